What follows belongs to an exercise in optimizing a design on an open flow for small area and a short achievable clock period; a production flow would make more cautious choices.
The RTL was checked by simulation tests, not by an equivalence proof against the original design.
The runs stand in the order in which they began. Some may have run side by side, so a run need not build on the results above it, and the first need not be the original design.
The series may have gaps, and a smaller design here may also do less where the tests do not look.
Power is estimated from default activity; no workload was simulated.

### design/flow/config.mk
export PLATFORM = sky130hd
export DESIGN_NAME = dsp_trader
export DESIGN_NICKNAME = dsp_trader
export VERILOG_FILES = /design/flow/design.v
export SDC_FILE = /design/flow/constraint.sdc
export NUM_CORES = 4
export LEC_CHECK = 0
export CAP_MARGIN = 20
export CORE_MARGIN = 2
export CORE_UTILIZATION = 40
export SLEW_MARGIN = 20
### design/flow/constraint.sdc
create_clock -name core_clock -period 7.5 [get_ports {clk}]
set_input_delay 1.5000 -clock core_clock [delete_from_list [all_inputs] [get_ports {clk}]]
set_output_delay 1.5000 -clock core_clock [all_outputs]
set_load 0.01 [all_outputs]
### design/flow/design.v
module dsp_trader (
    input  wire        clk,
    input  wire        rst,
    input  wire [15:0] price_in,
    input  wire        price_valid,
    output reg  [31:0] trade_word,
    output reg         trade_valid
);
    reg        [31:0] ema_short;
    reg        [31:0] ema_long;
    reg signed [32:0] diff;
    reg signed [32:0] prev_diff;
    reg        [31:0] next_short;
    reg        [31:0] next_long;
    wire signed [32:0] price_q   = $signed({1'b0, price_in, 16'd0});
    wire signed [32:0] err_short = price_q - $signed({1'b0, ema_short});
    wire signed [32:0] err_long  = price_q - $signed({1'b0, ema_long});
    wire signed [32:0] step_short = err_short >>> 3;
    wire signed [32:0] step_long  = err_long  >>> 6;
    reg [7:0] warmup_cnt; 
    localparam signed [32:0] THRESHOLD = 33'sd65536; 
    always @(posedge clk) begin
        if (rst) begin
            ema_short   <= 0;
            ema_long    <= 0;
            diff        <= 0;
            prev_diff   <= 0;
            trade_valid <= 0;
            warmup_cnt  <= 0;
        end else begin
            trade_valid <= 0;  
            if (price_valid) begin
                if (warmup_cnt < 200) begin
                    if (warmup_cnt == 0) begin
                         ema_short <= {price_in, 16'd0};
                         ema_long  <= {price_in, 16'd0};
                    end else begin
                        ema_short <= ema_short + step_short[31:0];
                        ema_long  <= ema_long  + step_long[31:0];
                    end
                    warmup_cnt <= warmup_cnt + 1;
                end 
                else begin
                    next_short = ema_short + step_short[31:0];
                    next_long  = ema_long  + step_long[31:0];
                    ema_short <= next_short;
                    ema_long  <= next_long;
                    prev_diff <= diff;
                    diff      <= $signed({1'b0, next_short}) - $signed({1'b0, next_long});
                    if ((prev_diff < THRESHOLD) && (diff >= THRESHOLD)) begin
                        trade_word  <= {1'b1, 15'd50, price_in};  
                        trade_valid <= 1;
                    end
                    else if ((prev_diff > -THRESHOLD) && (diff <= -THRESHOLD)) begin
                        trade_word  <= {1'b0, 15'd50, price_in};  
                        trade_valid <= 1;
                    end
                end
            end
        end
    end
endmodule
### design/flow/run.sh
#!/bin/bash
# synth_recipe.tcl (not shown) runs the flow's synth.tcl, then flattens the netlist and writes it again
# the make line also repeats each setting of config.mk as NAME=value (left out here)
make -C /OpenROAD-flow-scripts/flow DESIGN_CONFIG=/design/flow/config.mk WORK_HOME=/design/flow/orfs CLKGATE_MAP_FILE= SYNTH_SCRIPT=/design/flow/synth_recipe.tcl finish
==> results of run 1 <==
## final cells by class
class                   instances  area, µm²
clock buffers                  17        425
clock inverters                15        171
fillers                      3162      17200
inverters                      63        236
multi-input cells            1370       9140
flip-flops and latches        156       3290
well taps                     402        503
repair buffers                 75        651
## worst paths after layout
kind / slack [ns] / to / cells after the start / startpoint
max: 0.48 / diff[29] / 26 / price_in[0]
min: 0.46 / prev_diff[7] / 2 / prev_diff[7]
max reg2reg: 0.81 / diff[30] / 28 / ema_long[2]
min reg2reg: 0.46 / prev_diff[7] / 2 / prev_diff[7]
## stage by stage
stage | std cells | TNS (ns) | util | setup WS (ns) | hold slack, ns
after global placement | 2066 | 0 | 0.435 | 0.0973 | 0.445
final | 2098 | 0 | 0.456 | 0.476 | 0.457
after detailed placement | 2066 | -0.0186 | 0.435 | -0.0186 | 0.449
after CTS | 2098 | 0 | 0.454 | 0.376 | 0.458
after floorplan | 1664 | 0 | - | 1.18 | 0.436
after global routing | 2098 | 0 | 0.456 | 0.00366 | 0.477
## cell usage after synthesis (all sizes together), types with 33 or more instances
cell	number
nand2	210
a21oi	175
nor2	155
dfxtp	139
ha	119
xnor2	78
o21ai	70
inv	63
clkbuf	53
xor2	49
nor4	34
nor3	33
o21a	33
## layer usage
metal,vias up,routed length [µm]
li1,6033,-
met1,5694,18200
met5,-,0
met2,275,16200
met3,43,1600
met4,0,765
## registers in the layout, indices dropped and copies added (netlist names)
register and cells:
diff 33, ema_short 32, ema_long 32, trade_valid 1, trade_word 17, prev_diff 33
warmup_cnt 8
## logic make-up (layout without fill, tap and decap cells)
| kind of cell | Yosys count | in the layout |
|---|---|---|
| AO/OA/AOI/OAI | 487 | 487 |
| XOR/XNOR | 128 | 128 |
| adder cells (fa/ha/maj) | 129 | 129 |
| buffers and inverters | 138 | 170 |
| flip-flops | 156 | 156 |
| multiplexers | 6 | 6 |
| other | 2 | 15 |
| AND/OR/NAND/NOR | 605 | 605 |
## critical path: stages
cell and delay [ns]:
clkdlybuf4s50_1 0.51, ha_1 0.37, nor4b_1 0.30, a31oi_2 0.20
a21o_1 0.25, xnor2_1 0.14, ha_1 0.36, a21oi_1 0.23
o21ai_0 0.17, a21oi_1 0.22, o21ai_1 0.13, xnor2_2 0.19
ha_1 0.40, o21ai_0 0.12, nand2b_1 0.08, a21oi_1 0.08
nor3_1 0.20, o2bb2ai_1 0.14, nor3_1 0.09, o221ai_2 0.18
a32oi_2 0.16, maj3_4 0.38, a2111oi_2 0.39, a211oi_2 0.11
and3_1 0.18, o31a_1 0.28
## cells in the final DEF (no fill, tap or decap), types with 35 or more instances in the layout
cell             instances
nand2_1                208
a21oi_1                172
nor2_1                 154
dfxtp_1                139
ha_1                   119
xnor2_1                 71
inv_1                   62
o21ai_0                 59
xor2_1                  47
buf_4                   40
clkdlybuf4s50_1         35
==> results.toml, run 1 <==
[synth]
synth_top_area_frac = 0.216
ys_ff_latch = 156
yosys_warnings = 1
synth_cell_types = 98
postSynthAreaPerCell_um2 = 7.81
synth-edff-count = 17
synth_top_cell_by_area = "dfxtp_1"
synth_area_leaders = "dfxtp_1 (22%), ha_1 (12%), a21oi_1 (6.7%)"
synth_top_family_by_area = "compound AO/OA/AOI/OAI gates"
synth-xor-area-share = 0.0917
syn_area_um2 = 12900
synth-compound-area-share = 0.252
synth.area.mux_share = 0.00465
synthSimpleGateAreaFrac = 0.224
synth_adder_area_share = 0.126
yosysSeqAreaShare = 0.255
syn_inst = 1651
synthArstFlopShare = 0
synthFlopType = "dfxtp_1"

[floorplan]
die_x_um = 184
die_area_um2 = 33700
dieHeight_um = 184
ios = 52
start_util = 0.408
num_rows = 65
fp.coreArea_um2 = 31600

[routing]
first_iter_violations = 836
via_per_inst = 5.74
drt_wl_total_um = 36700
wire_per_inst_um = 17.5
first_pass_iters = 5
ant_nets = 0
vias = 12000
drc = 0

[critical_path]
path_max_fanout = 6
required_ns = 7.83
crit_type = "primary input to register"
start_kind = "primary input"
cp-end-kind = "register"
worstPathArrival_ns = 7.35

[global_routing]
grt_use_met1 = 0.316
grt_overflow = 0
grt_pass1_vias = 11300
grt_usage = 0.219
grt_max_degree = 88
use_met2 = 0.346
antenna_found_initial = 0
grt_pass1_wl_um = 59300
grt_busiest_layer = "met2"
grt_util_met3 = 0.0206

[clock_network]
cts-buffers-inserted = 17
hold_buffers = 0
clk_pin_slew_ns = 0.07
clockBufferDepth = 2
clk_latency_ns = 0.44
cts-resized-gates = 0
cts_root_buf = "clkbuf_16"
post_cts_buffers = 0
cts_tree = "yes"
cts_sinks = 156
htreeDepth = 4

[timing]
drv_slew = 0
tightest_slew_ns = 0.974
max_freq_mhz = 142
finalClockSkew_ns = 0.0148
finalCritPeriodShare = 0.937
min_period_ns = 7.02
hold_viol_final = 0
rsz0062_at_grt = "false"
setup_viol = 0
slew_headroom = 0.350

[place]
io_buffers = 36
gp_congestion = 0.935
place_area_um2 = 13800
hpwl_um = 28300

[layout]
n_antenna_cell = 0
finalInstanceArea_um2 = 14400
drive_above_1_share = 0.0796
layout-area-overhead-vs-synth_pct = 11.7
fin_nets = 1824

[run]
drv_cap = 0

[hold_path]
holdCritPathClass = "register to register"

[run_status]
status = "finished clean"
Power of run 1 is not shown: the default activity estimate is doubtful for this run.
==> run 2: changes to the inputs <==
==> design/flow/design.v (replaced) <==
module dsp_trader (
    input  wire        clk,
    input  wire        rst,
    input  wire [15:0] price_in,
    input  wire        price_valid,
    output wire [31:0] trade_word,
    output reg         trade_valid
);
    reg [31:0] ema_short;
    reg [31:0] ema_long;
    reg [7:0]  cnt;
    reg        p_ge;
    reg        p_le;
    reg [15:0] last_price;
    wire signed [32:0] price_q    = $signed({1'b0, price_in, 16'd0});
    wire signed [32:0] err_short  = price_q - $signed({1'b0, ema_short});
    wire signed [32:0] err_long   = price_q - $signed({1'b0, ema_long});
    wire signed [32:0] step_short = err_short >>> 3;
    wire signed [32:0] step_long  = err_long  >>> 6;
    wire        [31:0] next_short = ema_short + step_short[31:0];
    wire        [31:0] next_long  = ema_long  + step_long[31:0];
    wire first   = (cnt == 8'd0);
    wire trading = (cnt >= 8'd200);
    wire d_valid = (cnt == 8'd201);
    wire [32:0] diff_sl = {1'b0, ema_short} - {1'b0, ema_long} - 33'd65536;
    wire [32:0] diff_ls = {1'b0, ema_long} - {1'b0, ema_short} - 33'd65536;
    wire d_ge = d_valid & ~diff_sl[32];
    wire d_le = d_valid & ~diff_ls[32];
    always @(posedge clk) begin
        if (price_valid) begin
            ema_short <= first ? {price_in, 16'd0} : next_short;
            ema_long  <= first ? {price_in, 16'd0} : next_long;
        end
        if (price_valid && trading) begin
            p_ge <= d_ge;
            p_le <= d_le;
        end
        last_price <= price_in;
    end
    always @(posedge clk) begin
        if (rst) begin
            cnt         <= 8'd0;
            trade_valid <= 1'b0;
        end else begin
            trade_valid <= price_valid & trading & ((~p_ge & d_ge) | (~p_le & d_le));
            if (price_valid && cnt != 8'd201)
                cnt <= cnt + 8'd1;
        end
    end
    assign trade_word = {p_ge, 15'd50, last_price};
endmodule
==> run 2 against run 1 <==
  * Still clean on timing, DRC and antenna
  * Critical path depth decreased by 6
  * Sequential cell count down 65
  * Register-to-register slack gained 1.3 ns
  * Global-route usage decreased by 3.0 points
  * Maximum frequency is 21% higher
  * Sequential share of layout area fell by 1.3 points
  * Via count down 29%
  * Hold slack gained 0.038 ns
  * Area after synthesis down 19%
  * Synthesized cell count fell by 27%
  * Clock-buffer cell count fell by 7
  * Largest cell class unchanged
==> results.toml, run 2 <==
[synth]
syn_inst = 1206
synthFlopType = "edfxtp_1"
synth_top_area_frac = 0.263
syn_area_um2 = 10500
yosysSeqAreaShare = 0.236
synth_top_cell_by_area = "ha_1"
synth-edff-count = 66
synthArstFlopShare = 0
postSynthAreaPerCell_um2 = 8.71
synth_cell_types = 74
synth_area_leaders = "ha_1 (26%), edfxtp_1 (19%), xnor2_1 (5.5%)"
synth_most_common_cell = "ha_1"
ys_ff_latch = 91
synthTopCellsByCount = "ha_1 (221), inv_1 (123), a21oi_1 (96)"
yosys_warnings = 1

[timing]
slew_headroom = 0.337
setup_viol = 0
rsz0062_at_grt = "false"
tns_ns = 0
hold_viol_final = 0
tightest_slew_ns = 0.994
drv_slew = 0
finalClockSkew_ns = 0.0139
min_period_ns = 5.81
finalCritPeriodShare = 0.775
max_freq_mhz = 172

[critical_path]
crit_type = "primary input to register"
cp-end-kind = "register"
reg2reg_slack_ns = 2.09
start_kind = "primary input"
required_ns = 7.61
worstPathArrival_ns = 5.92
path_max_fanout = 4

[global_routing]
antenna_found_initial = 1
grt_pass1_wl_um = 42500
grt_usage = 0.189
grt_max_degree = 63
grt_busiest_layer = "met2"
grt_use_met1 = 0.256
use_met2 = 0.318
grt_pass1_vias = 8199
grt_util_met3 = 0.0257
grt_overflow = 0

[routing]
wire_per_inst_um = 16.4
ant_nets = 0
drt_wl_total_um = 25900
first_pass_iters = 5
drc = 0
via_per_inst = 5.39
vias = 8501
first_iter_violations = 503

[floorplan]
fp.coreArea_um2 = 25900
num_rows = 59
die_x_um = 166
start_util = 0.406
die_area_um2 = 27600
dieHeight_um = 166
ios = 52

[place]
io_buffers = 36
hpwl_um = 20600
gp_congestion = 0.912

[clock_network]
cts_sinks = 91
clk_latency_ns = 0.36
hold_buffers = 0
cts-resized-gates = 0
post_cts_buffers = 0
cts_tree = "yes"
cts_root_buf = "clkbuf_16"
cts-buffers-inserted = 9
htreeDepth = 3
clk_pin_slew_ns = 0.07
clockBufferDepth = 2

[layout]
fin_nets = 1478
drive_above_1_share = 0.0395
final_cell_mix = "ha_1 (221), inv_1 (123), a21oi_1 (96)"
layout-area-overhead-vs-synth_pct = 9.48
layout_commonest_cell = "ha_1"
reg_top3 = "ema_long: 32 flops, ema_short: 32 flops, last_price: 16 flops"
n_antenna_cell = 0

[run]
drv_cap = 0

[run_status]
status = "finished clean"

[hold_path]
holdCritPathClass = "register to register"
==> run 2: logic make-up (layout without fill, tap and decap cells) <==
kind of cell	Yosys count	after routing	synth area share
AOI/OAI and AO/OA	310	310	0.194
xor gates and xnor gates	105	105	0.0875
adders and majority gates	223	223	0.267
buffers and inverters	156	178	0.0621
DFF	91	91	0.236
other	2	15	0.000715
and+or+nand+nor	319	319	0.153
==> run 2: layout make-up <==
type	instances	area [µm²]
Fill cell	2521	14400
Multi-Input combinational cell	972	7440
Sequential cell	91	2480
Inverter	123	462
Tap cell	335	419
Timing Repair Buffer	39	380
Clock buffer	10	239
Clock inverter	6	87.6
==> run 2: worst max-delay path, stage by stage <==
cell and delay (ns):
clkdlybuf4s50_1 0.50, ha_1 0.27, or3_1 0.39, o21a_1 0.21, a21oi_1 0.26, o21ai_0 0.21, a21oi_1 0.22, xnor2_1 0.14
ha_1 0.28, nand2_1 0.10, nor2_1 0.08, nand2_1 0.09, nor3_1 0.06, or4_4 0.54, a211oi_1 0.24, nor2_1 0.14
a211o_1 0.27, a21oi_1 0.18, xor2_1 0.17, o21ai_1 0.07
==> run 2: per-stage QoR <==
stage	cells	hold WS, ns	setup slack [ns]	utilization	cell area (µm²)
global placement	1560	0.484	1.41	0.431	11200
detailed placement	1560	0.493	1.36	0.431	11200
CTS	1576	0.501	1.71	0.444	11500
global route	1576	0.523	1.17	0.444	11500
finish	1576	0.494	1.69	0.444	11500
floorplan	1219	0.466	2.24	-	10600
==> run 2: worst paths after layout <==
check / from / end / cells past startpoint
worst min-delay path: cnt[1] / cnt[1] / 2
worst max register to register: ema_short[1] / ema_short[30] / 18
worst max-delay path: price_in[1] / ema_short[30] / 20
worst min register to register: cnt[1] / cnt[1] / 2
==> run 2: routing by layer <==
layer  share of wire  up-vias
li1                -     4353
met1            0.49     3966
met2            0.46      146
met3           0.033       36
met4           0.021        0
met5               0        -
Power of run 2 is not shown: the default activity estimate is doubtful for this run.
==> run 3: changes to the inputs <==
--- a/design/flow/design.v
+++ b/design/flow/design.v
@@ -13,11 +13,8 @@
     reg        p_le;
     reg [15:0] last_price;
-    wire signed [32:0] price_q    = $signed({1'b0, price_in, 16'd0});
-    wire signed [32:0] err_short  = price_q - $signed({1'b0, ema_short});
-    wire signed [32:0] err_long   = price_q - $signed({1'b0, ema_long});
-    wire signed [32:0] step_short = err_short >>> 3;
-    wire signed [32:0] step_long  = err_long  >>> 6;
-    wire        [31:0] next_short = ema_short + step_short[31:0];
-    wire        [31:0] next_long  = ema_long  + step_long[31:0];
+    wire [34:0] sum_short = {ema_short, 3'b0} + {3'b0, price_in, 16'd0} - {3'b0, ema_short};
+    wire [37:0] sum_long  = {ema_long,  6'b0} + {6'b0, price_in, 16'd0} - {6'b0, ema_long};
+    wire [31:0] next_short = sum_short[34:3];
+    wire [31:0] next_long  = sum_long[37:6];
     wire first   = (cnt == 8'd0);
     wire trading = (cnt >= 8'd200);
==> run 3 against run 2 <==
  * Clock skew is 0.0026 ns lower
  * Sequential cell count unchanged
  * Final cell count down 13%
  * Area after synthesis is 8.9% lower
  * Sequential share of layout area rose by 1.9 points
  * Non-clock buffer count unchanged
  * First-iteration DRC count decreased by 38%
  * Die area down 8.7%
  * Wire length is 16% lower
  * Register-to-register slack improved by 1.8 ns
  * Highest routed layer unchanged
  * Critical path depth fell by 6
  * Critical path type unchanged
==> results.toml, run 3 <==
[layout]
fin_nets = 1301
layout_commonest_cell = "ha_1"
reg_top3 = "ema_long: 32 flops, ema_short: 32 flops, last_price: 16 flops"
fillers = 2252
final_cell_mix = "ha_1 (200), inv_1 (194), edfxtp_1 (66)"
finalInstanceArea_um2 = 10600
n_antenna_cell = 0
layout-area-overhead-vs-synth_pct = 10.2
drive_above_1_share = 0.0427

[critical_path]
crit_buf_inv = 3
worstPathArrival_ns = 5.07
start_kind = "primary input"
crit_top_cell = "inv_1"
crit_type = "primary input to register"
critPathTopFamily = "simple AND/OR/NAND/NOR gates"
crit_chain = "clkdlybuf4s50_1 > inv_1 > fa_1 > inv_1 > ha_1 > a211o_1 > a2111oi_2 > and2_1 > nand3_1 > nand3b_1 > nand2_1 > a21o_1 > and4_1 > or3_1"
critPathMaxStageDelay_ns = 0.55
path_max_fanout = 4
cp-end-kind = "register"
cp_slowest_cell = "fa_1"
required_ns = 7.61

[global_routing]
grt_util_met3 = 0.0316
use_met2 = 0.297
grt_max_degree = 71
grt_busiest_layer = "met2"
grt_overflow = 0
grt_pass1_wl_um = 35500
grt_usage = 0.177
grt_use_met1 = 0.233
grt_pass1_vias = 7002
antenna_found_initial = 1

[routing]
drt_wl_total_um = 21700
first_iter_violations = 313
via_per_inst = 5.14
first_pass_iters = 5
drc = 0
vias = 7061
wire_per_inst_um = 15.8
ant_nets = 0

[timing]
tns_ns = 0
hold_slack_ns = 0.525
min_period_ns = 4.97
hold_viol_final = 0
max_freq_mhz = 201
finalClockSkew_ns = 0.0114
rsz0062_at_grt = "false"
setup_viol = 0
drv_slew = 0
finalCritPeriodShare = 0.662
slew_headroom = 0.307
tightest_slew_ns = 1.04

[clock_network]
clk_pin_slew_ns = 0.07
cts_root_buf = "clkbuf_16"
post_cts_buffers = 0
cts_sinks = 91
cts-resized-gates = 0
hold_buffers = 0
clockBufferDepth = 2
cts-buffers-inserted = 9
cts_tree = "yes"
htreeDepth = 3
clk_latency_ns = 0.36

[floorplan]
die_x_um = 159
die_area_um2 = 25200
ios = 52
dieHeight_um = 159
num_rows = 56
fp.coreArea_um2 = 23500
start_util = 0.408

[synth]
synthSimpleGateAreaFrac = 0.0994
yosysSeqAreaShare = 0.259
postSynthAreaPerCell_um2 = 9.43
synth.area.mux_share = 0.00418
syn_area_um2 = 9580
synth_cell_types = 72
yosys_warnings = 1
synth-compound-area-share = 0.147
synth_most_common_cell = "ha_1"
ys_ff_latch = 91
synthArstFlopShare = 0
synth_area_leaders = "ha_1 (26%), edfxtp_1 (21%), inv_1 (7.6%)"
synth-xor-area-share = 0.0613
synth_top_cell_by_area = "ha_1"
synth_top_area_frac = 0.261
synth-edff-count = 66
synth_adder_area_share = 0.332
synthTopCellsByCount = "ha_1 (200), inv_1 (194), edfxtp_1 (66)"
synth_top_family_by_area = "adder cells"
syn_inst = 1016
synthFlopType = "edfxtp_1"

[hold_path]
holdCritPathClass = "register to register"

[place]
hpwl_um = 17400
place_area_um2 = 10200
io_buffers = 36
gp_congestion = 0.823

[run_status]
status = "finished clean"

[run]
drv_cap = 0
-- run 3: cell count changes after synthesis, sizes merged, moves of 21 or more --
cell / before / now
a21o: 63 / 35
a21oi: 96 / 56
fa: 2 / 32
ha: 221 / 200
inv: 123 / 194
nand2: 80 / 47
nor2: 91 / 55
xnor2: 66 / 31
-- run 3: worst paths after layout --
path,start,endpoint,slack [ns],depth (start not counted)
min,cnt[5],cnt[5],0.52,2
min reg2reg,cnt[5],cnt[5],0.52,2
max reg2reg,ema_long[21],ema_long[28],3.84,13
max,price_in[9],ema_long[28],2.53,14
-- run 3: worst min-delay path, stage by stage, from the launching register on --
cell	delay, ns
dfxtp_1	0.33
o21ai_0	0.08
a21oi_1	0.06
-- run 3: final cells by class --
cell class / count / area [µm²] / share of cell area
clock buffer: 10 / 239 / 0.0226
timing repair buffer: 39 / 380 / 0.0360
clock inverter: 6 / 86.3 / 0.00818
sequential: 91 / 2480 / 0.235
multi-input combinational: 715 / 6240 / 0.591
inverter: 194 / 728 / 0.0690
tap: 319 / 399 / 0.0378
-- run 3: cell families (layout without fill, tap and decap cells) --
family	count (synthesis)	after routing
flip-flops	91	91
multiplexers	4	4
buffers and inverters	223	249
adder cells (fa/ha/maj)	236	236
other	2	15
AND/OR/NAND/NOR	186	186
XOR/XNOR	67	67
AO/OA/AOI/OAI	207	207
-- run 3: metrics by stage --
| stage | std cells | setup WS (ns) | util |
|---|---|---|---|
| after CTS | 1374 | 2.55 | 0.450 |
| after global placement | 1358 | 2.22 | 0.436 |
| after global routing | 1374 | 2.33 | 0.450 |
| after detailed placement | 1358 | 2.18 | 0.436 |
| final | 1374 | 2.53 | 0.450 |
| after floorplan | 1029 | 3.05 | - |
-- run 3: metal layers --
metal  wire length, µm  share of wire
met5                 0              0
met4               411          0.019
met1             10300           0.47
met2             10100           0.47
met3               875          0.040
Power of run 3 is not shown: the default activity estimate is doubtful for this run.
==> run 4: changes to the inputs <==
==> design/flow/design.v (replaced) <==
module dsp_trader (
    input  wire        clk,
    input  wire        rst,
    input  wire [15:0] price_in,
    input  wire        price_valid,
    output wire [31:0] trade_word,
    output reg         trade_valid
);
    reg [31:0] ema_short;
    reg [31:0] ema_long;
    reg [7:0]  cnt;
    reg        p_ge;    
    reg        p_le;    
    reg [15:0] last_price;
    wire n1 = ~ema_short[3];
    wire n2 = ~ema_short[4];
    wire n3 = ~ema_short[5];
    wire n4 = ~ema_short[6];
    wire n5 = ~ema_short[7];
    wire n6 = ~ema_short[8];
    wire n7 = ~ema_short[9];
    wire n8 = ~ema_short[10];
    wire n9 = ~ema_short[11];
    wire n10 = ~ema_short[12];
    wire n11 = ~ema_short[13];
    wire n12 = ~ema_short[14];
    wire n13 = ~ema_short[15];
    wire n14 = ~ema_short[16];
    wire n15 = ~ema_short[17];
    wire n16 = ~ema_short[18];
    wire n17 = ~ema_short[19];
    wire n18 = ~ema_short[20];
    wire n19 = ~ema_short[21];
    wire n20 = ~ema_short[22];
    wire n21 = ~ema_short[23];
    wire n22 = ~ema_short[24];
    wire n23 = ~ema_short[25];
    wire n24 = ~ema_short[26];
    wire n25 = ~ema_short[27];
    wire n26 = ~ema_short[28];
    wire n27 = ~ema_short[29];
    wire n28 = ~ema_short[30];
    wire n29 = ~ema_short[31];
    wire n30 = ~|ema_short[2:0];
    wire n31 = ema_short[13] ^ price_in[0];
    wire n32 = n31 ^ n14;
    wire n33 = ema_short[13] & price_in[0];
    wire n34 = ema_short[13] ^ price_in[0];
    wire n35 = n14 & n34;
    wire n36 = n33 | n35;
    wire n37 = ema_short[14] ^ price_in[1];
    wire n38 = n37 ^ n15;
    wire n39 = ema_short[14] & price_in[1];
    wire n40 = ema_short[14] ^ price_in[1];
    wire n41 = n15 & n40;
    wire n42 = n39 | n41;
    wire n43 = ema_short[15] ^ price_in[2];
    wire n44 = n43 ^ n16;
    wire n45 = ema_short[15] & price_in[2];
    wire n46 = ema_short[15] ^ price_in[2];
    wire n47 = n16 & n46;
    wire n48 = n45 | n47;
    wire n49 = ema_short[16] ^ price_in[3];
    wire n50 = n49 ^ n17;
    wire n51 = ema_short[16] & price_in[3];
    wire n52 = ema_short[16] ^ price_in[3];
    wire n53 = n17 & n52;
    wire n54 = n51 | n53;
    wire n55 = ema_short[17] ^ price_in[4];
    wire n56 = n55 ^ n18;
    wire n57 = ema_short[17] & price_in[4];
    wire n58 = ema_short[17] ^ price_in[4];
    wire n59 = n18 & n58;
    wire n60 = n57 | n59;
    wire n61 = ema_short[18] ^ price_in[5];
    wire n62 = n61 ^ n19;
    wire n63 = ema_short[18] & price_in[5];
    wire n64 = ema_short[18] ^ price_in[5];
    wire n65 = n19 & n64;
    wire n66 = n63 | n65;
    wire n67 = ema_short[19] ^ price_in[6];
    wire n68 = n67 ^ n20;
    wire n69 = ema_short[19] & price_in[6];
    wire n70 = ema_short[19] ^ price_in[6];
    wire n71 = n20 & n70;
    wire n72 = n69 | n71;
    wire n73 = ema_short[20] ^ price_in[7];
    wire n74 = n73 ^ n21;
    wire n75 = ema_short[20] & price_in[7];
    wire n76 = ema_short[20] ^ price_in[7];
    wire n77 = n21 & n76;
    wire n78 = n75 | n77;
    wire n79 = ema_short[21] ^ price_in[8];
    wire n80 = n79 ^ n22;
    wire n81 = ema_short[21] & price_in[8];
    wire n82 = ema_short[21] ^ price_in[8];
    wire n83 = n22 & n82;
    wire n84 = n81 | n83;
    wire n85 = ema_short[22] ^ price_in[9];
    wire n86 = n85 ^ n23;
    wire n87 = ema_short[22] & price_in[9];
    wire n88 = ema_short[22] ^ price_in[9];
    wire n89 = n23 & n88;
    wire n90 = n87 | n89;
    wire n91 = ema_short[23] ^ price_in[10];
    wire n92 = n91 ^ n24;
    wire n93 = ema_short[23] & price_in[10];
    wire n94 = ema_short[23] ^ price_in[10];
    wire n95 = n24 & n94;
    wire n96 = n93 | n95;
    wire n97 = ema_short[24] ^ price_in[11];
    wire n98 = n97 ^ n25;
    wire n99 = ema_short[24] & price_in[11];
    wire n100 = ema_short[24] ^ price_in[11];
    wire n101 = n25 & n100;
    wire n102 = n99 | n101;
    wire n103 = ema_short[25] ^ price_in[12];
    wire n104 = n103 ^ n26;
    wire n105 = ema_short[25] & price_in[12];
    wire n106 = ema_short[25] ^ price_in[12];
    wire n107 = n26 & n106;
    wire n108 = n105 | n107;
    wire n109 = ema_short[26] ^ price_in[13];
    wire n110 = n109 ^ n27;
    wire n111 = ema_short[26] & price_in[13];
    wire n112 = ema_short[26] ^ price_in[13];
    wire n113 = n27 & n112;
    wire n114 = n111 | n113;
    wire n115 = ema_short[27] ^ price_in[14];
    wire n116 = n115 ^ n28;
    wire n117 = ema_short[27] & price_in[14];
    wire n118 = ema_short[27] ^ price_in[14];
    wire n119 = n28 & n118;
    wire n120 = n117 | n119;
    wire n121 = ema_short[28] ^ price_in[15];
    wire n122 = n121 ^ n29;
    wire n123 = ema_short[28] & price_in[15];
    wire n124 = ema_short[28] ^ price_in[15];
    wire n125 = n29 & n124;
    wire n126 = n123 | n125;
    wire n127 = ~ema_short[29];
    wire n128 = n127 ^ n126;
    wire n129 = ema_short[29] | n126;
    wire n130 = ~ema_short[30];
    wire n131 = n130 ^ n129;
    wire n132 = ema_short[30] | n129;
    wire n133 = ~ema_short[31];
    wire n134 = n133 ^ n132;
    wire n135 = ema_short[31] | n132;
    wire n136 = ema_short[0] & n1;
    wire n137 = ema_short[1] & n2;
    wire n138 = ema_short[2] & n3;
    wire n139 = ema_short[3] & n4;
    wire n140 = ema_short[4] & n5;
    wire n141 = ema_short[5] & n6;
    wire n142 = ema_short[6] & n7;
    wire n143 = ema_short[7] & n8;
    wire n144 = ema_short[8] & n9;
    wire n145 = ema_short[9] & n10;
    wire n146 = ema_short[10] & n11;
    wire n147 = ema_short[11] & n12;
    wire n148 = ema_short[12] & n13;
    wire n149 = n36 & n38;
    wire n150 = n42 & n44;
    wire n151 = n48 & n50;
    wire n152 = n54 & n56;
    wire n153 = n60 & n62;
    wire n154 = n66 & n68;
    wire n155 = n72 & n74;
    wire n156 = n78 & n80;
    wire n157 = n84 & n86;
    wire n158 = n90 & n92;
    wire n159 = n96 & n98;
    wire n160 = n102 & n104;
    wire n161 = n108 & n110;
    wire n162 = n114 & n116;
    wire n163 = n120 & n122;
    wire n164 = ema_short[0] ^ n1;
    wire n165 = ema_short[1] ^ n2;
    wire n166 = ema_short[2] ^ n3;
    wire n167 = ema_short[3] ^ n4;
    wire n168 = ema_short[4] ^ n5;
    wire n169 = ema_short[5] ^ n6;
    wire n170 = ema_short[6] ^ n7;
    wire n171 = ema_short[7] ^ n8;
    wire n172 = ema_short[8] ^ n9;
    wire n173 = ema_short[9] ^ n10;
    wire n174 = ema_short[10] ^ n11;
    wire n175 = ema_short[11] ^ n12;
    wire n176 = ema_short[12] ^ n13;
    wire n177 = n36 ^ n38;
    wire n178 = n42 ^ n44;
    wire n179 = n48 ^ n50;
    wire n180 = n54 ^ n56;
    wire n181 = n60 ^ n62;
    wire n182 = n66 ^ n68;
    wire n183 = n72 ^ n74;
    wire n184 = n78 ^ n80;
    wire n185 = n84 ^ n86;
    wire n186 = n90 ^ n92;
    wire n187 = n96 ^ n98;
    wire n188 = n102 ^ n104;
    wire n189 = n108 ^ n110;
    wire n190 = n114 ^ n116;
    wire n191 = n120 ^ n122;
    wire n192 = n164 & n30;
    wire n193 = n136 | n192;
    wire n194 = n165 & n193;
    wire n195 = n137 | n194;
    wire n196 = n165 & n164;
    wire n197 = n167 & n138;
    wire n198 = n139 | n197;
    wire n199 = n167 & n166;
    wire n200 = n169 & n140;
    wire n201 = n141 | n200;
    wire n202 = n169 & n168;
    wire n203 = n171 & n142;
    wire n204 = n143 | n203;
    wire n205 = n171 & n170;
    wire n206 = n173 & n144;
    wire n207 = n145 | n206;
    wire n208 = n173 & n172;
    wire n209 = n175 & n146;
    wire n210 = n147 | n209;
    wire n211 = n175 & n174;
    wire n212 = n32 & n148;
    wire n213 = n32 & n176;
    wire n214 = n178 & n149;
    wire n215 = n150 | n214;
    wire n216 = n178 & n177;
    wire n217 = n180 & n151;
    wire n218 = n152 | n217;
    wire n219 = n180 & n179;
    wire n220 = n182 & n153;
    wire n221 = n154 | n220;
    wire n222 = n182 & n181;
    wire n223 = n184 & n155;
    wire n224 = n156 | n223;
    wire n225 = n184 & n183;
    wire n226 = n186 & n157;
    wire n227 = n158 | n226;
    wire n228 = n186 & n185;
    wire n229 = n188 & n159;
    wire n230 = n160 | n229;
    wire n231 = n188 & n187;
    wire n232 = n190 & n161;
    wire n233 = n162 | n232;
    wire n234 = n190 & n189;
    wire n235 = n128 & n163;
    wire n236 = n128 & n191;
    wire n237 = n134 & n131;
    wire n238 = n166 & n195;
    wire n239 = n138 | n238;
    wire n240 = n166 & n196;
    wire n241 = n199 & n195;
    wire n242 = n198 | n241;
    wire n243 = n199 & n196;
    wire n244 = n170 & n201;
    wire n245 = n142 | n244;
    wire n246 = n170 & n202;
    wire n247 = n205 & n201;
    wire n248 = n204 | n247;
    wire n249 = n205 & n202;
    wire n250 = n174 & n207;
    wire n251 = n146 | n250;
    wire n252 = n174 & n208;
    wire n253 = n211 & n207;
    wire n254 = n210 | n253;
    wire n255 = n211 & n208;
    wire n256 = n177 & n212;
    wire n257 = n149 | n256;
    wire n258 = n177 & n213;
    wire n259 = n216 & n212;
    wire n260 = n215 | n259;
    wire n261 = n216 & n213;
    wire n262 = n181 & n218;
    wire n263 = n153 | n262;
    wire n264 = n181 & n219;
    wire n265 = n222 & n218;
    wire n266 = n221 | n265;
    wire n267 = n222 & n219;
    wire n268 = n185 & n224;
    wire n269 = n157 | n268;
    wire n270 = n185 & n225;
    wire n271 = n228 & n224;
    wire n272 = n227 | n271;
    wire n273 = n228 & n225;
    wire n274 = n189 & n230;
    wire n275 = n161 | n274;
    wire n276 = n189 & n231;
    wire n277 = n234 & n230;
    wire n278 = n233 | n277;
    wire n279 = n234 & n231;
    wire n280 = n131 & n235;
    wire n281 = n131 & n236;
    wire n282 = n237 & n235;
    wire n283 = n237 & n236;
    wire n284 = n168 & n242;
    wire n285 = n140 | n284;
    wire n286 = n168 & n243;
    wire n287 = n202 & n242;
    wire n288 = n201 | n287;
    wire n289 = n202 & n243;
    wire n290 = n246 & n242;
    wire n291 = n245 | n290;
    wire n292 = n246 & n243;
    wire n293 = n249 & n242;
    wire n294 = n248 | n293;
    wire n295 = n249 & n243;
    wire n296 = n176 & n254;
    wire n297 = n148 | n296;
    wire n298 = n176 & n255;
    wire n299 = n213 & n254;
    wire n300 = n212 | n299;
    wire n301 = n213 & n255;
    wire n302 = n258 & n254;
    wire n303 = n257 | n302;
    wire n304 = n258 & n255;
    wire n305 = n261 & n254;
    wire n306 = n260 | n305;
    wire n307 = n261 & n255;
    wire n308 = n183 & n266;
    wire n309 = n155 | n308;
    wire n310 = n183 & n267;
    wire n311 = n225 & n266;
    wire n312 = n224 | n311;
    wire n313 = n225 & n267;
    wire n314 = n270 & n266;
    wire n315 = n269 | n314;
    wire n316 = n270 & n267;
    wire n317 = n273 & n266;
    wire n318 = n272 | n317;
    wire n319 = n273 & n267;
    wire n320 = n191 & n278;
    wire n321 = n163 | n320;
    wire n322 = n191 & n279;
    wire n323 = n236 & n278;
    wire n324 = n235 | n323;
    wire n325 = n236 & n279;
    wire n326 = n281 & n278;
    wire n327 = n280 | n326;
    wire n328 = n281 & n279;
    wire n329 = n283 & n278;
    wire n330 = n282 | n329;
    wire n331 = n283 & n279;
    wire n332 = n172 & n294;
    wire n333 = n144 | n332;
    wire n334 = n172 & n295;
    wire n335 = n208 & n294;
    wire n336 = n207 | n335;
    wire n337 = n208 & n295;
    wire n338 = n252 & n294;
    wire n339 = n251 | n338;
    wire n340 = n252 & n295;
    wire n341 = n255 & n294;
    wire n342 = n254 | n341;
    wire n343 = n255 & n295;
    wire n344 = n298 & n294;
    wire n345 = n297 | n344;
    wire n346 = n298 & n295;
    wire n347 = n301 & n294;
    wire n348 = n300 | n347;
    wire n349 = n301 & n295;
    wire n350 = n304 & n294;
    wire n351 = n303 | n350;
    wire n352 = n304 & n295;
    wire n353 = n307 & n294;
    wire n354 = n306 | n353;
    wire n355 = n307 & n295;
    wire n356 = n187 & n318;
    wire n357 = n159 | n356;
    wire n358 = n187 & n319;
    wire n359 = n231 & n318;
    wire n360 = n230 | n359;
    wire n361 = n231 & n319;
    wire n362 = n276 & n318;
    wire n363 = n275 | n362;
    wire n364 = n276 & n319;
    wire n365 = n279 & n318;
    wire n366 = n278 | n365;
    wire n367 = n279 & n319;
    wire n368 = n322 & n318;
    wire n369 = n321 | n368;
    wire n370 = n322 & n319;
    wire n371 = n325 & n318;
    wire n372 = n324 | n371;
    wire n373 = n325 & n319;
    wire n374 = n328 & n318;
    wire n375 = n327 | n374;
    wire n376 = n328 & n319;
    wire n377 = n331 & n318;
    wire n378 = n330 | n377;
    wire n379 = n331 & n319;
    wire n380 = n179 & n354;
    wire n381 = n151 | n380;
    wire n382 = n179 & n355;
    wire n383 = n219 & n354;
    wire n384 = n218 | n383;
    wire n385 = n219 & n355;
    wire n386 = n264 & n354;
    wire n387 = n263 | n386;
    wire n388 = n264 & n355;
    wire n389 = n267 & n354;
    wire n390 = n266 | n389;
    wire n391 = n267 & n355;
    wire n392 = n310 & n354;
    wire n393 = n309 | n392;
    wire n394 = n310 & n355;
    wire n395 = n313 & n354;
    wire n396 = n312 | n395;
    wire n397 = n313 & n355;
    wire n398 = n316 & n354;
    wire n399 = n315 | n398;
    wire n400 = n316 & n355;
    wire n401 = n319 & n354;
    wire n402 = n318 | n401;
    wire n403 = n319 & n355;
    wire n404 = n358 & n354;
    wire n405 = n357 | n404;
    wire n406 = n358 & n355;
    wire n407 = n361 & n354;
    wire n408 = n360 | n407;
    wire n409 = n361 & n355;
    wire n410 = n364 & n354;
    wire n411 = n363 | n410;
    wire n412 = n364 & n355;
    wire n413 = n367 & n354;
    wire n414 = n366 | n413;
    wire n415 = n367 & n355;
    wire n416 = n370 & n354;
    wire n417 = n369 | n416;
    wire n418 = n370 & n355;
    wire n419 = n373 & n354;
    wire n420 = n372 | n419;
    wire n421 = n373 & n355;
    wire n422 = n376 & n354;
    wire n423 = n375 | n422;
    wire n424 = n376 & n355;
    wire n425 = n379 & n354;
    wire n426 = n378 | n425;
    wire n427 = n379 & n355;
    wire n428 = n164 ^ n30;
    wire n429 = n165 ^ n193;
    wire n430 = n166 ^ n195;
    wire n431 = n167 ^ n239;
    wire n432 = n168 ^ n242;
    wire n433 = n169 ^ n285;
    wire n434 = n170 ^ n288;
    wire n435 = n171 ^ n291;
    wire n436 = n172 ^ n294;
    wire n437 = n173 ^ n333;
    wire n438 = n174 ^ n336;
    wire n439 = n175 ^ n339;
    wire n440 = n176 ^ n342;
    wire n441 = n32 ^ n345;
    wire n442 = n177 ^ n348;
    wire n443 = n178 ^ n351;
    wire n444 = n179 ^ n354;
    wire n445 = n180 ^ n381;
    wire n446 = n181 ^ n384;
    wire n447 = n182 ^ n387;
    wire n448 = n183 ^ n390;
    wire n449 = n184 ^ n393;
    wire n450 = n185 ^ n396;
    wire n451 = n186 ^ n399;
    wire n452 = n187 ^ n402;
    wire n453 = n188 ^ n405;
    wire n454 = n189 ^ n408;
    wire n455 = n190 ^ n411;
    wire n456 = n191 ^ n414;
    wire n457 = n128 ^ n417;
    wire n458 = n131 ^ n420;
    wire n459 = n134 ^ n423;
    wire n460 = ~ema_long[6];
    wire n461 = ~ema_long[7];
    wire n462 = ~ema_long[8];
    wire n463 = ~ema_long[9];
    wire n464 = ~ema_long[10];
    wire n465 = ~ema_long[11];
    wire n466 = ~ema_long[12];
    wire n467 = ~ema_long[13];
    wire n468 = ~ema_long[14];
    wire n469 = ~ema_long[15];
    wire n470 = ~ema_long[16];
    wire n471 = ~ema_long[17];
    wire n472 = ~ema_long[18];
    wire n473 = ~ema_long[19];
    wire n474 = ~ema_long[20];
    wire n475 = ~ema_long[21];
    wire n476 = ~ema_long[22];
    wire n477 = ~ema_long[23];
    wire n478 = ~ema_long[24];
    wire n479 = ~ema_long[25];
    wire n480 = ~ema_long[26];
    wire n481 = ~ema_long[27];
    wire n482 = ~ema_long[28];
    wire n483 = ~ema_long[29];
    wire n484 = ~ema_long[30];
    wire n485 = ~ema_long[31];
    wire n486 = ~|ema_long[5:0];
    wire n487 = ema_long[10] ^ price_in[0];
    wire n488 = n487 ^ n470;
    wire n489 = ema_long[10] & price_in[0];
    wire n490 = ema_long[10] ^ price_in[0];
    wire n491 = n470 & n490;
    wire n492 = n489 | n491;
    wire n493 = ema_long[11] ^ price_in[1];
    wire n494 = n493 ^ n471;
    wire n495 = ema_long[11] & price_in[1];
    wire n496 = ema_long[11] ^ price_in[1];
    wire n497 = n471 & n496;
    wire n498 = n495 | n497;
    wire n499 = ema_long[12] ^ price_in[2];
    wire n500 = n499 ^ n472;
    wire n501 = ema_long[12] & price_in[2];
    wire n502 = ema_long[12] ^ price_in[2];
    wire n503 = n472 & n502;
    wire n504 = n501 | n503;
    wire n505 = ema_long[13] ^ price_in[3];
    wire n506 = n505 ^ n473;
    wire n507 = ema_long[13] & price_in[3];
    wire n508 = ema_long[13] ^ price_in[3];
    wire n509 = n473 & n508;
    wire n510 = n507 | n509;
    wire n511 = ema_long[14] ^ price_in[4];
    wire n512 = n511 ^ n474;
    wire n513 = ema_long[14] & price_in[4];
    wire n514 = ema_long[14] ^ price_in[4];
    wire n515 = n474 & n514;
    wire n516 = n513 | n515;
    wire n517 = ema_long[15] ^ price_in[5];
    wire n518 = n517 ^ n475;
    wire n519 = ema_long[15] & price_in[5];
    wire n520 = ema_long[15] ^ price_in[5];
    wire n521 = n475 & n520;
    wire n522 = n519 | n521;
    wire n523 = ema_long[16] ^ price_in[6];
    wire n524 = n523 ^ n476;
    wire n525 = ema_long[16] & price_in[6];
    wire n526 = ema_long[16] ^ price_in[6];
    wire n527 = n476 & n526;
    wire n528 = n525 | n527;
    wire n529 = ema_long[17] ^ price_in[7];
    wire n530 = n529 ^ n477;
    wire n531 = ema_long[17] & price_in[7];
    wire n532 = ema_long[17] ^ price_in[7];
    wire n533 = n477 & n532;
    wire n534 = n531 | n533;
    wire n535 = ema_long[18] ^ price_in[8];
    wire n536 = n535 ^ n478;
    wire n537 = ema_long[18] & price_in[8];
    wire n538 = ema_long[18] ^ price_in[8];
    wire n539 = n478 & n538;
    wire n540 = n537 | n539;
    wire n541 = ema_long[19] ^ price_in[9];
    wire n542 = n541 ^ n479;
    wire n543 = ema_long[19] & price_in[9];
    wire n544 = ema_long[19] ^ price_in[9];
    wire n545 = n479 & n544;
    wire n546 = n543 | n545;
    wire n547 = ema_long[20] ^ price_in[10];
    wire n548 = n547 ^ n480;
    wire n549 = ema_long[20] & price_in[10];
    wire n550 = ema_long[20] ^ price_in[10];
    wire n551 = n480 & n550;
    wire n552 = n549 | n551;
    wire n553 = ema_long[21] ^ price_in[11];
    wire n554 = n553 ^ n481;
    wire n555 = ema_long[21] & price_in[11];
    wire n556 = ema_long[21] ^ price_in[11];
    wire n557 = n481 & n556;
    wire n558 = n555 | n557;
    wire n559 = ema_long[22] ^ price_in[12];
    wire n560 = n559 ^ n482;
    wire n561 = ema_long[22] & price_in[12];
    wire n562 = ema_long[22] ^ price_in[12];
    wire n563 = n482 & n562;
    wire n564 = n561 | n563;
    wire n565 = ema_long[23] ^ price_in[13];
    wire n566 = n565 ^ n483;
    wire n567 = ema_long[23] & price_in[13];
    wire n568 = ema_long[23] ^ price_in[13];
    wire n569 = n483 & n568;
    wire n570 = n567 | n569;
    wire n571 = ema_long[24] ^ price_in[14];
    wire n572 = n571 ^ n484;
    wire n573 = ema_long[24] & price_in[14];
    wire n574 = ema_long[24] ^ price_in[14];
    wire n575 = n484 & n574;
    wire n576 = n573 | n575;
    wire n577 = ema_long[25] ^ price_in[15];
    wire n578 = n577 ^ n485;
    wire n579 = ema_long[25] & price_in[15];
    wire n580 = ema_long[25] ^ price_in[15];
    wire n581 = n485 & n580;
    wire n582 = n579 | n581;
    wire n583 = ~ema_long[26];
    wire n584 = n583 ^ n582;
    wire n585 = ema_long[26] | n582;
    wire n586 = ~ema_long[27];
    wire n587 = n586 ^ n585;
    wire n588 = ema_long[27] | n585;
    wire n589 = ~ema_long[28];
    wire n590 = n589 ^ n588;
    wire n591 = ema_long[28] | n588;
    wire n592 = ~ema_long[29];
    wire n593 = n592 ^ n591;
    wire n594 = ema_long[29] | n591;
    wire n595 = ~ema_long[30];
    wire n596 = n595 ^ n594;
    wire n597 = ema_long[30] | n594;
    wire n598 = ~ema_long[31];
    wire n599 = n598 ^ n597;
    wire n600 = ema_long[31] | n597;
    wire n601 = ema_long[0] & n460;
    wire n602 = ema_long[1] & n461;
    wire n603 = ema_long[2] & n462;
    wire n604 = ema_long[3] & n463;
    wire n605 = ema_long[4] & n464;
    wire n606 = ema_long[5] & n465;
    wire n607 = ema_long[6] & n466;
    wire n608 = ema_long[7] & n467;
    wire n609 = ema_long[8] & n468;
    wire n610 = ema_long[9] & n469;
    wire n611 = n492 & n494;
    wire n612 = n498 & n500;
    wire n613 = n504 & n506;
    wire n614 = n510 & n512;
    wire n615 = n516 & n518;
    wire n616 = n522 & n524;
    wire n617 = n528 & n530;
    wire n618 = n534 & n536;
    wire n619 = n540 & n542;
    wire n620 = n546 & n548;
    wire n621 = n552 & n554;
    wire n622 = n558 & n560;
    wire n623 = n564 & n566;
    wire n624 = n570 & n572;
    wire n625 = n576 & n578;
    wire n626 = ema_long[0] ^ n460;
    wire n627 = ema_long[1] ^ n461;
    wire n628 = ema_long[2] ^ n462;
    wire n629 = ema_long[3] ^ n463;
    wire n630 = ema_long[4] ^ n464;
    wire n631 = ema_long[5] ^ n465;
    wire n632 = ema_long[6] ^ n466;
    wire n633 = ema_long[7] ^ n467;
    wire n634 = ema_long[8] ^ n468;
    wire n635 = ema_long[9] ^ n469;
    wire n636 = n492 ^ n494;
    wire n637 = n498 ^ n500;
    wire n638 = n504 ^ n506;
    wire n639 = n510 ^ n512;
    wire n640 = n516 ^ n518;
    wire n641 = n522 ^ n524;
    wire n642 = n528 ^ n530;
    wire n643 = n534 ^ n536;
    wire n644 = n540 ^ n542;
    wire n645 = n546 ^ n548;
    wire n646 = n552 ^ n554;
    wire n647 = n558 ^ n560;
    wire n648 = n564 ^ n566;
    wire n649 = n570 ^ n572;
    wire n650 = n576 ^ n578;
    wire n651 = n626 & n486;
    wire n652 = n601 | n651;
    wire n653 = n627 & n652;
    wire n654 = n602 | n653;
    wire n655 = n627 & n626;
    wire n656 = n629 & n603;
    wire n657 = n604 | n656;
    wire n658 = n629 & n628;
    wire n659 = n631 & n605;
    wire n660 = n606 | n659;
    wire n661 = n631 & n630;
    wire n662 = n633 & n607;
    wire n663 = n608 | n662;
    wire n664 = n633 & n632;
    wire n665 = n635 & n609;
    wire n666 = n610 | n665;
    wire n667 = n635 & n634;
    wire n668 = n636 & n488;
    wire n669 = n638 & n612;
    wire n670 = n613 | n669;
    wire n671 = n638 & n637;
    wire n672 = n640 & n614;
    wire n673 = n615 | n672;
    wire n674 = n640 & n639;
    wire n675 = n642 & n616;
    wire n676 = n617 | n675;
    wire n677 = n642 & n641;
    wire n678 = n644 & n618;
    wire n679 = n619 | n678;
    wire n680 = n644 & n643;
    wire n681 = n646 & n620;
    wire n682 = n621 | n681;
    wire n683 = n646 & n645;
    wire n684 = n648 & n622;
    wire n685 = n623 | n684;
    wire n686 = n648 & n647;
    wire n687 = n650 & n624;
    wire n688 = n625 | n687;
    wire n689 = n650 & n649;
    wire n690 = n587 & n584;
    wire n691 = n593 & n590;
    wire n692 = n599 & n596;
    wire n693 = n628 & n654;
    wire n694 = n603 | n693;
    wire n695 = n628 & n655;
    wire n696 = n658 & n654;
    wire n697 = n657 | n696;
    wire n698 = n658 & n655;
    wire n699 = n632 & n660;
    wire n700 = n607 | n699;
    wire n701 = n632 & n661;
    wire n702 = n664 & n660;
    wire n703 = n663 | n702;
    wire n704 = n664 & n661;
    wire n705 = n488 & n666;
    wire n706 = n488 & n667;
    wire n707 = n668 & n666;
    wire n708 = n611 | n707;
    wire n709 = n668 & n667;
    wire n710 = n639 & n670;
    wire n711 = n614 | n710;
    wire n712 = n639 & n671;
    wire n713 = n674 & n670;
    wire n714 = n673 | n713;
    wire n715 = n674 & n671;
    wire n716 = n643 & n676;
    wire n717 = n618 | n716;
    wire n718 = n643 & n677;
    wire n719 = n680 & n676;
    wire n720 = n679 | n719;
    wire n721 = n680 & n677;
    wire n722 = n647 & n682;
    wire n723 = n622 | n722;
    wire n724 = n647 & n683;
    wire n725 = n686 & n682;
    wire n726 = n685 | n725;
    wire n727 = n686 & n683;
    wire n728 = n584 & n688;
    wire n729 = n584 & n689;
    wire n730 = n690 & n688;
    wire n731 = n690 & n689;
    wire n732 = n596 & n691;
    wire n733 = n692 & n691;
    wire n734 = n630 & n697;
    wire n735 = n605 | n734;
    wire n736 = n630 & n698;
    wire n737 = n661 & n697;
    wire n738 = n660 | n737;
    wire n739 = n661 & n698;
    wire n740 = n701 & n697;
    wire n741 = n700 | n740;
    wire n742 = n701 & n698;
    wire n743 = n704 & n697;
    wire n744 = n703 | n743;
    wire n745 = n704 & n698;
    wire n746 = n637 & n708;
    wire n747 = n612 | n746;
    wire n748 = n637 & n709;
    wire n749 = n671 & n708;
    wire n750 = n670 | n749;
    wire n751 = n671 & n709;
    wire n752 = n712 & n708;
    wire n753 = n711 | n752;
    wire n754 = n712 & n709;
    wire n755 = n715 & n708;
    wire n756 = n714 | n755;
    wire n757 = n715 & n709;
    wire n758 = n645 & n720;
    wire n759 = n620 | n758;
    wire n760 = n645 & n721;
    wire n761 = n683 & n720;
    wire n762 = n682 | n761;
    wire n763 = n683 & n721;
    wire n764 = n724 & n720;
    wire n765 = n723 | n764;
    wire n766 = n724 & n721;
    wire n767 = n727 & n720;
    wire n768 = n726 | n767;
    wire n769 = n727 & n721;
    wire n770 = n590 & n730;
    wire n771 = n590 & n731;
    wire n772 = n691 & n730;
    wire n773 = n691 & n731;
    wire n774 = n732 & n730;
    wire n775 = n732 & n731;
    wire n776 = n733 & n730;
    wire n777 = n733 & n731;
    wire n778 = n634 & n744;
    wire n779 = n609 | n778;
    wire n780 = n634 & n745;
    wire n781 = n667 & n744;
    wire n782 = n666 | n781;
    wire n783 = n667 & n745;
    wire n784 = n706 & n744;
    wire n785 = n705 | n784;
    wire n786 = n706 & n745;
    wire n787 = n709 & n744;
    wire n788 = n708 | n787;
    wire n789 = n709 & n745;
    wire n790 = n748 & n744;
    wire n791 = n747 | n790;
    wire n792 = n748 & n745;
    wire n793 = n751 & n744;
    wire n794 = n750 | n793;
    wire n795 = n751 & n745;
    wire n796 = n754 & n744;
    wire n797 = n753 | n796;
    wire n798 = n754 & n745;
    wire n799 = n757 & n744;
    wire n800 = n756 | n799;
    wire n801 = n757 & n745;
    wire n802 = n649 & n768;
    wire n803 = n624 | n802;
    wire n804 = n649 & n769;
    wire n805 = n689 & n768;
    wire n806 = n688 | n805;
    wire n807 = n689 & n769;
    wire n808 = n729 & n768;
    wire n809 = n728 | n808;
    wire n810 = n729 & n769;
    wire n811 = n731 & n768;
    wire n812 = n730 | n811;
    wire n813 = n731 & n769;
    wire n814 = n771 & n768;
    wire n815 = n770 | n814;
    wire n816 = n771 & n769;
    wire n817 = n773 & n768;
    wire n818 = n772 | n817;
    wire n819 = n773 & n769;
    wire n820 = n775 & n768;
    wire n821 = n774 | n820;
    wire n822 = n775 & n769;
    wire n823 = n777 & n768;
    wire n824 = n776 | n823;
    wire n825 = n777 & n769;
    wire n826 = n641 & n800;
    wire n827 = n616 | n826;
    wire n828 = n641 & n801;
    wire n829 = n677 & n800;
    wire n830 = n676 | n829;
    wire n831 = n677 & n801;
    wire n832 = n718 & n800;
    wire n833 = n717 | n832;
    wire n834 = n718 & n801;
    wire n835 = n721 & n800;
    wire n836 = n720 | n835;
    wire n837 = n721 & n801;
    wire n838 = n760 & n800;
    wire n839 = n759 | n838;
    wire n840 = n760 & n801;
    wire n841 = n763 & n800;
    wire n842 = n762 | n841;
    wire n843 = n763 & n801;
    wire n844 = n766 & n800;
    wire n845 = n765 | n844;
    wire n846 = n766 & n801;
    wire n847 = n769 & n800;
    wire n848 = n768 | n847;
    wire n849 = n769 & n801;
    wire n850 = n804 & n800;
    wire n851 = n803 | n850;
    wire n852 = n804 & n801;
    wire n853 = n807 & n800;
    wire n854 = n806 | n853;
    wire n855 = n807 & n801;
    wire n856 = n810 & n800;
    wire n857 = n809 | n856;
    wire n858 = n810 & n801;
    wire n859 = n813 & n800;
    wire n860 = n812 | n859;
    wire n861 = n813 & n801;
    wire n862 = n816 & n800;
    wire n863 = n815 | n862;
    wire n864 = n816 & n801;
    wire n865 = n819 & n800;
    wire n866 = n818 | n865;
    wire n867 = n819 & n801;
    wire n868 = n822 & n800;
    wire n869 = n821 | n868;
    wire n870 = n822 & n801;
    wire n871 = n825 & n800;
    wire n872 = n824 | n871;
    wire n873 = n825 & n801;
    wire n874 = n626 ^ n486;
    wire n875 = n627 ^ n652;
    wire n876 = n628 ^ n654;
    wire n877 = n629 ^ n694;
    wire n878 = n630 ^ n697;
    wire n879 = n631 ^ n735;
    wire n880 = n632 ^ n738;
    wire n881 = n633 ^ n741;
    wire n882 = n634 ^ n744;
    wire n883 = n635 ^ n779;
    wire n884 = n488 ^ n782;
    wire n885 = n636 ^ n785;
    wire n886 = n637 ^ n788;
    wire n887 = n638 ^ n791;
    wire n888 = n639 ^ n794;
    wire n889 = n640 ^ n797;
    wire n890 = n641 ^ n800;
    wire n891 = n642 ^ n827;
    wire n892 = n643 ^ n830;
    wire n893 = n644 ^ n833;
    wire n894 = n645 ^ n836;
    wire n895 = n646 ^ n839;
    wire n896 = n647 ^ n842;
    wire n897 = n648 ^ n845;
    wire n898 = n649 ^ n848;
    wire n899 = n650 ^ n851;
    wire n900 = n584 ^ n854;
    wire n901 = n587 ^ n857;
    wire n902 = n590 ^ n860;
    wire n903 = n593 ^ n863;
    wire n904 = n596 ^ n866;
    wire n905 = n599 ^ n869;
    wire [31:0] next_short = {n459, n458, n457, n456, n455, n454, n453, n452, n451, n450, n449, n448, n447, n446, n445, n444, n443, n442, n441, n440, n439, n438, n437, n436, n435, n434, n433, n432, n431, n430, n429, n428};
    wire [31:0] next_long = {n905, n904, n903, n902, n901, n900, n899, n898, n897, n896, n895, n894, n893, n892, n891, n890, n889, n888, n887, n886, n885, n884, n883, n882, n881, n880, n879, n878, n877, n876, n875, n874};
    wire n906 = ~ema_long[0];
    wire n907 = ~ema_long[1];
    wire n908 = ~ema_long[2];
    wire n909 = ~ema_long[3];
    wire n910 = ~ema_long[4];
    wire n911 = ~ema_long[5];
    wire n912 = ~ema_long[6];
    wire n913 = ~ema_long[7];
    wire n914 = ~ema_long[8];
    wire n915 = ~ema_long[9];
    wire n916 = ~ema_long[10];
    wire n917 = ~ema_long[11];
    wire n918 = ~ema_long[12];
    wire n919 = ~ema_long[13];
    wire n920 = ~ema_long[14];
    wire n921 = ~ema_long[15];
    wire n922 = ~ema_long[16];
    wire n923 = ~ema_long[17];
    wire n924 = ~ema_long[18];
    wire n925 = ~ema_long[19];
    wire n926 = ~ema_long[20];
    wire n927 = ~ema_long[21];
    wire n928 = ~ema_long[22];
    wire n929 = ~ema_long[23];
    wire n930 = ~ema_long[24];
    wire n931 = ~ema_long[25];
    wire n932 = ~ema_long[26];
    wire n933 = ~ema_long[27];
    wire n934 = ~ema_long[28];
    wire n935 = ~ema_long[29];
    wire n936 = ~ema_long[30];
    wire n937 = ~ema_long[31];
    wire n938 = ema_short[0] & n906;
    wire n939 = ema_short[1] & n907;
    wire n940 = ema_short[2] & n908;
    wire n941 = ema_short[3] & n909;
    wire n942 = ema_short[4] & n910;
    wire n943 = ema_short[5] & n911;
    wire n944 = ema_short[6] & n912;
    wire n945 = ema_short[7] & n913;
    wire n946 = ema_short[8] & n914;
    wire n947 = ema_short[9] & n915;
    wire n948 = ema_short[10] & n916;
    wire n949 = ema_short[11] & n917;
    wire n950 = ema_short[12] & n918;
    wire n951 = ema_short[13] & n919;
    wire n952 = ema_short[14] & n920;
    wire n953 = ema_short[15] & n921;
    wire n954 = ema_short[16] & n922;
    wire n955 = ema_short[17] & n923;
    wire n956 = ema_short[18] & n924;
    wire n957 = ema_short[19] & n925;
    wire n958 = ema_short[20] & n926;
    wire n959 = ema_short[21] & n927;
    wire n960 = ema_short[22] & n928;
    wire n961 = ema_short[23] & n929;
    wire n962 = ema_short[24] & n930;
    wire n963 = ema_short[25] & n931;
    wire n964 = ema_short[26] & n932;
    wire n965 = ema_short[27] & n933;
    wire n966 = ema_short[28] & n934;
    wire n967 = ema_short[29] & n935;
    wire n968 = ema_short[30] & n936;
    wire n969 = ema_short[31] & n937;
    wire n970 = ema_short[0] ^ n906;
    wire n971 = ema_short[1] ^ n907;
    wire n972 = ema_short[2] ^ n908;
    wire n973 = ema_short[3] ^ n909;
    wire n974 = ema_short[4] ^ n910;
    wire n975 = ema_short[5] ^ n911;
    wire n976 = ema_short[6] ^ n912;
    wire n977 = ema_short[7] ^ n913;
    wire n978 = ema_short[8] ^ n914;
    wire n979 = ema_short[9] ^ n915;
    wire n980 = ema_short[10] ^ n916;
    wire n981 = ema_short[11] ^ n917;
    wire n982 = ema_short[12] ^ n918;
    wire n983 = ema_short[13] ^ n919;
    wire n984 = ema_short[14] ^ n920;
    wire n985 = ema_short[15] ^ n921;
    wire n986 = ema_short[16] ^ n922;
    wire n987 = ema_short[17] ^ n923;
    wire n988 = ema_short[18] ^ n924;
    wire n989 = ema_short[19] ^ n925;
    wire n990 = ema_short[20] ^ n926;
    wire n991 = ema_short[21] ^ n927;
    wire n992 = ema_short[22] ^ n928;
    wire n993 = ema_short[23] ^ n929;
    wire n994 = ema_short[24] ^ n930;
    wire n995 = ema_short[25] ^ n931;
    wire n996 = ema_short[26] ^ n932;
    wire n997 = ema_short[27] ^ n933;
    wire n998 = ema_short[28] ^ n934;
    wire n999 = ema_short[29] ^ n935;
    wire n1000 = ema_short[30] ^ n936;
    wire n1001 = ema_short[31] ^ n937;
    wire n1002 = n938 | n970;
    wire n1003 = n971 & n1002;
    wire n1004 = n939 | n1003;
    wire n1005 = n971 & n970;
    wire n1006 = n973 & n940;
    wire n1007 = n941 | n1006;
    wire n1008 = n973 & n972;
    wire n1009 = n975 & n942;
    wire n1010 = n943 | n1009;
    wire n1011 = n975 & n974;
    wire n1012 = n977 & n944;
    wire n1013 = n945 | n1012;
    wire n1014 = n977 & n976;
    wire n1015 = n979 & n946;
    wire n1016 = n947 | n1015;
    wire n1017 = n979 & n978;
    wire n1018 = n981 & n948;
    wire n1019 = n949 | n1018;
    wire n1020 = n981 & n980;
    wire n1021 = n983 & n950;
    wire n1022 = n951 | n1021;
    wire n1023 = n983 & n982;
    wire n1024 = n985 & n952;
    wire n1025 = n953 | n1024;
    wire n1026 = n985 & n984;
    wire n1027 = n987 & n954;
    wire n1028 = n955 | n1027;
    wire n1029 = n987 & n986;
    wire n1030 = n989 & n956;
    wire n1031 = n957 | n1030;
    wire n1032 = n989 & n988;
    wire n1033 = n991 & n958;
    wire n1034 = n959 | n1033;
    wire n1035 = n991 & n990;
    wire n1036 = n993 & n960;
    wire n1037 = n961 | n1036;
    wire n1038 = n993 & n992;
    wire n1039 = n995 & n962;
    wire n1040 = n963 | n1039;
    wire n1041 = n995 & n994;
    wire n1042 = n997 & n964;
    wire n1043 = n965 | n1042;
    wire n1044 = n997 & n996;
    wire n1045 = n999 & n966;
    wire n1046 = n967 | n1045;
    wire n1047 = n999 & n998;
    wire n1048 = n1001 & n968;
    wire n1049 = n969 | n1048;
    wire n1050 = n1001 & n1000;
    wire n1051 = n1008 & n1004;
    wire n1052 = n1007 | n1051;
    wire n1053 = n1008 & n1005;
    wire n1054 = n1014 & n1010;
    wire n1055 = n1013 | n1054;
    wire n1056 = n1014 & n1011;
    wire n1057 = n1020 & n1016;
    wire n1058 = n1019 | n1057;
    wire n1059 = n1020 & n1017;
    wire n1060 = n1026 & n1022;
    wire n1061 = n1025 | n1060;
    wire n1062 = n1026 & n1023;
    wire n1063 = n1032 & n1028;
    wire n1064 = n1031 | n1063;
    wire n1065 = n1032 & n1029;
    wire n1066 = n1038 & n1034;
    wire n1067 = n1037 | n1066;
    wire n1068 = n1038 & n1035;
    wire n1069 = n1044 & n1040;
    wire n1070 = n1043 | n1069;
    wire n1071 = n1044 & n1041;
    wire n1072 = n1050 & n1046;
    wire n1073 = n1049 | n1072;
    wire n1074 = n1050 & n1047;
    wire n1075 = n1056 & n1052;
    wire n1076 = n1055 | n1075;
    wire n1077 = n1056 & n1053;
    wire n1078 = n1062 & n1058;
    wire n1079 = n1061 | n1078;
    wire n1080 = n1062 & n1059;
    wire n1081 = n1068 & n1064;
    wire n1082 = n1067 | n1081;
    wire n1083 = n1068 & n1065;
    wire n1084 = n1074 & n1070;
    wire n1085 = n1073 | n1084;
    wire n1086 = n1074 & n1071;
    wire n1087 = n1080 & n1076;
    wire n1088 = n1079 | n1087;
    wire n1089 = n1080 & n1077;
    wire n1090 = n1086 & n1082;
    wire n1091 = n1085 | n1090;
    wire n1092 = n1086 & n1083;
    wire n1093 = n1092 & n1088;
    wire n1094 = n1091 | n1093;
    wire n1095 = n1092 & n1089;
    wire n1096 = n1083 & n1088;
    wire n1097 = n1082 | n1096;
    wire n1098 = n1083 & n1089;
    wire n1099 = n1059 & n1076;
    wire n1100 = n1058 | n1099;
    wire n1101 = n1059 & n1077;
    wire n1102 = n1065 & n1088;
    wire n1103 = n1064 | n1102;
    wire n1104 = n1065 & n1089;
    wire n1105 = n1071 & n1097;
    wire n1106 = n1070 | n1105;
    wire n1107 = n1071 & n1098;
    wire n1108 = n1011 & n1052;
    wire n1109 = n1010 | n1108;
    wire n1110 = n1011 & n1053;
    wire n1111 = n1017 & n1076;
    wire n1112 = n1016 | n1111;
    wire n1113 = n1017 & n1077;
    wire n1114 = n1023 & n1100;
    wire n1115 = n1022 | n1114;
    wire n1116 = n1023 & n1101;
    wire n1117 = n1029 & n1088;
    wire n1118 = n1028 | n1117;
    wire n1119 = n1029 & n1089;
    wire n1120 = n1035 & n1103;
    wire n1121 = n1034 | n1120;
    wire n1122 = n1035 & n1104;
    wire n1123 = n1041 & n1097;
    wire n1124 = n1040 | n1123;
    wire n1125 = n1041 & n1098;
    wire n1126 = n1047 & n1106;
    wire n1127 = n1046 | n1126;
    wire n1128 = n1047 & n1107;
    wire n1129 = n972 & n1004;
    wire n1130 = n940 | n1129;
    wire n1131 = n972 & n1005;
    wire n1132 = n974 & n1052;
    wire n1133 = n942 | n1132;
    wire n1134 = n974 & n1053;
    wire n1135 = n976 & n1109;
    wire n1136 = n944 | n1135;
    wire n1137 = n976 & n1110;
    wire n1138 = n978 & n1076;
    wire n1139 = n946 | n1138;
    wire n1140 = n978 & n1077;
    wire n1141 = n980 & n1112;
    wire n1142 = n948 | n1141;
    wire n1143 = n980 & n1113;
    wire n1144 = n982 & n1100;
    wire n1145 = n950 | n1144;
    wire n1146 = n982 & n1101;
    wire n1147 = n984 & n1115;
    wire n1148 = n952 | n1147;
    wire n1149 = n984 & n1116;
    wire n1150 = n986 & n1088;
    wire n1151 = n954 | n1150;
    wire n1152 = n986 & n1089;
    wire n1153 = n988 & n1118;
    wire n1154 = n956 | n1153;
    wire n1155 = n988 & n1119;
    wire n1156 = n990 & n1103;
    wire n1157 = n958 | n1156;
    wire n1158 = n990 & n1104;
    wire n1159 = n992 & n1121;
    wire n1160 = n960 | n1159;
    wire n1161 = n992 & n1122;
    wire n1162 = n994 & n1097;
    wire n1163 = n962 | n1162;
    wire n1164 = n994 & n1098;
    wire n1165 = n996 & n1124;
    wire n1166 = n964 | n1165;
    wire n1167 = n996 & n1125;
    wire n1168 = n998 & n1106;
    wire n1169 = n966 | n1168;
    wire n1170 = n998 & n1107;
    wire n1171 = n1000 & n1127;
    wire n1172 = n968 | n1171;
    wire n1173 = n1000 & n1128;
    wire n1174 = ~n970;
    wire n1175 = n971 ^ n1002;
    wire n1176 = n972 ^ n1004;
    wire n1177 = n973 ^ n1130;
    wire n1178 = n974 ^ n1052;
    wire n1179 = n975 ^ n1133;
    wire n1180 = n976 ^ n1109;
    wire n1181 = n977 ^ n1136;
    wire n1182 = n978 ^ n1076;
    wire n1183 = n979 ^ n1139;
    wire n1184 = n980 ^ n1112;
    wire n1185 = n981 ^ n1142;
    wire n1186 = n982 ^ n1100;
    wire n1187 = n983 ^ n1145;
    wire n1188 = n984 ^ n1115;
    wire n1189 = n985 ^ n1148;
    wire n1190 = n986 ^ n1088;
    wire n1191 = n987 ^ n1151;
    wire n1192 = n988 ^ n1118;
    wire n1193 = n989 ^ n1154;
    wire n1194 = n990 ^ n1103;
    wire n1195 = n991 ^ n1157;
    wire n1196 = n992 ^ n1121;
    wire n1197 = n993 ^ n1160;
    wire n1198 = n994 ^ n1097;
    wire n1199 = n995 ^ n1163;
    wire n1200 = n996 ^ n1124;
    wire n1201 = n997 ^ n1166;
    wire n1202 = n998 ^ n1106;
    wire n1203 = n999 ^ n1169;
    wire n1204 = n1000 ^ n1127;
    wire n1205 = n1001 ^ n1172;
    wire n1206 = ~n1094;
    wire [32:0] d_now = {n1206, n1205, n1204, n1203, n1202, n1201, n1200, n1199, n1198, n1197, n1196, n1195, n1194, n1193, n1192, n1191, n1190, n1189, n1188, n1187, n1186, n1185, n1184, n1183, n1182, n1181, n1180, n1179, n1178, n1177, n1176, n1175, n1174};    
    wire s_ge = ~d_now[32] & (|d_now[31:16]);                      
    wire s_le = d_now[32] & ~((&d_now[31:16]) & (|d_now[15:0]));   
    wire first   = (cnt == 8'd0);
    wire trading = (cnt >= 8'd200);
    wire d_valid = (cnt == 8'd201);
    wire d_ge = d_valid & s_ge;
    wire d_le = d_valid & s_le;
    always @(posedge clk) begin
        if (price_valid) begin
            ema_short <= first ? {price_in, 16'd0} : next_short;
            ema_long  <= first ? {price_in, 16'd0} : next_long;
        end
        if (price_valid && trading) begin
            p_ge <= d_ge;
            p_le <= d_le;
        end
        last_price <= price_in;
    end
    always @(posedge clk) begin
        if (rst) begin
            cnt         <= 8'd0;
            trade_valid <= 1'b0;
        end else begin
            trade_valid <= price_valid & trading & ((~p_ge & d_ge) | (~p_le & d_le));
            if (price_valid && cnt != 8'd201)
                cnt <= cnt + 8'd1;
        end
    end
    assign trade_word = {p_ge, 15'd50, last_price};
endmodule
==> run 4 against run 3 <==
  * Utilization increased by 0.57 points
  * Final area decreased by 15%
  * Still clean
  * Register-to-register slack got worse by 0.96 ns
  * First-iteration DRC count fell by 19%
  * Critical path type unchanged
  * Setup slack gained 0.33 ns
  * Highest routed layer unchanged
==> results.toml, run 4 <==
[synth]
yosysSeqAreaShare = 0.308
synth-edff-count = 66
synth_most_common_cell = "inv_1"
synthFlopType = "edfxtp_1"
syn_area_um2 = 8050
ys_ff_latch = 91
synth_top_cell_by_area = "edfxtp_1"
synth_top_area_frac = 0.246
synth_cell_types = 66
synthArstFlopShare = 0
synth_area_leaders = "edfxtp_1 (25%), fa_1 (15%), ha_1 (14%)"
synthTopCellsByCount = "inv_1 (93), ha_1 (90), edfxtp_1 (66)"
yosys_warnings = 1
syn_inst = 786
postSynthAreaPerCell_um2 = 10.2

[global_routing]
grt_overflow = 0
grt_usage = 0.179
grt_pass1_wl_um = 30200
grt_max_degree = 62
grt_pass1_vias = 5813
antenna_found_initial = 0

[power_and_ir_drop]
power_density_nw_per_um2 = 412
ir_drop_mv = 0.226
netSwitchingPower_w = 0.00169
pwr-share-clk = 0.121
power_frac_comb = 0.653
internal_power_w = 0.00198
swShare = 0.461
pwr-share-seq = 0.227
leakage_nw = 3.77

[place]
io_buffers = 36
hpwl_um = 14400
gp_congestion = 0.835
place_ws_ns = 2.50
place_area_um2 = 8650

[critical_path]
worstPathArrival_ns = 4.71
path_max_fanout = 5
required_ns = 7.57
crit_type = "primary input to register"
cp-end-kind = "register"
start_kind = "primary input"

[timing]
finalClockSkew_ns = 0.0122
setup_viol = 0
setup_ws_ns = 2.86
tns_ns = 0
hold_slack_ns = 0.505
hold_viol_final = 0
drv_slew = 0
tightest_slew_ns = 0.903
max_freq_mhz = 215
finalCritPeriodShare = 0.619
rsz0062_at_grt = "false"
min_period_ns = 4.64
slew_headroom = 0.398

[layout]
reg_top3 = "ema_long: 32 flops, ema_short: 32 flops, last_price: 16 flops"
fin_nets = 991
fillers = 1873
layout-area-overhead-vs-synth_pct = 10.8
final_util = 0.455
finalInstanceArea_um2 = 8920
final_cell_mix = "inv_1 (93), ha_1 (90), edfxtp_1 (66)"
layout_commonest_cell = "inv_1"
n_antenna_cell = 0
drive_above_1_share = 0.0508

[clock_network]
cts-resized-gates = 0
cts_sinks = 91
clk_latency_ns = 0.36
post_cts_buffers = 0
cts_root_buf = "clkbuf_16"
htreeDepth = 3
clockBufferDepth = 2
cts-buffers-inserted = 9
clk_pin_slew_ns = 0.06
hold_buffers = 0
cts_tree = "yes"

[floorplan]
die_area_um2 = 21300
die_x_um = 146
num_rows = 51
ios = 52
dieHeight_um = 146
fp.coreArea_um2 = 19600
start_util = 0.411

[routing]
first_pass_iters = 5
drt_wl_total_um = 18300
first_iter_violations = 252
ant_nets = 0
wire_per_inst_um = 16.8
via_per_inst = 5.32
drc = 0
vias = 5809

[run_status]
status = "finished clean"

[hold_path]
holdCritPathClass = "register to register"

[run]
drv_cap = 0
run 4: cell types whose count changed after synthesis, moves of 11 or more:
cell and delta:
xor2_1 -11, a21oi_1 -15, fa_1 +28, a21o_1 -16, ha_1 -110, inv_1 -101
run 4: final timing paths:
check	startpoint	to	slack, ns	cells after the start
setup / recovery	price_in[2]	ema_short[30]	2.86	10
hold / removal	cnt[1]	cnt[1]	0.51	2
setup reg to reg	ema_short[0]	trade_valid	2.88	18
hold reg to reg	cnt[1]	cnt[1]	0.51	2
run 4: cell families (layout without fill, tap and decap cells):
group | after synthesis | in the layout | share of synthesized area
simple gates | 210 | 210 | 0.139
compound gates | 161 | 161 | 0.142
fa+ha+maj | 150 | 150 | 0.289
buf+inv | 119 | 147 | 0.0629
flops | 91 | 91 | 0.308
xor+xnor | 52 | 52 | 0.0566
other cells | 2 | 15 | 0.000933
mux | 1 | 1 | 0.00124
run 4: worst max-delay path: stages:
cell and delay, ns:
clkdlybuf4s50_1 0.54, fa_1 0.52, ha_1 0.32, and4_1 0.25
a221oi_1 0.47, or2_2 0.25, a311oi_4 0.13, o41ai_2 0.46
xnor2_1 0.17, o21ai_0 0.09
run 4: area by class of cell:
type	instances	area [µm²]	area share
clock buffers	12	246	0.0276
well taps	265	332	0.0372
flip-flops and latches	91	2480	0.278
repair buffers	38	370	0.0415
clock inverters	4	26.3	0.00295
inverters	93	349	0.0391
multi-input cells	589	5110	0.573
run 4: routing by layer:
| layer | GRT usage | wire length (µm) |
|---|---|---|
| met5 | 0 | 0 |
| met4 | 0.0446 | 265 |
| met3 | 0.0351 | 722 |
| met2 | 0.289 | 8440 |
| met1 | 0.250 | 8870 |
run 4: through the flow:
stage	cells	power, W
after floorplan	799	0.00270
after global placement	1076	0.00322
after detailed placement	1076	0.00323
after CTS	1092	0.00369
after global routing	1092	0.00407
final	1092	0.00368
run 4: power by group through the flow:
stage	Sequential, W	Combinational, W	Clock [W]
after floorplan	0.000798	0.00190	0
after global placement	0.000848	0.00237	0
after detailed placement	0.000848	0.00238	0
after CTS	0.000836	0.00240	0.000457
after global routing	0.000854	0.00275	0.000475
final	0.000834	0.00240	0.000443
==> run 5: changes to the inputs <==
--- a/design/flow/design.v
+++ b/design/flow/design.v
@@ -1016,212 +1016,166 @@
     wire n1000 = ema_short[30] ^ n936;
     wire n1001 = ema_short[31] ^ n937;
-    wire n1002 = n938 | n970;
-    wire n1003 = n971 & n1002;
-    wire n1004 = n939 | n1003;
-    wire n1005 = n971 & n970;
-    wire n1006 = n973 & n940;
-    wire n1007 = n941 | n1006;
-    wire n1008 = n973 & n972;
-    wire n1009 = n975 & n942;
-    wire n1010 = n943 | n1009;
-    wire n1011 = n975 & n974;
-    wire n1012 = n977 & n944;
-    wire n1013 = n945 | n1012;
-    wire n1014 = n977 & n976;
-    wire n1015 = n979 & n946;
-    wire n1016 = n947 | n1015;
-    wire n1017 = n979 & n978;
-    wire n1018 = n981 & n948;
-    wire n1019 = n949 | n1018;
-    wire n1020 = n981 & n980;
-    wire n1021 = n983 & n950;
-    wire n1022 = n951 | n1021;
-    wire n1023 = n983 & n982;
-    wire n1024 = n985 & n952;
-    wire n1025 = n953 | n1024;
-    wire n1026 = n985 & n984;
-    wire n1027 = n987 & n954;
-    wire n1028 = n955 | n1027;
-    wire n1029 = n987 & n986;
-    wire n1030 = n989 & n956;
-    wire n1031 = n957 | n1030;
-    wire n1032 = n989 & n988;
-    wire n1033 = n991 & n958;
-    wire n1034 = n959 | n1033;
-    wire n1035 = n991 & n990;
-    wire n1036 = n993 & n960;
-    wire n1037 = n961 | n1036;
-    wire n1038 = n993 & n992;
-    wire n1039 = n995 & n962;
-    wire n1040 = n963 | n1039;
-    wire n1041 = n995 & n994;
-    wire n1042 = n997 & n964;
-    wire n1043 = n965 | n1042;
-    wire n1044 = n997 & n996;
-    wire n1045 = n999 & n966;
-    wire n1046 = n967 | n1045;
-    wire n1047 = n999 & n998;
-    wire n1048 = n1001 & n968;
-    wire n1049 = n969 | n1048;
-    wire n1050 = n1001 & n1000;
-    wire n1051 = n1008 & n1004;
-    wire n1052 = n1007 | n1051;
-    wire n1053 = n1008 & n1005;
-    wire n1054 = n1014 & n1010;
-    wire n1055 = n1013 | n1054;
-    wire n1056 = n1014 & n1011;
-    wire n1057 = n1020 & n1016;
-    wire n1058 = n1019 | n1057;
-    wire n1059 = n1020 & n1017;
-    wire n1060 = n1026 & n1022;
-    wire n1061 = n1025 | n1060;
-    wire n1062 = n1026 & n1023;
-    wire n1063 = n1032 & n1028;
-    wire n1064 = n1031 | n1063;
-    wire n1065 = n1032 & n1029;
-    wire n1066 = n1038 & n1034;
-    wire n1067 = n1037 | n1066;
-    wire n1068 = n1038 & n1035;
-    wire n1069 = n1044 & n1040;
-    wire n1070 = n1043 | n1069;
-    wire n1071 = n1044 & n1041;
-    wire n1072 = n1050 & n1046;
-    wire n1073 = n1049 | n1072;
-    wire n1074 = n1050 & n1047;
-    wire n1075 = n1056 & n1052;
-    wire n1076 = n1055 | n1075;
-    wire n1077 = n1056 & n1053;
-    wire n1078 = n1062 & n1058;
-    wire n1079 = n1061 | n1078;
-    wire n1080 = n1062 & n1059;
-    wire n1081 = n1068 & n1064;
-    wire n1082 = n1067 | n1081;
-    wire n1083 = n1068 & n1065;
-    wire n1084 = n1074 & n1070;
-    wire n1085 = n1073 | n1084;
-    wire n1086 = n1074 & n1071;
-    wire n1087 = n1080 & n1076;
-    wire n1088 = n1079 | n1087;
-    wire n1089 = n1080 & n1077;
-    wire n1090 = n1086 & n1082;
-    wire n1091 = n1085 | n1090;
-    wire n1092 = n1086 & n1083;
-    wire n1093 = n1092 & n1088;
-    wire n1094 = n1091 | n1093;
-    wire n1095 = n1092 & n1089;
-    wire n1096 = n1083 & n1088;
-    wire n1097 = n1082 | n1096;
-    wire n1098 = n1083 & n1089;
-    wire n1099 = n1059 & n1076;
-    wire n1100 = n1058 | n1099;
-    wire n1101 = n1059 & n1077;
-    wire n1102 = n1065 & n1088;
-    wire n1103 = n1064 | n1102;
-    wire n1104 = n1065 & n1089;
-    wire n1105 = n1071 & n1097;
-    wire n1106 = n1070 | n1105;
-    wire n1107 = n1071 & n1098;
-    wire n1108 = n1011 & n1052;
-    wire n1109 = n1010 | n1108;
-    wire n1110 = n1011 & n1053;
-    wire n1111 = n1017 & n1076;
-    wire n1112 = n1016 | n1111;
-    wire n1113 = n1017 & n1077;
-    wire n1114 = n1023 & n1100;
-    wire n1115 = n1022 | n1114;
-    wire n1116 = n1023 & n1101;
-    wire n1117 = n1029 & n1088;
-    wire n1118 = n1028 | n1117;
-    wire n1119 = n1029 & n1089;
-    wire n1120 = n1035 & n1103;
-    wire n1121 = n1034 | n1120;
-    wire n1122 = n1035 & n1104;
-    wire n1123 = n1041 & n1097;
-    wire n1124 = n1040 | n1123;
-    wire n1125 = n1041 & n1098;
-    wire n1126 = n1047 & n1106;
-    wire n1127 = n1046 | n1126;
-    wire n1128 = n1047 & n1107;
-    wire n1129 = n972 & n1004;
-    wire n1130 = n940 | n1129;
-    wire n1131 = n972 & n1005;
-    wire n1132 = n974 & n1052;
-    wire n1133 = n942 | n1132;
-    wire n1134 = n974 & n1053;
-    wire n1135 = n976 & n1109;
-    wire n1136 = n944 | n1135;
-    wire n1137 = n976 & n1110;
-    wire n1138 = n978 & n1076;
-    wire n1139 = n946 | n1138;
-    wire n1140 = n978 & n1077;
-    wire n1141 = n980 & n1112;
-    wire n1142 = n948 | n1141;
-    wire n1143 = n980 & n1113;
-    wire n1144 = n982 & n1100;
-    wire n1145 = n950 | n1144;
-    wire n1146 = n982 & n1101;
-    wire n1147 = n984 & n1115;
-    wire n1148 = n952 | n1147;
-    wire n1149 = n984 & n1116;
-    wire n1150 = n986 & n1088;
-    wire n1151 = n954 | n1150;
-    wire n1152 = n986 & n1089;
-    wire n1153 = n988 & n1118;
-    wire n1154 = n956 | n1153;
-    wire n1155 = n988 & n1119;
-    wire n1156 = n990 & n1103;
-    wire n1157 = n958 | n1156;
-    wire n1158 = n990 & n1104;
-    wire n1159 = n992 & n1121;
-    wire n1160 = n960 | n1159;
-    wire n1161 = n992 & n1122;
-    wire n1162 = n994 & n1097;
-    wire n1163 = n962 | n1162;
-    wire n1164 = n994 & n1098;
-    wire n1165 = n996 & n1124;
-    wire n1166 = n964 | n1165;
-    wire n1167 = n996 & n1125;
-    wire n1168 = n998 & n1106;
-    wire n1169 = n966 | n1168;
-    wire n1170 = n998 & n1107;
-    wire n1171 = n1000 & n1127;
-    wire n1172 = n968 | n1171;
-    wire n1173 = n1000 & n1128;
-    wire n1174 = ~n970;
-    wire n1175 = n971 ^ n1002;
-    wire n1176 = n972 ^ n1004;
-    wire n1177 = n973 ^ n1130;
-    wire n1178 = n974 ^ n1052;
-    wire n1179 = n975 ^ n1133;
-    wire n1180 = n976 ^ n1109;
-    wire n1181 = n977 ^ n1136;
-    wire n1182 = n978 ^ n1076;
-    wire n1183 = n979 ^ n1139;
-    wire n1184 = n980 ^ n1112;
-    wire n1185 = n981 ^ n1142;
-    wire n1186 = n982 ^ n1100;
-    wire n1187 = n983 ^ n1145;
-    wire n1188 = n984 ^ n1115;
-    wire n1189 = n985 ^ n1148;
-    wire n1190 = n986 ^ n1088;
-    wire n1191 = n987 ^ n1151;
-    wire n1192 = n988 ^ n1118;
-    wire n1193 = n989 ^ n1154;
-    wire n1194 = n990 ^ n1103;
-    wire n1195 = n991 ^ n1157;
-    wire n1196 = n992 ^ n1121;
-    wire n1197 = n993 ^ n1160;
-    wire n1198 = n994 ^ n1097;
-    wire n1199 = n995 ^ n1163;
-    wire n1200 = n996 ^ n1124;
-    wire n1201 = n997 ^ n1166;
-    wire n1202 = n998 ^ n1106;
-    wire n1203 = n999 ^ n1169;
-    wire n1204 = n1000 ^ n1127;
-    wire n1205 = n1001 ^ n1172;
-    wire n1206 = ~n1094;
-    wire [32:0] d_now = {n1206, n1205, n1204, n1203, n1202, n1201, n1200, n1199, n1198, n1197, n1196, n1195, n1194, n1193, n1192, n1191, n1190, n1189, n1188, n1187, n1186, n1185, n1184, n1183, n1182, n1181, n1180, n1179, n1178, n1177, n1176, n1175, n1174};    
-    wire s_ge = ~d_now[32] & (|d_now[31:16]);                      
-    wire s_le = d_now[32] & ~((&d_now[31:16]) & (|d_now[15:0]));   
+    wire n1002 = ema_short[0] | n906;
+    wire n1003 = ema_short[1] | n907;
+    wire n1004 = ema_short[2] | n908;
+    wire n1005 = ema_short[3] | n909;
+    wire n1006 = ema_short[4] | n910;
+    wire n1007 = ema_short[5] | n911;
+    wire n1008 = ema_short[6] | n912;
+    wire n1009 = ema_short[7] | n913;
+    wire n1010 = ema_short[8] | n914;
+    wire n1011 = ema_short[9] | n915;
+    wire n1012 = ema_short[10] | n916;
+    wire n1013 = ema_short[11] | n917;
+    wire n1014 = ema_short[12] | n918;
+    wire n1015 = ema_short[13] | n919;
+    wire n1016 = ema_short[14] | n920;
+    wire n1017 = ema_short[15] | n921;
+    wire n1018 = ema_short[16] | n922;
+    wire n1019 = ema_short[17] | n923;
+    wire n1020 = ema_short[18] | n924;
+    wire n1021 = ema_short[19] | n925;
+    wire n1022 = ema_short[20] | n926;
+    wire n1023 = ema_short[21] | n927;
+    wire n1024 = ema_short[22] | n928;
+    wire n1025 = ema_short[23] | n929;
+    wire n1026 = ema_short[24] | n930;
+    wire n1027 = ema_short[25] | n931;
+    wire n1028 = ema_short[26] | n932;
+    wire n1029 = ema_short[27] | n933;
+    wire n1030 = ema_short[28] | n934;
+    wire n1031 = ema_short[29] | n935;
+    wire n1032 = ema_short[30] | n936;
+    wire n1033 = ema_short[31] | n937;
+    wire n1034 = n971 & n938;
+    wire n1035 = n939 | n1034;
+    wire n1036 = n971 & n970;
+    wire n1037 = n973 & n940;
+    wire n1038 = n941 | n1037;
+    wire n1039 = n973 & n972;
+    wire n1040 = n975 & n942;
+    wire n1041 = n943 | n1040;
+    wire n1042 = n975 & n974;
+    wire n1043 = n977 & n944;
+    wire n1044 = n945 | n1043;
+    wire n1045 = n977 & n976;
+    wire n1046 = n979 & n946;
+    wire n1047 = n947 | n1046;
+    wire n1048 = n979 & n978;
+    wire n1049 = n981 & n948;
+    wire n1050 = n949 | n1049;
+    wire n1051 = n981 & n980;
+    wire n1052 = n983 & n950;
+    wire n1053 = n951 | n1052;
+    wire n1054 = n983 & n982;
+    wire n1055 = n985 & n952;
+    wire n1056 = n953 | n1055;
+    wire n1057 = n985 & n984;
+    wire n1058 = n1039 & n1035;
+    wire n1059 = n1038 | n1058;
+    wire n1060 = n1039 & n1036;
+    wire n1061 = n1045 & n1041;
+    wire n1062 = n1044 | n1061;
+    wire n1063 = n1045 & n1042;
+    wire n1064 = n1051 & n1047;
+    wire n1065 = n1050 | n1064;
+    wire n1066 = n1051 & n1048;
+    wire n1067 = n1057 & n1053;
+    wire n1068 = n1056 | n1067;
+    wire n1069 = n1057 & n1054;
+    wire n1070 = n1063 & n1059;
+    wire n1071 = n1062 | n1070;
+    wire n1072 = n1063 & n1060;
+    wire n1073 = n1069 & n1065;
+    wire n1074 = n1068 | n1073;
+    wire n1075 = n1069 & n1066;
+    wire n1076 = n1075 & n1071;
+    wire n1077 = n1074 | n1076;
+    wire n1078 = n1075 & n1072;
+    wire n1079 = n1077 | n1078;
+    wire n1080 = n987 & n954;
+    wire n1081 = n955 | n1080;
+    wire n1082 = n987 & n986;
+    wire n1083 = n989 & n956;
+    wire n1084 = n957 | n1083;
+    wire n1085 = n989 & n988;
+    wire n1086 = n991 & n958;
+    wire n1087 = n959 | n1086;
+    wire n1088 = n991 & n990;
+    wire n1089 = n993 & n960;
+    wire n1090 = n961 | n1089;
+    wire n1091 = n993 & n992;
+    wire n1092 = n995 & n962;
+    wire n1093 = n963 | n1092;
+    wire n1094 = n995 & n994;
+    wire n1095 = n997 & n964;
+    wire n1096 = n965 | n1095;
+    wire n1097 = n997 & n996;
+    wire n1098 = n999 & n966;
+    wire n1099 = n967 | n1098;
+    wire n1100 = n999 & n998;
+    wire n1101 = n1001 & n968;
+    wire n1102 = n969 | n1101;
+    wire n1103 = n1001 & n1000;
+    wire n1104 = n1085 & n1081;
+    wire n1105 = n1084 | n1104;
+    wire n1106 = n1085 & n1082;
+    wire n1107 = n1091 & n1087;
+    wire n1108 = n1090 | n1107;
+    wire n1109 = n1091 & n1088;
+    wire n1110 = n1097 & n1093;
+    wire n1111 = n1096 | n1110;
+    wire n1112 = n1097 & n1094;
+    wire n1113 = n1103 & n1099;
+    wire n1114 = n1102 | n1113;
+    wire n1115 = n1103 & n1100;
+    wire n1116 = n1109 & n1105;
+    wire n1117 = n1108 | n1116;
+    wire n1118 = n1109 & n1106;
+    wire n1119 = n1115 & n1111;
+    wire n1120 = n1114 | n1119;
+    wire n1121 = n1115 & n1112;
+    wire n1122 = n1121 & n1117;
+    wire n1123 = n1120 | n1122;
+    wire n1124 = n1121 & n1118;
+    wire n1125 = n1124 & n1079;
+    wire n1126 = n1123 | n1125;
+    wire n1127 = ~(n986 ^ n1079);
+    wire n1128 = ~(n987 ^ n1018);
+    wire n1129 = ~(n988 ^ n1019);
+    wire n1130 = ~(n989 ^ n1020);
+    wire n1131 = ~(n990 ^ n1021);
+    wire n1132 = ~(n991 ^ n1022);
+    wire n1133 = ~(n992 ^ n1023);
+    wire n1134 = ~(n993 ^ n1024);
+    wire n1135 = ~(n994 ^ n1025);
+    wire n1136 = ~(n995 ^ n1026);
+    wire n1137 = ~(n996 ^ n1027);
+    wire n1138 = ~(n997 ^ n1028);
+    wire n1139 = ~(n998 ^ n1029);
+    wire n1140 = ~(n999 ^ n1030);
+    wire n1141 = ~(n1000 ^ n1031);
+    wire n1142 = ~(n1001 ^ n1032);
+    wire n1143 = n986 ^ n1079;
+    wire n1144 = n987 ^ n954;
+    wire n1145 = n988 ^ n955;
+    wire n1146 = n989 ^ n956;
+    wire n1147 = n990 ^ n957;
+    wire n1148 = n991 ^ n958;
+    wire n1149 = n992 ^ n959;
+    wire n1150 = n993 ^ n960;
+    wire n1151 = n994 ^ n961;
+    wire n1152 = n995 ^ n962;
+    wire n1153 = n996 ^ n963;
+    wire n1154 = n997 ^ n964;
+    wire n1155 = n998 ^ n965;
+    wire n1156 = n999 ^ n966;
+    wire n1157 = n1000 ^ n967;
+    wire n1158 = n1001 ^ n968;
+    wire dh_zero = n1127 & n1128 & n1129 & n1130 & n1131 & n1132 & n1133 & n1134 & n1135 & n1136 & n1137 & n1138 & n1139 & n1140 & n1141 & n1142;
+    wire dh_ones = n1143 & n1144 & n1145 & n1146 & n1147 & n1148 & n1149 & n1150 & n1151 & n1152 & n1153 & n1154 & n1155 & n1156 & n1157 & n1158;
+    wire s_geq = n1126;
+    wire s_ge = s_geq & ~dh_zero;                                         
+    wire s_le = ~s_geq & ~(dh_ones & (ema_short[15:0] != ema_long[15:0]));   
     wire first   = (cnt == 8'd0);
     wire trading = (cnt >= 8'd200);
==> design/flow/flow/run.sh (new file) <==
#!/bin/bash
# The standard layout, with the port buffers made of buf_2 cells instead of the
# default choice (a slow delay-buffer cell that resizing may not swap out).
set -euo pipefail
bash standard.sh 'BUFFER_PORTS_ARGS=-buffer_cell sky130_fd_sc_hd__buf_2' finish > standard_flow.log 2>&1
==> design/flow/standard.sh (new file) <==
#!/bin/bash
# synth_recipe.tcl (not shown) runs the flow's synth.tcl, then flattens the netlist and writes it again
# the make line also repeats each setting of config.mk as NAME=value (left out here)
make -C /OpenROAD-flow-scripts/flow DESIGN_CONFIG=/design/flow/config.mk WORK_HOME=/design/flow/orfs CLKGATE_MAP_FILE= SYNTH_SCRIPT=/design/flow/synth_recipe.tcl "${@:-finish}"
--- a/design/flow/config.mk
+++ b/design/flow/config.mk
@@ -9,3 +9,4 @@
 export CORE_MARGIN = 2
 export CORE_UTILIZATION = 40
+export SETUP_SLACK_MARGIN = 3.5
 export SLEW_MARGIN = 20
removed: design/flow/run.sh
==> run 5 against run 4 <==
  * Still clean
  * Clock skew about the same
  * Sequential cell count unchanged
  * First-iteration DRC count increased by 48%
  * Clock-buffer cell count increased by 3
  * Hold slack got worse by 0.0049 ns
  * Final cell count increased by 0.27%
  * Synthesized cell count decreased by 0.25%
  * Maximum frequency increased by 18%
  * Wire length increased by 5.5%
  * Critical path depth increased by 1
  * Final area increased by 1.1%
  * Non-clock buffer count increased by 5
  * Critical path type unchanged
==> results.toml, run 5 <==
[run_status]
status = "finished clean"

[critical_path]
critPathMaxStageDelay_ns = 0.56
cp_slowest_cell = "fa_1"
start_kind = "primary input"
path_max_fanout = 5
reg2reg_depth = 14
crit_chain = "buf_2 > fa_1 > ha_4 > nand4_4 > a21oi_4 > a2111oi_4 > o21ai_2 > o2111ai_4 > a2111oi_4 > xnor2_1 > o21ai_1"
required_ns = 7.60
rr_endpoint = "ema_long[29]"
worstPathArrival_ns = 4.04
crit_top_cell = "a2111oi_4"
reg2reg_slack_ns = 4.00
crit_buf_inv = 1
critPathTopFamily = "compound AO/OA/AOI/OAI gates"
crit_type = "primary input to register"
r2r_start = "ema_long[4]"
cp-end-kind = "register"

[timing]
finalClockSkew_ns = 0.0119
setup_ws_ns = 3.56
tightest_slew_ns = 0.860
min_period_ns = 3.94
tns_ns = 0
slew_headroom = 0.427
hold_viol_final = 0
max_freq_mhz = 254
finalCritPeriodShare = 0.525
drv_slew = 0
rsz0062_at_grt = "true"
setup_viol = 0

[synth]
synth_top_area_frac = 0.247
synth_top_cell_by_area = "edfxtp_1"
synthArstFlopShare = 0
yosys_warnings = 1
syn_inst = 784
synth_cell_types = 67
synth-edff-count = 66
synth_area_leaders = "edfxtp_1 (25%), ha_1 (17%), fa_1 (13%)"
synthTopCellsByCount = "ha_1 (106), inv_1 (93), edfxtp_1 (66)"
ys_ff_latch = 91
synthFlopType = "edfxtp_1"
yosysSeqAreaShare = 0.309
synth_most_common_cell = "ha_1"
postSynthAreaPerCell_um2 = 10.2
syn_area_um2 = 8030

[hold_path]
hp-start = "cnt[1]"
worstHoldEndpoint = "cnt[1]"
holdCritPathClass = "register to register"
min_path_cells = 2

[layout]
layout-area-overhead-vs-synth_pct = 12.3
finalInstanceArea_um2 = 9020
drive_above_1_share = 0.117
fin_nets = 1002
multiInputGateArea_um2 = 5290
fillers = 1859
n_antenna_cell = 0
final_cell_mix = "ha_1 (99), inv_1 (93), edfxtp_1 (66)"
layout_commonest_cell = "ha_1"
reg_top3 = "ema_long: 32 flops, ema_short: 32 flops, last_price: 16 flops"
seq_area_um2 = 2480

[global_routing]
grt_max_degree = 39
grt_pass1_wl_um = 31000
grt_overflow = 0
antenna_found_initial = 0
grt_usage = 0.188
grt_pass1_vias = 5621

[floorplan]
start_util = 0.410
dieHeight_um = 146
num_rows = 51
ios = 52
fp.coreArea_um2 = 19600
die_x_um = 146
die_area_um2 = 21200

[routing]
ant_nets = 0
via_per_inst = 5.24
first_iter_violations = 372
first_pass_iters = 4
vias = 5741
drt_wl_total_um = 19300
wire_per_inst_um = 17.6
drc = 0

[clock_network]
clk_latency_ns = 0.35
cts_tree = "yes"
cts-buffers-inserted = 9
clockBufferDepth = 2
cts_root_buf = "clkbuf_16"
htreeDepth = 3
clk_pin_slew_ns = 0.07
cts_sinks = 91

[place]
gp_congestion = 0.916
io_buffers = 36
hpwl_um = 15100
place_ws_ns = 2.95
place_area_um2 = 8470

[run]
drv_cap = 0
run 5: cell types whose count changed in the layout (fill, tap and decap cells not counted), sizes merged, moves of 16 or more:
cell,delta
clkdlybuf4s50,-35
ha,+16
buf,+40
xor2,+23
run 5: worst register-to-register path: stages (launching register included):
cell,delay (ns)
edfxtp_1,0.40
inv_1,0.17
nand4_1,0.12
nor3_1,0.18
fa_1,0.20
inv_1,0.05
fa_1,0.42
nor2b_1,0.21
o31a_4,0.19
o211ai_2,0.15
a2111oi_4,0.36
buf_4,0.19
o221ai_4,0.16
o41a_1,0.34
o31ai_1,0.19
run 5: cell families after synthesis:
family	share of synthesized area
xor+xnor	0.0709
flops	0.309
simple gates	0.127
buf+inv	0.0631
other cells	0.000935
compound gates	0.134
fa+ha+maj	0.295
run 5: stage by stage:
step,utilization,hold slack [ns],cells
detailed placement,0.432,0.496,1075
floorplan,-,0.466,797
global placement,0.432,0.488,1075
finish,0.460,0.501,1095
global route,0.460,0.523,1095
CTS,0.450,0.505,1091
run 5: metal layers:
metal	track usage	part of all wire	vias up
met1	0.278	0.50	2771
met3	0.0295	0.037	28
met5	0	0	-
met2	0.280	0.44	133
met4	0.0623	0.023	0
li1	-	-	2809
run 5: worst max-delay path by stage:
stage | depth (start not counted) | to | slack (ns) | start
after CTS | 11 | ema_short[31] | 3.53 | price_in[6]
after global routing | 11 | ema_short[31] | 3.48 | price_in[3]
final | 11 | ema_short[31] | 3.56 | price_in[3]
after global placement | 11 | ema_long[28] | 2.99 | price_in[1]
after detailed placement | 11 | ema_long[28] | 2.95 | price_in[1]
after floorplan | 10 | ema_short[31] | 3.52 | price_in[2]
run 5: layout make-up:
| type | count | area share |
|---|---|---|
| Sequential cell | 91 | 0.275 |
| Clock inverter | 1 | 0.00333 |
| Clock buffer | 15 | 0.0320 |
| Timing Repair Buffer | 43 | 0.0272 |
| Inverter | 93 | 0.0387 |
| Multi-Input combinational cell | 587 | 0.587 |
| Tap cell | 265 | 0.0368 |
run 5: timing repair:
item / in CTS / in global routing
endpoints found under the hold margin: 0 / 0
gates resized for setup: 5 / 29
pin swaps: 3 / 18
setup buffers: 0 / 4
hold buffers: 0 / 0
endpoints found under the setup margin: 13 / 13
Power of run 5 is not shown: the default activity estimate is doubtful for this run.
==> run 6: changes to the inputs <==
==> design/flow/flow/run.sh (replaced) <==
#!/bin/bash
# The standard layout, with the port buffers made of buf_1 cells instead of the
# default choice (a slow delay-buffer cell that resizing may not swap out).
set -euo pipefail
bash standard.sh 'BUFFER_PORTS_ARGS=-buffer_cell sky130_fd_sc_hd__buf_1' finish > standard_flow.log 2>&1
--- a/design/flow/config.mk
+++ b/design/flow/config.mk
@@ -9,4 +9,5 @@
 export CORE_MARGIN = 2
 export CORE_UTILIZATION = 40
+export CTS_BUF_LIST = sky130_fd_sc_hd__clkbuf_4 sky130_fd_sc_hd__clkbuf_8
 export SETUP_SLACK_MARGIN = 3.5
 export SLEW_MARGIN = 20
==> run 6 against run 5 <==
  * Synthesized cell count stayed put
  * Setup slack gained 0.049 ns
  * Wire length grew 0.23%
  * Highest routed layer unchanged
==> results.toml, run 6 <==
[run_status]
status = "finished clean"

[layout]
reg_top3 = "ema_long: 32 flops, ema_short: 32 flops, last_price: 16 flops"
drive_above_1_share = 0.0763
final_util = 0.448
fin_nets = 998
finalNonFillerCells = 1091
final_cell_mix = "ha_1 (103), inv_1 (93), edfxtp_1 (66)"
layout_commonest_cell = "ha_1"
layout-area-overhead-vs-synth_pct = 9.41
n_antenna_cell = 0

[synth]
syn_area_um2 = 8030
synthArstFlopShare = 0
synthFlopType = "edfxtp_1"
yosysSeqAreaShare = 0.309
synth_top_cell_by_area = "edfxtp_1"
yosys_warnings = 1
synth_area_leaders = "edfxtp_1 (25%), ha_1 (17%), fa_1 (13%)"
synthTopCellsByCount = "ha_1 (106), inv_1 (93), edfxtp_1 (66)"
synth-edff-count = 66
synth_top_area_frac = 0.247
ys_ff_latch = 91
synth_cell_types = 67
syn_inst = 784
postSynthAreaPerCell_um2 = 10.2
synth_most_common_cell = "ha_1"

[critical_path]
worstPathArrival_ns = 4.03
required_ns = 7.64
reg2reg_slack_ns = 3.93
cp-end-kind = "register"
crit_buf_inv = 1
critPathTopFamily = "compound AO/OA/AOI/OAI gates"
start_kind = "primary input"
crit_type = "primary input to register"
cp_slowest_cell = "fa_1"
crit_chain = "buf_2 > fa_1 > ha_1 > a21oi_2 > a21oi_2 > a2111oi_4 > o21ai_2 > o2111ai_4 > a2111oi_4 > xnor2_1 > o21ai_1"
critPathMaxStageDelay_ns = 0.48
path_max_fanout = 5

[place]
io_buffers = 36
hpwl_um = 15500
dp_cells = 1075
place_ws_ns = 2.86
gp_congestion = 0.892

[floorplan]
start_util = 0.410
die_x_um = 146
dieHeight_um = 146
ios = 52
die_area_um2 = 21200
num_rows = 51
fp.coreArea_um2 = 19600

[clock_network]
clk_latency_ns = 0.39
clockBufferDepth = 2
cts-buffers-inserted = 9
clk_pin_slew_ns = 0.10
hold_buffers = 0
cts_sinks = 91
post_cts_buffers = 0
htreeDepth = 3
cts_root_buf = "clkbuf_8"
cts_tree = "yes"

[global_routing]
antenna_found_initial = 0
grt_overflow = 0
grt_max_degree = 47
grt_usage = 0.190
grt_pass1_vias = 5810
grt_pass1_wl_um = 31500

[timing]
hold_viol_final = 0
finalClockSkew_ns = 0.0203
slew_headroom = 0.566
min_period_ns = 3.89
setup_ws_ns = 3.61
finalCritPeriodShare = 0.518
setup_viol = 0
tns_ns = 0
rsz0062_at_grt = "true"
tightest_slew_ns = 0.650
max_freq_mhz = 257
drv_slew = 0

[hold_path]
holdCritPathClass = "register to register"

[routing]
first_pass_iters = 5
wire_per_inst_um = 17.7
ant_nets = 0
first_iter_violations = 250
drt_wl_total_um = 19300
drc = 0
via_per_inst = 5.23
vias = 5704

[power_and_ir_drop]
power_density_nw_per_um2 = 428
p_total_w = 0.00376
leakage_nw = 3.75
ir_drop_mv = 0.196

[run]
drv_cap = 0
==> run 6: cell families after synthesis <==
| kind of cell | Yosys count | share of synthesized area |
|---|---|---|
| AOI/OAI and AO/OA | 149 | 0.134 |
| xor gates and xnor gates | 65 | 0.0709 |
| adders and majority gates | 158 | 0.295 |
| buffers and inverters | 119 | 0.0631 |
| DFF | 91 | 0.309 |
| other | 2 | 0.000935 |
| and+or+nand+nor | 200 | 0.127 |
==> run 6: power breakdown <==
part | internal, W | switching, W | leakage [nW]
clock network | 0.000210 | 0.000194 | 0.120
registers | 0.000708 | 0.000140 | 0.875
logic | 0.00108 | 0.00143 | 2.76
==> run 6: final timing paths <==
path | to | start | depth (start not counted)
worst max-delay path | ema_short[31] | price_in[2] | 11
worst min-delay path | cnt[1] | cnt[1] | 2
worst max register to register | ema_long[28] | ema_long[4] | 14
worst min register to register | cnt[1] | cnt[1] | 2
==> run 6: per-layer routing <==
layer  part of all wire  vias up  global-route usage
li1                   -     2802                   -
met1               0.49     2764               0.273
met2               0.45      115               0.298
met3              0.037       23              0.0288
met4              0.019        0              0.0554
met5                  0        -                   0
==> run 6: through the flow <==
step | hold WS, ns | instance area (µm²)
2_1_floorplan | 0.466 | 8080
3_3_place_gp | 0.489 | 8430
3_5_place_dp | 0.493 | 8430
4_1_cts | 0.506 | 8700
5_1_grt | 0.539 | 8780
6_report | 0.497 | 8780
==> run 6: timing repair <==
item	4_1_cts	5_1_grt
endpoints found under the setup margin	17	15
gates resized for setup	8	19
pin swaps	0	6
==> run 6: worst register-to-register path: cells and delay by family (launching register included) <==
family                     cells  cell delay [ns]
xor gates and xnor gates       1             0.17
and+or+nand+nor                4             0.76
adders and majority gates      2             0.62
buffers and inverters          2             0.21
DFF                            1             0.42
AOI/OAI and AO/OA              5             1.14
==> run 6: cell type report <==
cell class / count / area, µm²
fillers: 1897 / 10800
multi-input cells: 587 / 5210
flip-flops and latches: 91 / 2480
inverters: 93 / 349
well taps: 265 / 332
repair buffers: 39 / 175
clock buffers: 12 / 159
clock inverters: 4 / 73.8
==> run 7: changes to the inputs <==
--- a/design/flow/design.v
+++ b/design/flow/design.v
@@ -1181,11 +1181,12 @@
     wire trading = (cnt >= 8'd200);
     wire d_valid = (cnt == 8'd201);
+    wire ld   = price_valid & first;
+    wire hold = ~price_valid;
+    wire upd  = price_valid & ~first;
     wire d_ge = d_valid & s_ge;
     wire d_le = d_valid & s_le;
     always @(posedge clk) begin
-        if (price_valid) begin
-            ema_short <= first ? {price_in, 16'd0} : next_short;
-            ema_long  <= first ? {price_in, 16'd0} : next_long;
-        end
+        ema_short <= ({32{ld}} & {price_in, 16'd0}) | ({32{hold}} & ema_short) | ({32{upd}} & next_short);
+        ema_long  <= ({32{ld}} & {price_in, 16'd0}) | ({32{hold}} & ema_long)  | ({32{upd}} & next_long);
         if (price_valid && trading) begin
             p_ge <= d_ge;
==> run 7 against run 6 <==
  * Final area is 0.68% lower
  * Still clean
  * Clock skew decreased by 0.0063 ns
  * Final cell count grew 7.5%
==> results.toml, run 7 <==
[routing]
drc = 0
via_per_inst = 5.23
vias = 6136
wire_per_inst_um = 16.8
ant_nets = 0
first_pass_iters = 5
drt_wl_total_um = 19700
first_iter_violations = 426

[synth]
synthArstFlopShare = 0
synth_cell_types = 58
synth_most_common_cell = "inv_1"
synthTopCellsByCount = "inv_1 (120), ha_1 (106), dfxtp_1 (89)"
synth_top_cell_by_area = "dfxtp_1"
synthFlopType = "dfxtp_1"
synth_top_area_frac = 0.229
yosysSeqAreaShare = 0.237
syn_inst = 876
ys_ff_latch = 91
synth_area_leaders = "dfxtp_1 (23%), ha_1 (17%), fa_1 (13%)"
yosys_warnings = 1
syn_area_um2 = 7770
postSynthAreaPerCell_um2 = 8.87
synth-edff-count = 2

[floorplan]
fp.coreArea_um2 = 18900
die_x_um = 143
ios = 52
dieHeight_um = 143
die_area_um2 = 20600
num_rows = 50
start_util = 0.411

[global_routing]
grt_overflow = 0
grt_usage = 0.202
grt_pass1_wl_um = 31800
grt_max_degree = 116
grt_pass1_vias = 5934
antenna_found_initial = 0

[layout]
layout-area-overhead-vs-synth_pct = 12.3
reg_top3 = "ema_long: 32 flops, ema_short: 32 flops, last_price: 16 flops"
drive_above_1_share = 0.0931
final_cell_mix = "inv_1 (113), ha_1 (94), dfxtp_1 (89)"
n_antenna_cell = 0
fin_nets = 1085
layout_commonest_cell = "inv_1"

[clock_network]
cts_tree = "yes"
clockBufferDepth = 2
cts-buffers-inserted = 9
htreeDepth = 3
clk_latency_ns = 0.40
cts_sinks = 91
cts_root_buf = "clkbuf_8"
clk_pin_slew_ns = 0.10

[timing]
slew_headroom = 0.382
finalClockSkew_ns = 0.0140
rsz0062_at_grt = "true"
setup_viol = 0
min_period_ns = 3.93
drv_slew = 0
finalCritPeriodShare = 0.524
hold_viol_final = 0
max_freq_mhz = 254
tns_ns = 0
tightest_slew_ns = 0.927
hold_slack_ns = 0.515

[hold_path]
min_path_cells = 2
holdCritPathClass = "register to register"
hp-start = "ema_long[3]"

[critical_path]
path_max_fanout = 4
cp-end-kind = "register"
startpoint = "price_in[1]"
critPathMaxStageDelay_ns = 0.48
worstPathArrival_ns = 4.22
critPathTopFamily = "compound AO/OA/AOI/OAI gates"
cp_slowest_cell = "fa_1"
crit_buf_inv = 1
required_ns = 7.79
r2r_start = "ema_short[2]"
cp.depth = 12
start_kind = "primary input"
crit_chain = "buf_2 > fa_1 > ha_1 > nand2_1 > a31oi_4 > o21bai_4 > a31o_4 > a211oi_4 > o21ai_4 > or4_4 > a21oi_2 > nor3b_2"
crit_type = "primary input to register"
reg2reg_depth = 14

[place]
hpwl_um = 15000
io_buffers = 36
gp_congestion = 0.900

[run]
drv_cap = 0

[run_status]
status = "finished clean"
==> run 7: final timing paths <==
check / to / slack [ns]
worst max-delay path: ema_long[31] / 3.57
worst min-delay path: ema_long[3] / 0.52
worst min register to register: ema_long[3] / 0.52
worst max register to register: ema_short[16] / 3.84
==> run 7: cell families after synthesis <==
| logic type | synth area share |
|---|---|
| adders and majority gates | 0.305 |
| and+or+nand+nor | 0.130 |
| other | 0.000967 |
| DFF | 0.237 |
| buffers and inverters | 0.0845 |
| AOI/OAI and AO/OA | 0.164 |
| xor gates and xnor gates | 0.0733 |
| muxes | 0.00515 |
==> run 7: per-layer routing <==
metal / share of wire / wire length [µm] / vias to the layer above / global-route usage
met4: 0.023 / 449 / 0 / 0.0707
met2: 0.42 / 8280 / 140 / 0.295
met5: 0 / 0 / - / 0
li1: - / - / 3052 / -
met3: 0.044 / 859 / 30 / 0.0277
met1: 0.51 / 10100 / 2914 / 0.303
==> run 7: worst register-to-register path, cell delays in order (launching register included) <==
cell      delay, ns
dfxtp_1        0.38
inv_1          0.10
nand3_1        0.09
fa_1           0.36
inv_1          0.07
fa_1           0.22
a211oi_1       0.11
o21a_1         0.22
nor3b_1        0.63
o21ai_2        0.13
nand2b_2       0.14
a221o_1        0.34
fa_1           0.52
a21oi_1        0.15
a21oi_1        0.08
==> run 7: timing repair <==
action | CTS | global route
gates cloned | 0 | 0
gates resized for setup | 47 | 25
endpoints found under the setup margin | 21 | 19
pin swaps | 19 | 19
hold buffers | 0 | 0
buffers inserted | 7 | 1
==> run 7: final cells by class <==
cell class                      instances  area, µm²
Inverter                              120        455
Tap cell                              260        325
Clock buffer                            9        124
Multi-Input combinational cell        639       5630
Fill cell                            1861      10200
Timing Repair Buffer                   47        284
Clock inverter                          7       67.6
Sequential cell                        91       1840
==> run 7: through the flow <==
stage,util,std cells,area (µm²),setup WS [ns]
after global routing,0.462,1173,8720,3.44
after CTS,0.453,1172,8560,3.42
final,0.462,1173,8720,3.57
after global placement,0.431,1149,8150,2.76
after floorplan,-,889,7870,3.49
after detailed placement,0.431,1149,8150,2.72
Power of run 7 is left out: the tool's default activity adds up to more than one toggle a clock period on the data nets, which glitch-free logic cannot reach.
==> run 8: changes to the inputs <==
==> design/flow/flow/run.sh (replaced) <==
#!/bin/bash
# The standard layout with two changes:
#  - synthesis maps logic with a shorter ABC script (one &dch + &nf mapping pass and
#    gate sizing) instead of ORFS's five-round speed script; every other synthesis step,
#    and so every register, is unchanged. The ORFS scripts are copied into this work
#    folder and only abc_speed.script is replaced.
#  - the port buffers are buf_1 cells instead of the default choice (a slow delay-buffer
#    cell that resizing may not swap out).
set -euo pipefail
here=$PWD
rm -rf "$here/orfs_scripts"
cp -r "$FLOW_HOME/scripts" "$here/orfs_scripts"
cp "$here/flow/abc_speed.script" "$here/orfs_scripts/abc_speed.script"
bash standard.sh "SCRIPTS_DIR=$here/orfs_scripts" \
  'BUFFER_PORTS_ARGS=-buffer_cell sky130_fd_sc_hd__buf_1' finish > standard_flow.log 2>&1
==> design/flow/flow/abc_speed.script (new file) <==
&get -n
&st
&dch
&nf
&put
buffer -c
topo
stime -c
upsize -c
dnsize -c
==> run 8 against run 7 <==
  * Final area is 5.2% lower
  * Utilization is 2.0 points lower
  * Register-to-register slack better by 0.22 ns
  * Sequential cell count did not move
  * Synthesized cell count decreased by 4.2%
  * Non-clock buffer count shrank 3
==> results.toml, run 8 <==
[run_status]
status = "finished clean"

[synth]
synthTopCellsByCount = "inv_1 (121), ha_1 (106), dfxtp_1 (89)"
synth_cell_types = 64
synth_top_cell_by_area = "dfxtp_1"
ys_ff_latch = 91
postSynthAreaPerCell_um2 = 9.06
synthArstFlopShare = 0
synth_top_area_frac = 0.234
yosys_warnings = 1
syn_inst = 839
yosysSeqAreaShare = 0.242
synth_most_common_cell = "inv_1"
synth-edff-count = 2
synth_area_leaders = "dfxtp_1 (23%), ha_1 (17%), fa_1 (14%)"
synthFlopType = "dfxtp_1"
syn_area_um2 = 7600

[run]
drv_cap = 0

[critical_path]
crit_type = "primary input to register"
r2r_start = "ema_long[1]"
path_max_fanout = 4
start_kind = "primary input"
cp-end-kind = "register"
rr_endpoint = "ema_long[29]"
worstPathArrival_ns = 4.11
reg2reg_depth = 14
required_ns = 7.73
reg2reg_slack_ns = 4.06

[timing]
min_period_ns = 3.88
slew_headroom = 0.359
setup_viol = 0
finalClockSkew_ns = 0.0181
drv_slew = 0
finalCritPeriodShare = 0.517
max_freq_mhz = 258
rsz0062_at_grt = "false"
tightest_slew_ns = 0.962
setup_ws_ns = 3.62
tns_ns = 0
hold_viol_final = 0

[floorplan]
start_util = 0.406
dieHeight_um = 142
ios = 52
die_x_um = 142
fp.coreArea_um2 = 18700
die_area_um2 = 20100
num_rows = 50

[hold_path]
min_path_cells = 2
worstHoldEndpoint = "ema_short[30]"
holdCritPathClass = "register to register"
hp-start = "ema_short[30]"

[global_routing]
grt_overflow = 0
antenna_found_initial = 0
grt_pass1_wl_um = 30900
grt_usage = 0.198
grt_max_degree = 53
grt_pass1_vias = 5891

[routing]
ant_nets = 0
drc = 0
vias = 5964
wire_per_inst_um = 16.9
first_pass_iters = 5
drt_wl_total_um = 18800
via_per_inst = 5.36
first_iter_violations = 303

[layout]
finalInstanceArea_um2 = 8270
layout_commonest_cell = "inv_1"
final_cell_mix = "inv_1 (120), ha_1 (101), dfxtp_1 (89)"
layout-area-overhead-vs-synth_pct = 8.81
finalNonFillerCells = 1113
n_antenna_cell = 0
reg_top3 = "ema_long: 32 flops, ema_short: 32 flops, last_price: 16 flops"
fin_nets = 1051
drive_above_1_share = 0.0819

[place]
dp_cells = 1093
place_area_um2 = 7940
gp_congestion = 0.844
io_buffers = 36
place_ws_ns = 2.62
hpwl_um = 14400

[clock_network]
htreeDepth = 3
hold_buffers = 0
clk_latency_ns = 0.40
cts_root_buf = "clkbuf_8"
cts-buffers-inserted = 9
cts_sinks = 91
clk_pin_slew_ns = 0.09
clockBufferDepth = 2
cts_tree = "yes"
run 8: cell types whose count changed after synthesis, moves of 11 or more:
cell	before	now
a21o_1	27	11
a21oi_1	41	52
a31oi_1	18	3
nand2_1	42	63
nand3_1	31	14
o21ai_0	52	39
xnor2_1	45	20
xor2_1	20	36
run 8: final cells by class:
| class | count | area [µm²] |
|---|---|---|
| repair buffers | 44 | 226 |
| well taps | 234 | 293 |
| flip-flops and latches | 91 | 1840 |
| inverters | 122 | 458 |
| multi-input cells | 606 | 5280 |
| fillers | 1832 | 10400 |
| clock buffers | 12 | 146 |
| clock inverters | 4 | 27.5 |
run 8: kinds of logic after synthesis:
logic type	after synthesis	synth area share
buffers and inverters	155	0.0846
other	2	0.000988
AND/OR/NAND/NOR	172	0.111
flip-flops	91	0.242
XOR/XNOR	57	0.0681
AO/OA/AOI/OAI	204	0.182
adder cells (fa/ha/maj)	158	0.311
run 8: how the worst max path moves through the flow:
stage,cells past startpoint,from,end,slack [ns]
2_1_floorplan,12,price_in[10],ema_long[31],3.51
3_3_place_gp,12,price_in[1],ema_short[30],2.71
3_5_place_dp,12,price_in[1],ema_short[30],2.62
4_1_cts,12,price_in[2],ema_short[30],3.48
5_1_grt,11,price_in[4],ema_short[31],3.51
6_report,12,price_in[13],ema_long[31],3.62
run 8: metal layers:
metal | up-vias | share of wire | routed length, µm | track usage
li1 | 2953 | - | - | -
met1 | 2868 | 0.48 | 9070 | 0.272
met2 | 126 | 0.47 | 8850 | 0.326
met3 | 17 | 0.034 | 641 | 0.0321
met4 | 0 | 0.012 | 223 | 0.0505
met5 | - | 0 | 0 | 0
run 8: worst max-delay path: stages:
cell	delay (ns)
buf_1	0.25
inv_1	0.12
fa_1	0.57
inv_1	0.05
ha_1	0.34
and2_1	0.16
a221o_1	0.33
a21o_1	0.19
a31o_4	0.24
nand3b_1	0.13
xnor2_1	0.13
o221ai_1	0.11
run 8: through the flow:
stage               hold WS (ns)   util
global placement           0.502  0.425
detailed placement         0.512  0.425
floorplan                  0.470      -
global route               0.561  0.442
CTS                        0.527  0.437
finish                     0.524  0.442
run 8: repair_timing:
| action | in CTS | in global routing |
|---|---|---|
| cloned | 0 | 0 |
| pin swaps | 1 | 5 |
| gates resized for setup | 9 | 22 |
| setup buffers | 3 | 1 |
| setup endpoints to repair | 14 | 17 |
Power of run 8 is not shown: the default activity estimate is doubtful for this run.
==> run 9: changes to the inputs <==
==> design/flow/flow/run.sh (replaced) <==
#!/bin/bash
# The standard layout with three changes:
#  - synthesis maps logic with a shorter ABC script (one &dch + &nf mapping pass and
#    gate sizing) instead of ORFS's five-round speed script; the ORFS scripts are copied
#    into this work folder and only abc_speed.script is replaced;
#  - the half-adder cells (ha_*) are added to the don't-use list, so Yosys extracts only
#    full adders and ABC maps the rest of the adders' logic itself; every register is as
#    in the standard synthesis;
#  - the port buffers are buf_1 cells instead of the default choice (a slow delay-buffer
#    cell that resizing may not swap out).
set -euo pipefail
here=$PWD
rm -rf "$here/orfs_scripts"
cp -r "$FLOW_HOME/scripts" "$here/orfs_scripts"
cp "$here/flow/abc_speed.script" "$here/orfs_scripts/abc_speed.script"
# the platform's own don't-use list, plus the half adders
dont_use=$(sed -n '/^export DONT_USE_CELLS += /,/^#/p' "$FLOW_HOME/platforms/sky130hd/config.mk" \
  | grep -o 'sky130_fd_sc_hd__[a-z0-9_]*' | tr '\n' ' ')
dont_use="$dont_use sky130_fd_sc_hd__ha_1 sky130_fd_sc_hd__ha_2 sky130_fd_sc_hd__ha_4"
echo "DONT_USE_CELLS=$dont_use" > dont_use.log
bash standard.sh "SCRIPTS_DIR=$here/orfs_scripts" "DONT_USE_CELLS=$dont_use" \
  'BUFFER_PORTS_ARGS=-buffer_cell sky130_fd_sc_hd__buf_1' finish > standard_flow.log 2>&1
==> run 9 against run 8 <==
  * Still clean
  * Area after synthesis down 4.2%
  * Setup slack better by 0.033 ns
  * Register-to-register slack worse by 0.30 ns
  * Wire length down 0.19%
  * Clock skew down 0.0021 ns
  * Critical endpoint is now ema_long[21]
==> results.toml, run 9 <==
[critical_path]
rr_endpoint = "ema_short[16]"
worstPathArrival_ns = 4.08
reg2reg_slack_ns = 3.76
cp_slowest_cell = "fa_1"
reg2reg_depth = 13
crit_chain = "buf_1 > fa_1 > and2_1 > nor2_1 > a31o_1 > a221o_1 > a31o_4 > a21bo_2 > maj3_2 > xor2_1 > o221ai_2"
cp-end-kind = "register"
startpoint = "price_in[1]"
start_kind = "primary input"
path_max_fanout = 6
crit_type = "primary input to register"
required_ns = 7.73
r2r_start = "ema_short[2]"
endpoint = "ema_long[21]"
critPathMaxStageDelay_ns = 0.57

[layout]
finalNonFillerCells = 1117
final_util = 0.436
n_antenna_cell = 0
layout-area-overhead-vs-synth_pct = 7.11
fin_nets = 954
drive_above_1_share = 0.0518
layout_commonest_cell = "dfxtp_1"
finalInstanceArea_um2 = 7800
fillers = 1793
final_cell_mix = "dfxtp_1 (89), xnor2_1 (85), nand2_1 (84)"
reg_top3 = "ema_long: 32 flops, ema_short: 32 flops, last_price: 16 flops"

[floorplan]
die_area_um2 = 19300
die_x_um = 139
fp.coreArea_um2 = 17900
ios = 52
start_util = 0.407
dieHeight_um = 139
num_rows = 49

[synth]
synth_top_cell_by_area = "dfxtp_1"
synthSimpleGateAreaFrac = 0.179
synth.area.mux_share = 0
synthFlopType = "dfxtp_1"
synthArstFlopShare = 0
synth_cell_types = 69
synth_top_family_by_area = "compound AO/OA/AOI/OAI gates"
syn_inst = 862
syn_area_um2 = 7280
ys_ff_latch = 91
synth-xor-area-share = 0.154
synth_area_leaders = "dfxtp_1 (24%), fa_1 (14%), xnor2_1 (10%)"
synth-compound-area-share = 0.195
synth_adder_area_share = 0.154
synth-edff-count = 2
yosysSeqAreaShare = 0.253
synth_top_area_frac = 0.245
synth_most_common_cell = "dfxtp_1"
synthTopCellsByCount = "dfxtp_1 (89), xnor2_1 (87), nand2_1 (84)"
yosys_warnings = 1
postSynthAreaPerCell_um2 = 8.45

[clock_network]
clk_latency_ns = 0.38
htreeDepth = 3
clockBufferDepth = 2
cts-buffers-inserted = 9
cts_root_buf = "clkbuf_8"
hold_buffers = 0
cts_sinks = 91
clk_pin_slew_ns = 0.10
cts_tree = "yes"
cts-resized-gates = 1
post_cts_buffers = 0

[timing]
tightest_slew_ns = 0.884
drv_slew = 0
tns_ns = 0
setup_viol = 0
hold_viol_final = 0
finalClockSkew_ns = 0.0160
min_period_ns = 3.85
max_freq_mhz = 260
finalCritPeriodShare = 0.513
rsz0062_at_grt = "true"
slew_headroom = 0.409

[global_routing]
grt_usage = 0.196
grt_max_degree = 55
grt_overflow = 0
antenna_found_initial = 0
grt_pass1_wl_um = 30400
grt_pass1_vias = 5734

[run]
drv_cap = 0

[routing]
drt_wl_total_um = 18700
via_per_inst = 5.41
first_iter_violations = 439
first_pass_iters = 5
wire_per_inst_um = 16.8
vias = 6038
drc = 0
ant_nets = 0

[hold_path]
holdCritPathClass = "register to register"
hp-start = "cnt[0]"

[place]
gp_congestion = 0.859
dp_cells = 1101
io_buffers = 36
hpwl_um = 14400
place_area_um2 = 7560

[run_status]
status = "finished clean"
[run 9: worst min-delay path by stage]
stage             end  slack (ns)  cells past startpoint
6_report       cnt[0]        0.53                      1
5_1_grt        cnt[2]        0.55                      2
4_1_cts        cnt[2]        0.53                      2
3_5_place_dp   cnt[0]        0.51                      1
3_3_place_gp   cnt[0]        0.49                      1
2_1_floorplan  cnt[0]        0.47                      1
[run 9: area by class of cell]
type / count / area [µm²] / area share
clock buffers: 12 / 153 / 0.0196
clock inverters: 4 / 50.0 / 0.00642
inverters: 65 / 244 / 0.0313
multi-input cells: 676 / 5050 / 0.648
flip-flops and latches: 91 / 1840 / 0.236
well taps: 229 / 287 / 0.0367
repair buffers: 40 / 170 / 0.0218
[run 9: cells by family after synthesis]
logic type,after synthesis
xor gates and xnor gates,128
and+or+nand+nor,275
buffers and inverters,108
other,2
adders and majority gates,60
AOI/OAI and AO/OA,198
DFF,91
[run 9: per-layer routing]
metal	part of all wire	global-route usage
met5	0	0
met4	0.019	0.0590
met3	0.042	0.0342
met2	0.44	0.297
met1	0.50	0.287
[run 9: worst max-delay path, delay by kind of cell]
family | cells | cell delay (ns)
adders and majority gates | 2 | 0.89
and+or+nand+nor | 2 | 0.22
AOI/OAI and AO/OA | 5 | 1.15
xor gates and xnor gates | 1 | 0.16
buffers and inverters | 1 | 0.15
[run 9: metrics by stage]
step           setup WS, ns  hold WS [ns]
5_1_grt                3.44         0.547
3_5_place_dp           3.14         0.510
2_1_floorplan          3.60         0.466
3_3_place_gp           3.23         0.488
6_report               3.65         0.527
4_1_cts                3.55         0.530
Power of run 9 is left out: the tool's default activity adds up to more than one toggle a clock period on the data nets, which glitch-free logic cannot reach.
==> run 10: changes to the inputs <==
--- a/design/flow/config.mk
+++ b/design/flow/config.mk
@@ -10,4 +10,4 @@
 export CORE_UTILIZATION = 40
 export CTS_BUF_LIST = sky130_fd_sc_hd__clkbuf_4 sky130_fd_sc_hd__clkbuf_8
-export SETUP_SLACK_MARGIN = 3.5
+export SETUP_SLACK_MARGIN = 3.7
 export SLEW_MARGIN = 20
==> run 10 against run 9 <==
  * Area after synthesis unchanged
  * Final cell count about the same
  * Register-to-register slack improved by 0.14 ns
  * Final area increased by 0.93%
  * Critical path depth unchanged
  * Clock skew increased by 0.0079 ns
  * Die area unchanged
  * Global-route usage increased by 0.16 points
  * Wire length increased by 1.1%
  * Sequential share of layout area decreased by 0.22 points
  * Clock-buffer cell count decreased by 2
  * Critical endpoint is now ema_long[29]
  * Utilization increased by 0.41 points
  * Largest cell class unchanged
==> results.toml, run 10 <==
[run_status]
status = "finished clean"

[layout]
final_cell_mix = "dfxtp_1 (89), nand2_1 (83), xnor2_1 (83)"
fin_nets = 956
n_antenna_cell = 0
layout-area-overhead-vs-synth_pct = 8.11
reg_top3 = "ema_long: 32 flops, ema_short: 32 flops, last_price: 16 flops"
final_util = 0.440
layout_commonest_cell = "dfxtp_1"
finalInstanceArea_um2 = 7870
drive_above_1_share = 0.0776

[floorplan]
fp.coreArea_um2 = 17900
num_rows = 49
ios = 52
die_area_um2 = 19300
die_x_um = 139
start_util = 0.407
dieHeight_um = 139

[synth]
yosysSeqAreaShare = 0.253
synthArstFlopShare = 0
postSynthAreaPerCell_um2 = 8.45
synth_top_cell_by_area = "dfxtp_1"
yosys_warnings = 1
syn_inst = 862
synthFlopType = "dfxtp_1"
synth_area_leaders = "dfxtp_1 (24%), fa_1 (14%), xnor2_1 (10%)"
syn_area_um2 = 7280
synthTopCellsByCount = "dfxtp_1 (89), xnor2_1 (87), nand2_1 (84)"
synth_top_area_frac = 0.245
ys_ff_latch = 91
synth_cell_types = 69
synth_most_common_cell = "dfxtp_1"
synth-edff-count = 2

[critical_path]
cp_slowest_cell = "fa_1"
crit_chain = "buf_1 > fa_1 > xnor2_1 > nor3_1 > nand2_1 > o221a_2 > o31ai_1 > a31oi_2 > buf_4 > o21ai_0 > o221ai_1"
critPathMaxStageDelay_ns = 0.48
cp-end-kind = "register"
crit_buf_inv = 2
reg2reg_depth = 13
worstPathArrival_ns = 3.96
start_kind = "primary input"
crit_type = "primary input to register"
cp.depth = 11
path_max_fanout = 4
required_ns = 7.73
critPathTopFamily = "compound AO/OA/AOI/OAI gates"

[place]
gp_congestion = 0.876
hpwl_um = 14400
place_ws_ns = 3.13
place_area_um2 = 7590
io_buffers = 36

[timing]
setup_viol = 0
min_period_ns = 3.72
max_freq_mhz = 269
tightest_slew_ns = 0.700
hold_viol_final = 0
slew_headroom = 0.533
finalClockSkew_ns = 0.0239
rsz0062_at_grt = "true"
drv_slew = 0
setup_ws_ns = 3.78
tns_ns = 0
finalCritPeriodShare = 0.496

[clock_network]
cts-buffers-inserted = 9
clk_pin_slew_ns = 0.09
hold_buffers = 0
cts_tree = "yes"
clockBufferDepth = 2
clk_latency_ns = 0.40
cts_sinks = 91
cts_root_buf = "clkbuf_8"
htreeDepth = 3

[global_routing]
antenna_found_initial = 0
grt_busiest_layer = "met2"
use_met2 = 0.316
grt_max_degree = 55
grt_usage = 0.198
grt_overflow = 0
grt_util_met3 = 0.0297
grt_pass1_vias = 5706
grt_pass1_wl_um = 30400
grt_use_met1 = 0.282

[routing]
drc = 0
ant_nets = 0
vias = 6080
drt_wl_total_um = 19000
via_per_inst = 5.44
first_iter_violations = 395
wire_per_inst_um = 17.0
first_pass_iters = 5

[hold_path]
holdCritPathClass = "register to register"
min_path_cells = 1

[run]
drv_cap = 0
run 10: final timing paths:
path                 from       endpoint  slack [ns]
min reg2reg        cnt[0]         cnt[0]        0.52
max          price_in[12]   ema_long[29]        3.78
min                cnt[0]         cnt[0]        0.52
max reg2reg  ema_short[2]  ema_short[16]        3.90
run 10: kinds of logic (layout without fill, tap and decap cells):
kind of cell	after synthesis	in the layout	synth area share
other	2	15	0.00103
adder cells (fa/ha/maj)	60	60	0.154
AND/OR/NAND/NOR	275	275	0.179
buffers and inverters	108	122	0.0646
AO/OA/AOI/OAI	198	198	0.195
flip-flops	91	91	0.253
XOR/XNOR	128	128	0.154
run 10: timing repair:
item,in CTS,in global routing
endpoints found under the hold margin,0,0
pin swaps,0,2
gates resized for setup,7,21
setup endpoints to repair,9,19
buffers inserted,0,2
run 10: through the flow:
step	std cells	hold slack, ns
after global placement	1101	0.493
after floorplan	875	0.466
after global routing	1118	0.578
final	1118	0.522
after detailed placement	1101	0.496
after CTS	1116	0.516
run 10: layer usage:
layer | part of all wire | vias up
met3 | 0.039 | 19
met4 | 0.013 | 0
met5 | 0 | -
met1 | 0.49 | 2915
met2 | 0.46 | 148
li1 | - | 2998
run 10: cell type report:
class                      instances  area (µm²)
sequential                        91        1840
timing repair buffer              42         194
clock inverter                     5        28.8
multi-input combinational        676        5140
fill                            1774       10000
tap                              229         287
clock buffer                      10         131
inverter                          65         244
Power of run 10 is left out for the same reason.

==> re-timing with driven ports <==
Ports are ideal in the flow. The routed layouts listed here were re-timed in OpenROAD. Step 1 (the two cells are an assumption about what drives the block):
set clk [get_ports {clk}]
set_driving_cell -lib_cell sky130_fd_sc_hd__clkbuf_16 $clk
set_driving_cell -lib_cell sky130_fd_sc_hd__buf_2 [delete_from_list [all_inputs] $clk]
Step 2 also shifts input and output timing later by t, the mid clock arrival at the registers, as if the neighbouring blocks saw the same clock. Slacks: no drivers / after step 1 / after step 2; pairs: no drivers / after step 1.
run	shift t [ns]	slack for setup (ns)	cell pins on the clock port's net
run 1	0.476	0.476 / 0.493 / 0.018	1
run 2	0.402	1.686 / 1.711 / 1.309	1
run 3	0.400	2.532 / 2.556 / 2.157	1
run 4	0.393	2.858 / 2.877 / 2.484	1
run 5	0.388	3.563 / 3.584 / 3.196	1
run 6	0.427	3.612 / 3.635 / 3.208	1
run 7	0.428	3.570 / 3.555 / 3.127	1
run 8	0.425	3.621 / 3.638 / 3.213	1
run 9	0.409	3.654 / 3.669 / 3.260	1
run 10	0.428	3.777 / 3.793 / 3.365	1
After both steps every run listed still meets setup and hold. The setup slack of run 1, which loses most, moves by +0.017 ns with the drivers and by -0.458 ns with both steps.
